This design comes from an exercise in tuning for small area on the open sky130 flow, not from production work. RTL that was checked went through simulation tests only; none was proved equivalent to the original. Runs are listed by start time; runs that overlapped did not see each other's results, and the first one shown may already differ from the original design. The series may have gaps, and a smaller design here may also do less where the tests do not look. No functional check of the RTL was part of run 1. Power and IR drop assume default switching activity.

--- flow/config.mk ---
export PLATFORM = sky130hd
export DESIGN_NAME = AXI_LITE_PROJ
export DESIGN_NICKNAME = AXI_LITE_PROJ
export VERILOG_FILES = /design/flow/design.v
export SDC_FILE = /design/flow/constraint.sdc
export NUM_CORES = 4
export LEC_CHECK = 0
export CAP_MARGIN = 20
export CORE_MARGIN = 2
export CORE_UTILIZATION = 40
export PLACE_DENSITY = 0.6
export SLEW_MARGIN = 20
--- flow/constraint.sdc ---
create_clock -name core_clock -period 10.0 [get_ports {clk}]
set_input_delay 2.0000 -clock core_clock [delete_from_list [all_inputs] [get_ports {clk}]]
set_output_delay 2.0000 -clock core_clock [all_outputs]
set_load 0.01 [all_outputs]
--- flow/run.sh ---
#!/bin/bash
# synth_recipe.tcl (not shown) runs the flow's synth.tcl, then flattens the netlist and writes it again
# the make line also repeats each setting of config.mk as NAME=value (left out here)
make -C /OpenROAD-flow-scripts/flow DESIGN_CONFIG=/design/flow/config.mk WORK_HOME=/design/flow/orfs CLKGATE_MAP_FILE= SYNTH_SCRIPT=/design/flow/synth_recipe.tcl finish
--- flow/design.v ---
module AXI_MASTER(
    input ACLK,
    input ARESETN,
    input              AWREADY,
    output reg         AWVALID,
    output reg [31:0]  AWADDR,
    input              WREADY,
    output reg         WVALID,
    output reg [31:0]  WDATA,
    output reg [3:0 ]  WSTRB,
    input              BVALID,
    input      [1:0]   BRESP,
    output reg         BREADY,
    output reg         READY,
    input              ARREADY,
    output reg         ARVALID,
    output reg [31:0]  ARADDR,
    input               RREADY,
    output reg          RVALID,
    input      [31:0]   RDATA,
    input      [31:0]  C_ADRR,
    input      [31:0]  C_DATA,
    input              C_VALID,
    input              C_VALID_R,
    input      [31:0]  C_ADRR_R,
    output     [31:0]  C_DATA_READ,
    input      [3:0 ]  C_STRB
    );
    parameter   AW_IDLE     =    2'b01;
    parameter   AW_VALID    =    2'b10;
    reg      [1:0 ]  AW_STATE, AW_NEXT_STATE;
    reg      [31:0]  AW_DATA;
    always @(posedge ACLK or negedge ARESETN) begin
        if (!ARESETN) begin
            AW_STATE <= AW_IDLE;
        end
        else begin
            AW_STATE <= AW_NEXT_STATE;
        end    
    end
    always @(negedge ACLK) begin
        if (!ARESETN) begin
            AW_NEXT_STATE <= AW_IDLE;
            AWVALID       <= 0;
            AWADDR        <= 0;
        end
        else begin
            case (AW_STATE)
                AW_IDLE : begin
                    AWVALID <= 0;
                    if (C_VALID) begin
                        AW_NEXT_STATE <= AW_VALID;
                        AW_DATA <= C_ADRR;
                    end
                end
                AW_VALID : begin
                    AWVALID <= 1;
                    AWADDR <= AW_DATA;
                    if ( AWVALID && AWREADY ) begin
                        AW_NEXT_STATE <= AW_IDLE;
                         AWVALID <= 0;
                    end
                end
            endcase
        end
    end
    parameter   W_IDLE     =    2'b01;
    parameter   W_VALID    =    2'b10;
    reg      [1:0 ] W_STATE, W_NEXT_STATE;
    reg      [31:0] W_DATA;
    reg      [3: 0] W_STRB;
        always @(posedge ACLK or negedge ARESETN) begin
        if (!ARESETN) begin
            W_STATE     <= W_IDLE;
        end
        else begin
            W_STATE     <= W_NEXT_STATE;
        end    
    end
    always @(negedge ACLK) begin
        if (!ARESETN) begin
            W_NEXT_STATE <= W_IDLE;
            WVALID       <= 0;
            WDATA        <= 0;
            WSTRB        <= 0;
        end
        else begin
            case (W_STATE)
                W_IDLE : begin
                    WVALID   <= 0;
                    if (C_VALID) begin
                        W_NEXT_STATE <= W_VALID;
                        W_DATA  <= C_DATA;
                        W_STRB  <= C_STRB;
                    end
                end
                W_VALID : begin
                    WVALID   <= 1;
                    WDATA    <= W_DATA;
                    WSTRB    <= W_STRB;
                    if (WVALID && WREADY) begin
                        W_NEXT_STATE <= W_IDLE;
                        WVALID   <= 0;
                    end
                end
            endcase
        end
    end
    parameter   B_IDLE     =    2'b01;
    parameter   B_VALID    =    2'b10;
    reg      [1:0] B_STATE, B_NEXT_STATE;
    reg      [1:0] B_DATA;
    always @(posedge ACLK or negedge ARESETN) begin
        if (!ARESETN) begin
            B_STATE      <= B_IDLE;
        end
        else begin
            B_STATE      <= B_NEXT_STATE;
        end    
    end
    always @(negedge ACLK) begin
        if (!ARESETN) begin
            B_NEXT_STATE <= B_IDLE;
            BREADY       <= 0;
            READY        <= 0;
        end
        else begin
            case (B_STATE)
                B_IDLE : begin
                    BREADY   <= 0;
                    if (WVALID) begin
                        B_NEXT_STATE <= B_VALID;
                    end
                end
                B_VALID : begin
                    BREADY   <= 1;
                    if (BVALID && BREADY) begin
                        B_NEXT_STATE <= B_IDLE;
                        B_DATA       <= BRESP;
                        READY        <= 1'b1;
                    end
                end
            endcase
        end
    end
    parameter   AR_IDLE     =    2'b01;
    parameter   AR_VALID    =    2'b10;
    reg         [1:0]  AR_STATE, AR_NEXT_STATE;          
    reg         [31:0] AR_ADDR_SAVE_DATA;
    always @(posedge ACLK or negedge ARESETN) begin
        if (!ARESETN) begin
            AR_STATE <= AR_IDLE;
        end
        else begin
            AR_STATE <= AR_NEXT_STATE;
        end
    end
    always @(negedge ACLK) begin
        if (!ARESETN) begin
            AR_NEXT_STATE <= AR_IDLE;
            AR_ADDR_SAVE_DATA <= 0;
            ARVALID <= 0;
        end
        else begin
            case(AR_STATE)
                AR_IDLE : begin
                    ARVALID <= 0;
                    if(C_VALID_R) begin
                        AR_NEXT_STATE <= AR_VALID;
                        AR_ADDR_SAVE_DATA <= C_ADRR_R;
                    end
                end
                AR_VALID : begin
                    ARVALID <= 1;
                    ARADDR <= AR_ADDR_SAVE_DATA;
                    if(ARVALID && ARREADY) begin
                        AR_NEXT_STATE <= AR_IDLE;
                        ARVALID <= 0;
                    end
                end
            endcase
        end
    end
    parameter   R_IDLE      =   3'b001;
    parameter   R_VALID     =   3'b010;
    parameter   R_SAVE      =   3'b100;
    reg             [2:0]  R_STATE, R_NEXT_STATE;
    reg             [31:0] R_SAVE_DATA;
    reg             [31:0] R_MASTER_DATA;
    assign C_DATA_READ = R_MASTER_DATA;
    always @(posedge ACLK or negedge ARESETN) begin
        if(!ARESETN)begin
            R_STATE <= R_IDLE;
        end
        else begin
            R_STATE <= R_NEXT_STATE;
        end
    end
    always @(negedge ACLK) begin
        if(!ARESETN)begin
            R_NEXT_STATE <= R_IDLE;
            R_SAVE_DATA <= 0;
            RVALID <= 0;
        end
        else begin
            case(R_STATE)
                R_IDLE : begin
                    RVALID <= 0;
                    R_MASTER_DATA <= R_SAVE_DATA;
                    if(C_VALID_R) begin
                        R_NEXT_STATE <= R_VALID;
                    end
                end
                R_VALID : begin
                    RVALID <= 1;
                    if(RVALID && RREADY) begin
                        R_NEXT_STATE <= R_SAVE;
                        RVALID <= 0;
                    end
                end
                R_SAVE : begin
                    R_SAVE_DATA <= RDATA;
                    if(!RVALID) begin
                        R_NEXT_STATE <= R_IDLE;
                    end
                end
            endcase
        end
    end
endmodule
module AXI_SLAVE(
    input ACLK,
    input ARESETN,
    output reg        AWREADY,
    input             AWVALID,
    input      [31:0] AWADDR,
    output reg        WREADY,
    input             WVALID,
    input      [31:0] WDATA,
    input      [3:0 ] WSTRB,
    output reg       BVALID,
    output reg [1:0] BRESP,
    input            BREADY,
    output reg       ARREADY,
    input            ARVALID,
    input     [31:0] ARADDR,
    output reg      RREADY,
    input           RVALID,
    output  [31:0]  RDATA
    );
    parameter   AW_IDLE     =    2'b01;
    parameter   AW_VALID    =    2'b10;
    reg      [1:0 ]  AW_STATE, AW_NEXT_STATE;
    reg      [31:0]  AW_ADDR_SAVE_DATA;
    always @(posedge ACLK or negedge ARESETN) begin
        if (!ARESETN) begin
            AW_STATE <= AW_IDLE;
        end
        else begin
            AW_STATE <= AW_NEXT_STATE;
        end    
    end
    always @(negedge ACLK) begin
        if (!ARESETN) begin
            AW_NEXT_STATE <= AW_IDLE;
            AWREADY       <= 0;
            AW_ADDR_SAVE_DATA <= 0;
        end
        else begin
            case (AW_STATE)
                AW_IDLE : begin
                    AWREADY <= 0;
                    if (AWVALID) begin
                        AW_NEXT_STATE <= AW_VALID;
                    end
                end
                AW_VALID : begin
                    AWREADY <= 1;
                    if ( AWVALID && AWREADY ) begin
                        AW_NEXT_STATE <= AW_IDLE;
                        AW_ADDR_SAVE_DATA <= AWADDR;
                        AWREADY       <= 0;
                    end
                end
            endcase
        end
    end
    parameter   W_IDLE     =    3'b001;
    parameter   W_VALID    =    3'b010;
    parameter   W_SAVE     =    3'b100;
    reg      [2:0]  W_STATE, W_NEXT_STATE;
    reg      [31:0] W_SAVE_DATA;
    reg      [3:0]  W_STRB_REG;
    reg      [7:0] slave_mem [0:31];
    wire     [31:0] W_ADDR0 = AW_ADDR_SAVE_DATA;
    wire     [31:0] W_ADDR1 = AW_ADDR_SAVE_DATA + 32'd1;
    wire     [31:0] W_ADDR2 = AW_ADDR_SAVE_DATA + 32'd2;
    wire     [31:0] W_ADDR3 = AW_ADDR_SAVE_DATA + 32'd3;
        always @(posedge ACLK or negedge ARESETN) begin
            if(!ARESETN) begin
                W_STATE <= W_IDLE;
            end
            else begin
                W_STATE <= W_NEXT_STATE;
            end
        end
    always @(negedge ACLK) begin
        if (!ARESETN) begin
            W_NEXT_STATE <= W_IDLE;
            W_SAVE_DATA  <= 0;
            W_STRB_REG        <= 0;
            WREADY       <= 0;
        end
        else begin
            case (W_STATE)
                W_IDLE : begin
                    WREADY   <= 0;
                    if (WVALID) begin
                        W_NEXT_STATE <= W_VALID;
                    end
                end
                W_VALID : begin
                    WREADY   <= 1;
                    if (WVALID && WREADY) begin
                        WREADY   <= 0;
                        W_NEXT_STATE <= W_SAVE;
                        W_SAVE_DATA  <= WDATA;
                        W_STRB_REG <= WSTRB;
                    end
                end
                W_SAVE : begin
                    if(W_STRB_REG[0] && W_ADDR0 < 32) begin
                    slave_mem[W_ADDR0[4:0]] <= W_SAVE_DATA[7:0];     
                    end
                    if(W_STRB_REG[1] && W_ADDR1 < 32) begin
                    slave_mem[W_ADDR1[4:0]] <= W_SAVE_DATA[15:8];    
                    end
                    if(W_STRB_REG[2] && W_ADDR2 < 32) begin
                    slave_mem[W_ADDR2[4:0]] <= W_SAVE_DATA[23:16];   
                    end
                    if(W_STRB_REG[3] && W_ADDR3 < 32) begin
                    slave_mem[W_ADDR3[4:0]] <= W_SAVE_DATA[31:24];   
                    end
                    if (!WREADY) begin
                        W_NEXT_STATE <= W_IDLE;
                    end
                end
            endcase
        end
    end
    parameter   B_IDLE     =    2'b01;
    parameter   B_VALID    =    2'b10;
    reg      [1:0] B_STATE, B_NEXT_STATE;
    reg      [1:0] B_DATA;
    always @(posedge ACLK or negedge ARESETN) begin
        if (!ARESETN) begin
            B_STATE      <= B_IDLE;
        end
        else begin
            B_STATE      <= B_NEXT_STATE;
        end    
    end
    always @(negedge ACLK) begin
        if (!ARESETN) begin
            B_NEXT_STATE <= B_IDLE;
            BVALID       <= 0;
            B_DATA       <= 0;
            BRESP        <= 0;
        end
        else begin
            case (B_STATE)
                B_IDLE : begin
                    BVALID   <= 0;
                    if (WVALID && WREADY) begin
                        B_NEXT_STATE <= B_VALID;
                        BRESP <= 2'b00;
                    end
                end
                B_VALID : begin
                    BVALID   <= 1;
                    if (BVALID && BREADY) begin
                        B_NEXT_STATE <= B_IDLE;
                    end
                end
            endcase
        end
    end
    parameter   AR_IDLE     =   2'b01;
    parameter   AR_VALID    =   2'b10;
    reg         [1:0]  AR_STATE, AR_NEXT_STATE;
    reg         [31:0] AR_ADDR_SAVE_DATA;
    always @(posedge ACLK or negedge ARESETN) begin
        if(!ARESETN) begin
            AR_STATE <= AR_IDLE;
        end
        else begin
            AR_STATE <= AR_NEXT_STATE;
        end
    end
    always @(negedge ACLK) begin
        if(!ARESETN) begin
            AR_NEXT_STATE <= AR_IDLE;
            AR_ADDR_SAVE_DATA <= 0;
            ARREADY <= 0;
        end
        else begin
            case(AR_STATE)
                AR_IDLE : begin
                    ARREADY <= 0;
                    if(ARVALID)begin
                        AR_NEXT_STATE <= AR_VALID;
                        AR_ADDR_SAVE_DATA <= ARADDR;
                    end
                end
                AR_VALID : begin
                    ARREADY <= 1;
                    if(ARVALID && ARREADY) begin
                        AR_NEXT_STATE <= AR_IDLE;
                        ARREADY <= 0;
                    end
                end
            endcase
        end
    end
    parameter   R_IDLE      =   3'b001;
    parameter   R_VALID     =   3'b010;
    parameter   R_SAVE      =   3'b010;
    reg             [2:0]  R_STATE, R_NEXT_STATE;
    reg             [31:0] R_SAVE_DATA;
    wire     [31:0] R_ADDR0 = AR_ADDR_SAVE_DATA;
    wire     [31:0] R_ADDR1 = AR_ADDR_SAVE_DATA + 32'd1;
    wire     [31:0] R_ADDR2 = AR_ADDR_SAVE_DATA + 32'd2;
    wire     [31:0] R_ADDR3 = AR_ADDR_SAVE_DATA + 32'd3;
    wire     [7:0]  R_BYTE0 = (R_ADDR0 < 32) ? slave_mem[R_ADDR0[4:0]] : 8'd0;
    wire     [7:0]  R_BYTE1 = (R_ADDR1 < 32) ? slave_mem[R_ADDR1[4:0]] : 8'd0;
    wire     [7:0]  R_BYTE2 = (R_ADDR2 < 32) ? slave_mem[R_ADDR2[4:0]] : 8'd0;
    wire     [7:0]  R_BYTE3 = (R_ADDR3 < 32) ? slave_mem[R_ADDR3[4:0]] : 8'd0;
    assign RDATA = R_SAVE_DATA;   
    always @(posedge ACLK or negedge ARESETN) begin
        if(!ARESETN) begin
            R_STATE <= R_IDLE;
        end
        else begin
            R_STATE <= R_NEXT_STATE;
        end
    end
    always @(negedge ACLK or negedge ARESETN) begin
        if(!ARESETN) begin
            R_NEXT_STATE <= R_IDLE;
            RREADY <= 0;
        end
        else begin
            case(R_STATE)
                R_IDLE : begin
                RREADY <= 0;
                    if(RVALID) begin
                        R_NEXT_STATE <= R_VALID;
                    end
                end
                R_VALID: begin
                RREADY <= 1;
                    if (RVALID && RREADY) begin
                        R_SAVE_DATA <= {R_BYTE3, R_BYTE2, R_BYTE1, R_BYTE0};
                        RREADY <= 0;
                        R_NEXT_STATE <= R_IDLE;
                    end
                end
            endcase
        end
    end
endmodule
module AXI_LITE_PROJ #(
    parameter   ADDRESS     =   32,
    parameter   DATA_WIDTH  =   32
)
(
    input                   clk,
    input                   reset_n,
    input      [31:0]       C_ADRR,
    input      [31:0]       C_DATA,
    input                   C_VALID,
    input                   C_VALID_R,
    input      [31:0]       C_ADRR_R,
    output     [31:0]       C_DATA_READ,
    input      [3:0 ]       C_STRB,
    output reg              READY_S
);
 wire                       S_AWREADY;
 wire                       M_AWVALID;
 wire          [31: 0]      M_AWADDR;
 wire                       S_WREADY;
 wire                       M_WVALID;
 wire          [31: 0]      M_WDATA;
 wire                       S_BVALID;
 wire          [1 : 0]      S_BRESP;
 wire                       M_BREADY;
 wire                       S_ARREADY;
 wire                       M_ARVALID;
 wire          [31: 0]      M_ARADDR;
 wire                       S_RREADY;
 wire                       M_RVALID;
 wire          [31: 0]      S_RDATA;
 wire          [3 : 0]      M_WSTRB;
 wire                       READY;
always @(*) READY_S = READY;
 AXI_MASTER            AXI_M(
    .ACLK(clk),
    .ARESETN(reset_n),
    .AWREADY(S_AWREADY),
    .AWVALID(M_AWVALID),
    .AWADDR(M_AWADDR),
    .WREADY(S_WREADY),
    .WVALID(M_WVALID),
    .WDATA(M_WDATA),
    .WSTRB(M_WSTRB),
    .BVALID(S_BVALID),
    .BRESP(S_BRESP),
    .BREADY(M_BREADY),
    .READY(READY),
    .ARREADY(S_ARREADY),
    .ARVALID(M_ARVALID),
    .ARADDR(M_ARADDR),
    .RREADY(S_RREADY),
    .RVALID(M_RVALID),
    .RDATA(S_RDATA),
    .C_ADRR(C_ADRR),
    .C_DATA(C_DATA),
    .C_VALID(C_VALID),
    .C_VALID_R(C_VALID_R),
    .C_ADRR_R(C_ADRR_R),
    .C_DATA_READ(C_DATA_READ),
    .C_STRB(C_STRB)
    );
AXI_SLAVE               AXI_S(
    .ACLK(clk),
    .ARESETN(reset_n),
    .AWREADY(S_AWREADY),
    .AWVALID(M_AWVALID),
    .AWADDR(M_AWADDR),
    .WREADY(S_WREADY),
    .WVALID(M_WVALID),
    .WDATA(M_WDATA),
    .WSTRB(M_WSTRB),
    .BVALID(S_BVALID),
    .BRESP(S_BRESP),
    .BREADY(M_BREADY),
    .ARREADY(S_ARREADY),
    .ARVALID(M_ARVALID),
    .ARADDR(M_ARADDR),
    .RREADY(S_RREADY),
    .RVALID(M_RVALID),
    .RDATA(S_RDATA)
    );
endmodule
==> results by group, run 1 <==
CTS
  • Clk buf depth: 3
  • TritonCTS Sinks: about 710
  • CTS tree: built
  • H-tree level count: 3
  • Worst-Skew Late Latency: about 0.7 ns
  • CTS resizes: 0
  • Hold_buf cts: 0
  • CTS buffer count: about 80
  • CTS root buf: clkbuf_16
  • Reg clk slew, reported paths: roughly 0.03 ns
  • Post-CTS Setup Inserts: 0

Placement
  • Gpl congestion: 0.9782
  • Pre-CTS setup slack: -0.04784 ns
  • Post-DP HPWL: approximately 110000 µm
  • DP Area: 0.05001 mm²
  • Port Buf Inserts: between 100 and 150
  • Placed cell count: 5508

Critical path
  • CP required: 5.43 ns
  • CP bufs+invs: 6
  • RR Endpoint: AXI_S.slave_mem[22][1]
  • Delay-heaviest family, CP: buffers and inverters
  • Critical path type: in -> reg
  • Critical-path top delay cell: a2111oi_0
  • Reg2Reg Setup Slack: 1.46 ns
  • Most used cell, CP: buf_4
  • Crit-path cells: buf_6 > nor4bb_1 > buf_4 > o311ai_0 > a2111oi_0 > buf_4 > and4_1 > nand4b_1 > buf_4 > buf_4 > nor2_1 > buf_4 > nand2_1 > o221a_1
  • Critical Path AT: around 4.9 ns
  • Worst reg-to-reg path cell count: 13
  • Worst path max stage delay: 0.41 ns
  • Nature of the critical path endpoint: register
  • FF-to-FF Start: AXI_S.W_STATE[1]
  • Startpoint type of the worst setup path: input pin
  • Crit path max fanout: 8

Synth
  • Largest family of logic cells by synthesized area: multiplexers
  • Syn Area/Cell: ~11 µm²
  • XOR/XNOR Fraction of Synth Area: 0.01351
  • Top_reg_cell synth: edfxtp_1
  • Async S/R FF share, synth: 0.03536
  • Area share of fa/ha/maj cells after synthesis: 0.006065
  • Post-Syn Area: approximately 0.045 mm²
  • Yosys reg bits: ~710
  • Synth Instances: 3997
  • Post-synth EDFFs: 420
  • Mux cell area share after synthesis: 0.2775
  • Synth cell types: 94
  • Yosys warnings: 3
  • Synth Area in Simple Gates: 0.1486
  • Seq/Total Area, Yosys: 0.4075
  • Area fraction in compound gates after synthesis: 0.1092
  • Syn Nets: 4123

Timing
  • Post-route setup TNS: 0 ns
  • Max-slew violation count: 0
  • RSZ-0062 raised after global routing: no
  • Setup slack after layout: 0.5721 ns
  • Worst slew margin: 0.2164
  • Final Hold Viols: 0
  • Tightest Pin Transition: 1.175 ns
  • Final setup violating endpoints: 0
  • WHS: 0.4176 ns
  • Clock Skew: 0.06145 ns

Finish
  • # diodes: 0
  • Layout cells sized above 1: 0.1818
  • Fin cells: 6340
  • Final net count: 4900
  • Final Cell Area: 0.05534 mm²
  • Register area: 0.01851 mm²
  • Commonest non-fill, non-tap cell in the layout: inv_1
  • Area of the multi-input gates: ~0.025 mm²
  • Post-layout util: 0.4919
  • Area grow syn2layout: 21.94%
  • Fillcell total: 10.26k
  • Most frequent cells in the layout: inv_1, nand2_1, mux2i_1

Drt
  • DRT Pass-1 Iters: 6
  • Detailed Route WL: about 160000 µm
  • WL/cell: between 20 and 30 µm
  • DRT iter0 DRCs: 5004
  • Via density per instance: 6.143
  • Drt drc: 0
  • Vias: slightly below 40k
  • Antenna viol nets, final: 0

Floorplan
  • Die ar.: 0.1162 mm²
  • Die Width: 340.8 µm
  • Die Ht: between 300 and 400 µm
  • Starting Density: 0.4034
  • Io pins: 137
  • Total core area: approximately 0.11 mm²
  • Std-Cell Rows: 123

Global route
  • Initial antenna violation count: 2
  • First-pass GRT wire length: 241500 µm
  • Met2 Use GR: 0.4093
  • Maximum number of pins on one net before global-route repair: 200
  • Total congestion overflow: 0
  • M1 GR Usage: 0.3510
  • Busiest grt layer: met2
  • Vias in the first global route: 38.42k
  • GRT met3 Usage: 0.1055
  • Tot GR Track Use: 0.2768

Pwr
  • Pwr/cell area: roughly 150 mW/mm²
  • Leak: 21.36 nW
  • VDD IR max: approximately 0.15 mV
  • Total Power: just over 8 mW

Worst hold path
  • Worst Hold Class: reg -> reg
  • Hold depth: 0
  • Hold Path End: AXI_M.ARADDR[21]
  • HP Start: AXI_M.AR_ADDR_SAVE_DATA[21]

Run
  • MaxCap Viol Count: 0

Status
  • Status: finished clean
[power by group]
group | internal, mW | switching, mW
combinational | 0.318 | 0.345
clock | 2.19 | 1.99
sequential | 3.24 | 0.0743
[cells in the mapped netlist (53+ instances only)]
cell | instances | share of area
clkbuf_1 | 268 | 0.022
a21boi_0 | 104 | 0.017
nor2_1 | 156 | 0.013
nor3_1 | 65 | 0.0072
a21oi_1 | 169 | 0.019
nand4_1 | 56 | 0.0077
mux2_1 | 55 | 0.014
nand2_1 | 558 | 0.046
mux2i_1 | 446 | 0.098
o221a_1 | 80 | 0.020
mux4_2 | 320 | 0.16
nand3_1 | 73 | 0.0081
o22ai_1 | 77 | 0.011
dfxtp_1 | 262 | 0.12
nor2b_1 | 53 | 0.0073
edfxtp_1 | 420 | 0.28
buf_1 | 70 | 0.0058
[logic make-up (layout without fill, tap and decap cells)]
| logic type | Yosys count | in the layout |
|---|---|---|
| muxes | 848 | 848 |
| and+or+nand+nor | 1235 | 1235 |
| DFF | 707 | 707 |
| AOI/OAI and AO/OA | 686 | 686 |
| xor gates and xnor gates | 70 | 70 |
| buffers and inverters | 429 | 1272 |
| adders and majority gates | 22 | 22 |
[layer usage]
metal  routed length (µm)  vias to the layer above
met3                21200                      514
met1                62010                    18880
met2                72190                     2541
li1                     -                    17020
met4                 8135                        0
met5                    0                        -
[final cells by class]
cell class / instances / share of cell area
multi-input cells: 2861 / 0.4577
flip-flops and latches: 707 / 0.3345
repair buffers: 389 / 0.07400
clock inverters: 742 / 0.05650
clock buffers: 91 / 0.03997
well taps: 1500 / 0.03391
inverters: 50 / 0.003414
[worst register-to-register path: cells and delay by family, from the launching register on]
kind,cells,cell delay [ns]
buffers and inverters,5,0.91
and+or+nand+nor,5,1.07
AOI/OAI and AO/OA,3,0.89
DFF,1,0.45
[flip-flops by register name (all words and copies together), names as in the netlist, 3 cells and up]
register,flops
AXI_M.WSTRB,4
AXI_M.W_STRB,4
AXI_M.R_NEXT_STATE,3
AXI_M.AR_ADDR_SAVE_DATA,32
AXI_S.W_STRB_REG,4
AXI_M.AW_DATA,32
AXI_S.slave_mem,256
AXI_S.W_SAVE_DATA,32
AXI_S.AR_ADDR_SAVE_DATA,32
AXI_M.R_SAVE_DATA,32
AXI_M.W_DATA,32
AXI_M.AWADDR,32
AXI_M.R_MASTER_DATA,32
AXI_S.W_STATE,3
AXI_M.WDATA,32
AXI_S.AW_ADDR_SAVE_DATA,32
AXI_M.R_STATE,3
AXI_S.W_NEXT_STATE,3
AXI_M.ARADDR,32
AXI_S.R_SAVE_DATA,32
[how the worst max path moves through the flow]
stage / startpoint / to / cells after the start
detailed placement: reset_n / AXI_S.slave_mem[22][4] / 14
floorplan: reset_n / AXI_S.slave_mem[7][0] / 10
global route: reset_n / AXI_S.slave_mem[22][2] / 14
finish: reset_n / AXI_S.slave_mem[22][1] / 14
global placement: reset_n / AXI_S.slave_mem[3][1] / 14
CTS: reset_n / AXI_S.slave_mem[22][4] / 14
==> run 2, diff against run 1 <==
==> flow/design.v (replaced) <==
module AXI_LITE_PROJ #(
    parameter   ADDRESS     =   32,
    parameter   DATA_WIDTH  =   32
)
(
    input                   clk,
    input                   reset_n,
    input      [31:0]       C_ADRR,
    input      [31:0]       C_DATA,
    input                   C_VALID,
    input                   C_VALID_R,
    input      [31:0]       C_ADRR_R,
    output reg [31:0]       C_DATA_READ,
    input      [3:0 ]       C_STRB,
    output reg              READY_S
);
    reg  [31:0] mem [0:7];
    reg  [2:0]  w_cnt;       
    reg  [4:0]  w_addr;      
    reg  [3:0]  w_en;        
    reg  [31:0] w_data;      
    wire        w_hi_zero = ~|C_ADRR[31:5];
    wire        w_hi_ones = &C_ADRR[31:5];
    wire [3:0]  w_ovf;
    assign w_ovf[0] = 1'b0;
    assign w_ovf[1] = &C_ADRR[4:0];
    assign w_ovf[2] = &C_ADRR[4:1];
    assign w_ovf[3] = &C_ADRR[4:2] & (C_ADRR[1] | C_ADRR[0]);
    wire [3:0]  w_inr = ({4{w_hi_zero}} & ~w_ovf) | ({4{w_hi_ones}} & w_ovf);
    wire        w_load   = C_VALID & reset_n;
    wire        w_rotate = (w_cnt != 3'd0) & (w_cnt <= {1'b0, w_addr[1:0]});
    always @(posedge clk) begin
        if (!reset_n)
            w_cnt <= 3'd0;
        else if (C_VALID)
            w_cnt <= 3'd1;
        else if (w_cnt == 3'd6)
            w_cnt <= 3'd0;
        else if (w_cnt != 3'd0)
            w_cnt <= w_cnt + 3'd1;
    end
    always @(posedge clk) begin
        if (C_VALID) begin
            w_addr <= C_ADRR[4:0];
            w_en   <= C_STRB & w_inr;
        end
    end
    always @(posedge clk) begin
        if (C_VALID)
            w_data <= C_DATA;
        else if (w_rotate)
            w_data <= {w_data[23:0], w_data[31:24]};
    end
    wire        w_commit = (w_cnt == 3'd6);
    wire [2:0]  w_word   = w_addr[4:2];
    wire [2:0]  w_word1  = w_addr[4:2] + 3'd1;
    genvar k, l;
    generate
        for (l = 0; l < 4; l = l + 1) begin : wlane
            wire       lo    = (l < w_addr[1:0]);
            wire [2:0] word  = lo ? w_word1 : w_word;
            wire       en    = w_commit & w_en[(l - w_addr[1:0]) & 2'd3];
            for (k = 0; k < 8; k = k + 1) begin : wword
                always @(posedge clk)
                    if (en && word == k)
                        mem[k][8*l +: 8] <= w_data[8*l +: 8];
            end
        end
    endgenerate
    always @(posedge clk) begin
        if (!reset_n)
            READY_S <= 1'b0;
        else if (w_cnt == 3'd5)
            READY_S <= 1'b1;
    end
    reg  [2:0]  r_cnt;       
    reg  [4:0]  r_addr;      
    reg         r_wrap;      
    wire        r_hi_zero = ~|C_ADRR_R[31:5];
    wire        r_hi_ones = &C_ADRR_R[31:5];
    always @(posedge clk) begin
        if (!reset_n)
            r_cnt <= 3'd0;
        else if (C_VALID_R)
            r_cnt <= 3'd1;
        else if (r_cnt == 3'd5)
            r_cnt <= 3'd0;
        else if (r_cnt != 3'd0)
            r_cnt <= r_cnt + 3'd1;
    end
    always @(posedge clk) begin
        if (C_VALID_R) begin
            r_addr <= (r_hi_zero | r_hi_ones) ? C_ADRR_R[4:0] : 5'd0;
            r_wrap <= ~r_hi_zero;
        end
    end
    wire [3:0]  r_ovf;
    assign r_ovf[0] = 1'b0;
    assign r_ovf[1] = &r_addr[4:0];
    assign r_ovf[2] = &r_addr[4:1];
    assign r_ovf[3] = &r_addr[4:2] & (r_addr[1] | r_addr[0]);
    wire [3:0]  r_inr = r_wrap ? r_ovf : ~r_ovf;
    wire [2:0]  r_word  = r_addr[4:2];
    wire [2:0]  r_word1 = r_addr[4:2] + 3'd1;
    wire [31:0] r_lane;
    generate
        for (l = 0; l < 4; l = l + 1) begin : rlane
            wire       lo   = (l < r_addr[1:0]);
            wire [2:0] word = lo ? r_word1 : r_word;
            wire [31:0] w   = mem[word];
            assign r_lane[8*l +: 8] = w[8*l +: 8];
        end
    endgenerate
    wire [31:0] r_data;
    generate
        for (k = 0; k < 4; k = k + 1) begin : rbyte
            wire [1:0] lane = r_addr[1:0] + k;
            assign r_data[8*k +: 8] = r_inr[k] ? r_lane[8*lane +: 8] : 8'd0;
        end
    endgenerate
    always @(posedge clk) begin
        if (!reset_n)
            C_DATA_READ <= 32'd0;
        else if (r_cnt == 3'd5)
            C_DATA_READ <= r_data;
    end
endmodule
==> run 2 against run 1 <==
Clock power fell by 67%; register-to-register slack improved by 4.7 ns; clock skew fell by 0.037 ns; critical path depth is 5 lower; cell area decreased by 67%; via count down 74%; critical path type is now reg -> reg.
==> results by group, run 2 <==
Global route
  • First-pass GRT wire length: 61600 µm (was 241500 µm)
  • Total congestion overflow: 0 (unchanged)
  • Vias in the first global route: 9956 (was 38.42k)
  • Initial antenna violation count: 0 (was 2)
  • Tot GR Track Use: 0.2118 (was 0.2768)
  • Maximum number of pins on one net before global-route repair: 45 (was 200)

CTS
  • CTS tree: built (unchanged)
  • Worst-Skew Late Latency: 0.53 ns (was 0.71 ns)
  • Clk buf depth: 3 (unchanged)
  • Hold_buf cts: 0 (unchanged)
  • Post-CTS Setup Inserts: 0 (unchanged)
  • TritonCTS Sinks: 342 (was 707)
  • CTS root buf: clkbuf_16 (unchanged)
  • Reg clk slew, reported paths: 0.06 ns (was 0.03 ns)
  • H-tree level count: 2 (was 3)
  • CTS resizes: 0 (unchanged)
  • CTS buffer count: 38 (was 82)

Floorplan
  • Total core area: 0.03758 mm² (was 0.1125 mm²)
  • Die Width: 199.0 µm (was 340.8 µm)
  • Die Ht: 199.0 µm (was 340.8 µm)
  • Starting Density: 0.4050 (was 0.4034)
  • Io pins: 137 (unchanged)
  • Std-Cell Rows: 71 (was 123)
  • Die ar.: 0.03962 mm² (was 0.1162 mm²)

Timing
  • Crit share post-route: 0.3884
  • Max-slew violation count: 0 (unchanged)
  • Fmax: roughly 260 MHz
  • Tightest Pin Transition: 1.023 ns (was 1.175 ns)
  • Clock Skew: 0.02412 ns (was 0.06145 ns)
  • Clock period minus final worst setup slack: 3.884 ns
  • RSZ-0062 raised after global routing: no (unchanged)
  • Final setup violating endpoints: 0 (unchanged)
  • Worst slew margin: 0.3141 (was 0.2164)
  • Post-route setup TNS: 0 ns (unchanged)
  • Final Hold Viols: 0 (unchanged)

Critical path
  • CP bufs+invs: 1 (was 6)
  • Critical Path AT: 4.28 ns (was 4.86 ns)
  • Nature of the critical path endpoint: register (unchanged)
  • Delay-heaviest family, CP: compound AO/OA/AOI/OAI gates (was buffers and inverters)
  • Worst path max stage delay: 0.78 ns (was 0.41 ns)
  • Crit-path cells: inv_1 > ha_1 > nand2b_1 > nand2_1 > o21ai_0 > a222oi_1 > o32ai_1 > a22oi_1 > o21ai_0 (was buf_6 > nor4bb_1 > buf_4 > o311ai_0 > a2111oi_0 > buf_4 > and4_1 > nand4b_1 > buf_4 > buf_4 > nor2_1 > buf_4 > nand2_1 > o221a_1)
  • Critical path type: reg -> reg (was in -> reg)
  • CP required: 10.39 ns (was 5.43 ns)
  • Most used cell, CP: o21ai_0 (was buf_4)
  • Critical-path top delay cell: edfxtp_1 (was a2111oi_0)
  • Startpoint type of the worst setup path: register (was input pin)
  • Crit path max fanout: 18 (was 8)

Synth
  • Largest cells by area after synthesis: edfxtp_1, dfxtp_1, mux2_2, mux2i_1, ha_1 (was edfxtp_1, mux4_2, dfxtp_1, mux2i_1, nand2_1)
  • Syn Nets: 1253 (was 4123)
  • Synth Instances: 1122 (was 3997)
  • Area leader, netlist: edfxtp_1 (unchanged)
  • Synth cell types: 82 (was 94)
  • Seq/Total Area, Yosys: 0.6492 (was 0.4075)
  • Top_reg_cell synth: edfxtp_1 (unchanged)
  • Yosys reg bits: 342 (was 707)
  • Synth top area share: 0.5979 (was 0.2779)
  • Syn Area/Cell: 13.56 µm² (was 11.35 µm²)
  • Top cells by count, synth: edfxtp_1, nand2_1, nor2_1 (was nand2_1, mux2i_1, edfxtp_1)
  • Post-Syn Area: 0.01522 mm² (was 0.04538 mm²)
  • Most common cell in the synthesized netlist: edfxtp_1 (was nand2_1)
  • Async S/R FF share, synth: 0 (was 0.03536)
  • Post-synth EDFFs: 303 (was 420)
  • Yosys warnings: 2 (was 3)

Worst hold path
  • Worst Hold Class: reg -> reg (unchanged)

Drt
  • DRT iter0 DRCs: 1014 (was 5004)
  • WL/cell: 23.41 µm (was 25.79 µm)
  • Via density per instance: 5.726 (was 6.143)
  • Vias: 10.28k (was 38.95k)
  • Detailed Route WL: 42040 µm (was 163500 µm)
  • Drt drc: 0 (unchanged)
  • Antenna viol nets, final: 0 (unchanged)
  • DRT Pass-1 Iters: 7 (was 6)

Placement
  • Port Buf Inserts: 136 (unchanged)
  • Gpl congestion: 0.8930 (was 0.9782)
  • Post-DP HPWL: 29280 µm (was 108600 µm)

Finish
  • Commonest non-fill, non-tap cell in the layout: edfxtp_1 (was inv_1)
  • Post-layout util: 0.4866 (was 0.4919)
  • # diodes: 0 (unchanged)
  • Largest registers: mem x256, C_DATA_READ x32, w_data x32
  • Final net count: 1388 (was 4900)
  • Area grow syn2layout: 20.17% (was 21.94%)
  • Max reg flops: 256 (unchanged)
  • Most frequent cells in the layout: edfxtp_1, clkdlybuf4s50_1, nand2_1 (was inv_1, nand2_1, mux2i_1)
  • Layout cells sized above 1: 0.1152 (was 0.1818)

Pwr
  • Leak: 6.103 nW (was 21.36 nW)
  • Total Power: 3.409 mW (was 8.162 mW)
  • VDD IR max: 0.08871 mV (was 0.1537 mV)
  • Pwr/cell area: 186.4 mW/mm² (was 147.5 mW/mm²)

Status
  • Status: finished clean (unchanged)

Run
  • MaxCap Viol Count: 0 (unchanged)
[run 2: cell types whose count changed in the layout (fill, tap and decap cells not counted), sizes merged, moves of 103 or more]
cell    previous run  this run
mux4             320         9
buf              254        16
nand2            559        77
edfxtp           420       303
a21boi           106         3
dfxtp            262        39
a21oi            170        48
mux2i            446        37
inv              757        20
[run 2: logic make-up (layout without fill, tap and decap cells)]
kind of cell | count (synthesis) | after routing | synth area share
flops | 342 | 342 | 0.6492
simple gates | 311 | 311 | 0.1039
compound gates | 260 | 260 | 0.1174
mux | 99 | 99 | 0.07688
buf+inv | 76 | 239 | 0.02409
fa+ha+maj | 27 | 27 | 0.02220
xor+xnor | 7 | 7 | 0.006250
[run 2: final cells by class]
class                      count  area (µm²)
fill                        3327       19290
sequential                   342        9879
multi-input combinational    704        4979
timing repair buffer         151        1469
clock buffer                  52        1067
tap                          511       639.4
clock inverter                16       177.7
inverter                      20       75.07
[run 2: worst paths after layout]
kind                  start               to  slack (ns)  cells past startpoint
setup / recovery  r_addr[1]  C_DATA_READ[17]        6.12                      9
setup reg to reg  r_addr[1]  C_DATA_READ[17]        6.12                      9
hold / removal      READY_S          READY_S        0.49                      2
hold reg to reg     READY_S          READY_S        0.49                      2
[run 2: per-layer routing]
| metal | GRT usage | vias to the layer above | wire, µm |
|---|---|---|---|
| met1 | 0.2978 | 5088 | 18420 |
| met2 | 0.3354 | 417 | 19460 |
| met3 | 0.03035 | 72 | 2780 |
| li1 | - | 4707 | - |
| met4 | 0.07546 | 0 | 1382 |
| met5 | 0 | - | 0 |
[run 2: where the power goes]
part           internal [mW]  switching [mW]  leakage, nW
sequential              1.61          0.0652         3.08
combinational          0.137           0.195         2.42
clock                  0.850           0.552        0.601
total                   2.60           0.812         6.10
[run 2: tightest hold or removal path: cells and delay by family (launching register included)]
kind | cells | cell delay, ns
AO/OA/AOI/OAI | 1 | 0.04
flip-flops | 1 | 0.32
AND/OR/NAND/NOR | 1 | 0.09
[run 2: metrics by stage]
step / worst slack, ns / hold slack [ns] / instance area, µm² / instances
2_1_floorplan: 6.300 / 0.4625 / 15220 / 1122
3_3_place_gp: 5.910 / 0.4895 / 17040 / 1728
3_5_place_dp: 5.840 / 0.4804 / 17040 / 1728
4_1_cts: 6.143 / 0.4998 / 18290 / 1796
5_1_grt: 5.878 / 0.5139 / 18290 / 1796
6_report: 6.116 / 0.4903 / 18290 / 1796
==> run 3, diff against run 2 <==
--- a/flow/design.v
+++ b/flow/design.v
@@ -1,3 +1,17 @@
+module AXI_AO8 (
+    input  [7:0] a,
+    input  [7:0] s,
+    output       y
+);
+    assign y = |(a & s);
+endmodule
+module AXI_AO4 (
+    input  [3:0] a,
+    input  [3:0] s,
+    output       y
+);
+    assign y = |(a & s);
+endmodule
 module AXI_LITE_PROJ #(
     parameter   ADDRESS     =   32,
     parameter   DATA_WIDTH  =   32
@@ -14,6 +28,7 @@
     input      [3:0 ]       C_STRB,
     output reg              READY_S
 );
+    genvar k, l, b;
     reg  [31:0] mem [0:7];
     reg  [2:0]  w_cnt;       
     reg  [4:0]  w_addr;      
@@ -27,7 +42,6 @@
     assign w_ovf[2] = &C_ADRR[4:1];
     assign w_ovf[3] = &C_ADRR[4:2] & (C_ADRR[1] | C_ADRR[0]);
     wire [3:0]  w_inr = ({4{w_hi_zero}} & ~w_ovf) | ({4{w_hi_ones}} & w_ovf);
-    wire        w_load   = C_VALID & reset_n;
     wire        w_rotate = (w_cnt != 3'd0) & (w_cnt <= {1'b0, w_addr[1:0]});
     always @(posedge clk) begin
         if (!reset_n)
@@ -39,30 +53,31 @@
         else if (w_cnt != 3'd0)
             w_cnt <= w_cnt + 3'd1;
     end
+    always @(posedge clk)
+        if (C_VALID)
+            w_addr <= C_ADRR[4:0];
     always @(posedge clk) begin
         if (C_VALID) begin
-            w_addr <= C_ADRR[4:0];
+            w_data <= C_DATA;
             w_en   <= C_STRB & w_inr;
+        end else if (w_rotate) begin
+            w_data <= {w_data[23:0], w_data[31:24]};
+            w_en   <= {w_en[2:0], w_en[3]};
         end
     end
-    always @(posedge clk) begin
-        if (C_VALID)
-            w_data <= C_DATA;
-        else if (w_rotate)
-            w_data <= {w_data[23:0], w_data[31:24]};
-    end
     wire        w_commit = (w_cnt == 3'd6);
-    wire [2:0]  w_word   = w_addr[4:2];
-    wire [2:0]  w_word1  = w_addr[4:2] + 3'd1;
-    genvar k, l;
+    wire [7:0]  w_dec;
     generate
+        for (k = 0; k < 8; k = k + 1) begin : wdec
+            assign w_dec[k] = (w_addr[4:2] == k);
+        end
         for (l = 0; l < 4; l = l + 1) begin : wlane
-            wire       lo    = (l < w_addr[1:0]);
-            wire [2:0] word  = lo ? w_word1 : w_word;
-            wire       en    = w_commit & w_en[(l - w_addr[1:0]) & 2'd3];
+            wire       lo = (l < w_addr[1:0]);
+            wire       go = w_commit & w_en[l];
             for (k = 0; k < 8; k = k + 1) begin : wword
+                wire we = go & (lo ? w_dec[(k + 7) % 8] : w_dec[k]);
                 always @(posedge clk)
-                    if (en && word == k)
+                    if (we)
                         mem[k][8*l +: 8] <= w_data[8*l +: 8];
             end
         end
@@ -100,28 +115,43 @@
     assign r_ovf[2] = &r_addr[4:1];
     assign r_ovf[3] = &r_addr[4:2] & (r_addr[1] | r_addr[0]);
     wire [3:0]  r_inr = r_wrap ? r_ovf : ~r_ovf;
-    wire [2:0]  r_word  = r_addr[4:2];
-    wire [2:0]  r_word1 = r_addr[4:2] + 3'd1;
+    wire [7:0]  r_dec;
     wire [31:0] r_lane;
     generate
+        for (k = 0; k < 8; k = k + 1) begin : rdec
+            assign r_dec[k] = (r_addr[4:2] == k);
+        end
         for (l = 0; l < 4; l = l + 1) begin : rlane
-            wire       lo   = (l < r_addr[1:0]);
-            wire [2:0] word = lo ? r_word1 : r_word;
-            wire [31:0] w   = mem[word];
-            assign r_lane[8*l +: 8] = w[8*l +: 8];
+            wire       lo = (l < r_addr[1:0]);
+            wire [7:0] sel = lo ? {r_dec[6:0], r_dec[7]} : r_dec;
+            for (b = 0; b < 8; b = b + 1) begin : rbit
+                AXI_AO8 mux (
+                    .a ({mem[7][8*l+b], mem[6][8*l+b], mem[5][8*l+b], mem[4][8*l+b],
+                         mem[3][8*l+b], mem[2][8*l+b], mem[1][8*l+b], mem[0][8*l+b]}),
+                    .s (sel),
+                    .y (r_lane[8*l+b])
+                );
+            end
         end
     endgenerate
     wire [31:0] r_data;
     generate
         for (k = 0; k < 4; k = k + 1) begin : rbyte
             wire [1:0] lane = r_addr[1:0] + k;
-            assign r_data[8*k +: 8] = r_inr[k] ? r_lane[8*lane +: 8] : 8'd0;
+            wire [3:0] sel;
+            for (l = 0; l < 4; l = l + 1) begin : rrot
+                assign sel[l] = reset_n & r_inr[k] & (lane == l);
+            end
+            for (b = 0; b < 8; b = b + 1) begin : obit
+                AXI_AO4 mux (
+                    .a ({r_lane[24+b], r_lane[16+b], r_lane[8+b], r_lane[b]}),
+                    .s (sel),
+                    .y (r_data[8*k+b])
+                );
+            end
         end
     endgenerate
-    always @(posedge clk) begin
-        if (!reset_n)
-            C_DATA_READ <= 32'd0;
-        else if (r_cnt == 3'd5)
+    always @(posedge clk)
+        if (!reset_n || r_cnt == 3'd5)
             C_DATA_READ <= r_data;
-    end
 endmodule
--- a/flow/config.mk
+++ b/flow/config.mk
@@ -7,6 +7,8 @@
 export LEC_CHECK = 0
 export CAP_MARGIN = 20
 export CORE_MARGIN = 2
-export CORE_UTILIZATION = 40
-export PLACE_DENSITY = 0.6
+export CORE_UTILIZATION = 65
+export CTS_BUF_LIST = sky130_fd_sc_hd__clkbuf_4
+export PLACE_DENSITY = 0.75
 export SLEW_MARGIN = 20
+export SYNTH_HIERARCHICAL = 1
==> run 3 against run 2 <==
Die area down 43%; sequential share of layout area increased by 6.8 points; utilization is 31 points higher; combinational power is 29% lower; clock power is 19% lower; critical path type is now in -> reg; critical endpoint is now C_DATA_READ[27]; largest cell class unchanged; largest power group unchanged.
==> results by group, run 3 <==
Synth
  • Largest cells by area after synthesis: edfxtp_1, a22oi_1, mux2_2, nand4_1, nand2_1 (was edfxtp_1, dfxtp_1, mux2_2, mux2i_1, ha_1)
  • Yosys warnings: 8 (was 2)
  • Syn Nets: 1021 (was 1253)
  • Async S/R FF share, synth: 0 (unchanged)
  • XOR/XNOR Fraction of Synth Area: 0.004408 (was 0.006249)
  • Post-synth EDFFs: 335 (was 303)
  • Area fraction in compound gates after synthesis: 0.1198 (was 0.1174)
  • Synth Area in Simple Gates: 0.08924 (was 0.1039)
  • Post-Syn Area: 0.01391 mm² (was 0.01522 mm²)
  • Area share of fa/ha/maj cells after synthesis: 0.008096 (was 0.02220)
  • Synth cell types: 39 (was 82)
  • Most common cell in the synthesized netlist: edfxtp_1 (unchanged)
  • Syn Area/Cell: 15.32 µm² (was 13.56 µm²)
  • Mux cell area share after synthesis: 0.03347 (was 0.07688)
  • Top cells by count, synth: edfxtp_1, a22oi_1, nand2_1 (was edfxtp_1, nand2_1, nor2_1)
  • Top_reg_cell synth: edfxtp_1 (unchanged)
  • Seq/Total Area, Yosys: 0.7334 (was 0.6492)
  • Synth Instances: 908 (was 1122)
  • Synth top area share: 0.7233 (was 0.5979)
  • Area leader, netlist: edfxtp_1 (unchanged)
  • Yosys reg bits: 342 (unchanged)
  • Largest family of logic cells by synthesized area: compound AO/OA/AOI/OAI gates (unchanged)

Critical path
  • Worst path max stage delay: 1.02 ns (was 0.78 ns)
  • CP required: 10.54 ns (was 10.39 ns)
  • Critical path type: in -> reg (was reg -> reg)
  • Reg2Reg Setup Slack: 6.93 ns (was 6.12 ns)
  • Crit-path cells: clkdlybuf4s50_1 > nand2b_1 > nor3_1 > a22oi_1 > nand2_1 (was inv_1 > ha_1 > nand2b_1 > nand2_1 > o21ai_0 > a222oi_1 > o32ai_1 > a22oi_1 > o21ai_0)
  • Critical Path AT: 4.31 ns (was 4.28 ns)
  • Nature of the critical path endpoint: register (unchanged)
  • Crit path max fanout: 10 (was 18)
  • Startpoint type of the worst setup path: input pin (was register)
  • Critical-path top delay cell: nor3_1 (was edfxtp_1)

CTS
  • Hold_buf cts: 0 (unchanged)
  • H-tree level count: 3 (was 2)
  • TritonCTS Sinks: 342 (unchanged)
  • Clk buf depth: 3 (unchanged)
  • CTS buffer count: 82 (was 38)
  • Worst-Skew Late Latency: 0.72 ns (was 0.53 ns)
  • Post-CTS Setup Inserts: 0 (unchanged)
  • Reg clk slew, reported paths: 0.06 ns (about the same)
  • CTS tree: built (unchanged)
  • CTS root buf: clkbuf_4 (was clkbuf_16)
  • CTS resizes: 0 (unchanged)

Worst hold path
  • Worst Hold Class: reg -> reg (unchanged)

Floorplan
  • Total core area: 0.02102 mm² (was 0.03758 mm²)
  • Die Width: 150.3 µm (was 199.0 µm)
  • Die ar.: 0.02258 mm² (was 0.03962 mm²)
  • Std-Cell Rows: 53 (was 71)
  • Io pins: 137 (unchanged)
  • Die Ht: 150.3 µm (was 199.0 µm)
  • Starting Density: 0.6616 (was 0.4050)

Global route
  • Tot GR Track Use: 0.3252 (was 0.2118)
  • Initial antenna violation count: 2 (was 0)
  • Maximum number of pins on one net before global-route repair: 52 (was 45)
  • Total congestion overflow: 0 (unchanged)
  • First-pass GRT wire length: 53500 µm (was 61600 µm)
  • Vias in the first global route: 9290 (was 9956)

Pwr
  • Pwr/cell area: 183.8 mW/mm² (was 186.4 mW/mm²)
  • VDD IR max: 0.1219 mV (was 0.08871 mV)
  • Total Power: 3.080 mW (was 3.409 mW)
  • Leak: 5.606 nW (was 6.103 nW)

Finish
  • Layout cells sized above 1: 0.1632 (was 0.1152)
  • Commonest non-fill, non-tap cell in the layout: edfxtp_1 (unchanged)
  • Register area: 0.01020 mm² (was 0.009879 mm²)
  • Largest registers: mem x256, C_DATA_READ x32, w_data x32 (unchanged)
  • Max reg flops: 256 (unchanged)
  • Fillcell total: 1205 (was 3327)
  • Area of the multi-input gates: 0.003571 mm² (was 0.004979 mm²)
  • Final net count: 1242 (was 1388)
  • Most frequent cells in the layout: edfxtp_1, a22oi_1, clkdlybuf4s50_1 (was edfxtp_1, clkdlybuf4s50_1, nand2_1)
  • Area grow syn2layout: 20.48% (was 20.17%)

Drt
  • Antenna viol nets, final: 0 (unchanged)
  • Via density per instance: 6.620 (was 5.726)
  • DRT Pass-1 Iters: 6 (was 7)
  • Vias: 9699 (was 10.28k)
  • DRT iter0 DRCs: 1167 (was 1014)
  • Drt drc: 0 (unchanged)
  • WL/cell: 24.53 µm (was 23.41 µm)
  • Detailed Route WL: 35940 µm (was 42040 µm)

Timing
  • Clock period minus final worst setup slack: 3.765 ns (was 3.884 ns)
  • Post-route setup TNS: 0 ns (unchanged)
  • Tightest Pin Transition: 1.245 ns (was 1.023 ns)
  • Clock Skew: 0.06910 ns (was 0.02412 ns)
  • Final setup violating endpoints: 0 (unchanged)
  • Max-slew violation count: 0 (unchanged)
  • RSZ-0062 raised after global routing: no (unchanged)
  • Final Hold Viols: 0 (unchanged)
  • Setup slack after layout: 6.235 ns (was 6.116 ns)
  • Worst slew margin: 0.1636 (was 0.3141)
  • Fmax: 265.6 MHz (was 257.4 MHz)
  • Crit share post-route: 0.3765 (was 0.3884)

Run
  • MaxCap Viol Count: 0 (unchanged)

Placement
  • Port Buf Inserts: 136 (unchanged)
  • Pre-CTS setup slack: 5.767 ns (was 5.840 ns)
  • Gpl congestion: 0.9454 (was 0.8930)
  • Post-DP HPWL: 24650 µm (was 29280 µm)

Status
  • Status: finished clean (unchanged)
## run 3: final timing paths
check / from / endpoint / depth (start not counted)
max: reset_n / C_DATA_READ[27] / 5
min: r_cnt[1] / r_cnt[1] / 2
max reg2reg: r_addr[1] / C_DATA_READ[27] / 7
min reg2reg: r_cnt[1] / r_cnt[1] / 2
## run 3: kinds of logic (layout without fill, tap and decap cells)
group | Yosys count | count (layout)
flops | 342 | 342
simple gates | 246 | 246
compound gates | 228 | 228
mux | 42 | 42
buf+inv | 34 | 315
fa+ha+maj | 9 | 9
xor+xnor | 7 | 7
other cells | 0 | 1
## run 3: cell type report
type                       count  share of cell area
antenna                        1           0.0001493
timing repair buffer         157             0.09035
inverter                      14            0.003136
tap                          275             0.02053
multi-input combinational    532              0.2131
sequential                   342              0.6087
clock buffer                 116             0.05197
clock inverter                28             0.01202
## run 3: modules after synthesis (local to each module, per instance)
module | times used | cells inside
AXI_AO4 | 32 | 3
AXI_AO8 | 32 | 5
AXI_LITE_PROJ | 1 | 652
## run 3: layer usage
| layer | share of wire | GRT usage | wire (µm) | up-vias |
|---|---|---|---|---|
| met1 | 0.38 | 0.4508 | 13650 | 4609 |
| met5 | 0.00036 | 0 | 13 | - |
| met2 | 0.47 | 0.5059 | 16880 | 757 |
| met3 | 0.12 | 0.07000 | 4201 | 93 |
| met4 | 0.033 | 0.1401 | 1193 | 2 |
| li1 | - | - | - | 4238 |
## run 3: critical path, delay by kind of cell
kind / cells / cell delay (ns)
AND/OR/NAND/NOR: 3 / 1.45
buffers and inverters: 1 / 0.67
AO/OA/AOI/OAI: 1 / 0.19
## run 3: where the power goes
group	switching [mW]	internal (mW)
registers	0.0635	1.64
clock network	0.525	0.615
logic	0.135	0.102
total	0.724	2.36
## run 3: through the flow
| stage | cells | hold WS, ns | utilization | instance area [µm²] |
|---|---|---|---|---|
| final | 1465 | 0.5425 | 0.7971 | 16760 |
| after floorplan | 908 | 0.4905 | - | 13910 |
| after global routing | 1465 | 0.5800 | 0.7971 | 16760 |
| after global placement | 1320 | 0.5244 | 0.7456 | 15670 |
| after CTS | 1464 | 0.5451 | 0.7968 | 16750 |
| after detailed placement | 1320 | 0.5316 | 0.7458 | 15680 |
==> run 4, diff against run 3 <==
--- a/flow/config.mk
+++ b/flow/config.mk
@@ -8,7 +8,9 @@
 export CAP_MARGIN = 20
 export CORE_MARGIN = 2
 export CORE_UTILIZATION = 65
-export CTS_BUF_LIST = sky130_fd_sc_hd__clkbuf_4
+export CTS_BUF_LIST = sky130_fd_sc_hd__clkbuf_16
+export CTS_CLUSTER_DIAMETER = 100
+export CTS_CLUSTER_SIZE = 30
 export PLACE_DENSITY = 0.75
 export SLEW_MARGIN = 20
 export SYNTH_HIERARCHICAL = 1
==> run 4 against run 3 <==
Synthesized area unchanged; register-to-register slack hardly changed; largest cell class unchanged; utilization is 3.0 points lower; setup slack improved by 0.042 ns; synthesized cell count stayed put.
==> results by group, run 4 <==
Status
  • Status: finished clean (unchanged)

Drt
  • Drt drc: 0 (unchanged)
  • Antenna viol nets, final: 0 (unchanged)
  • Vias: 9241 (was 9699)
  • WL/cell: 25.74 µm (was 24.53 µm)
  • Via density per instance: 6.866 (was 6.620)
  • Detailed Route WL: 34650 µm (was 35940 µm)
  • DRT iter0 DRCs: 1063 (was 1167)
  • DRT Pass-1 Iters: 6 (unchanged)

Synth
  • Syn Area/Cell: 15.32 µm² (unchanged)
  • Synth top area share: 0.7233 (unchanged)
  • Post-Syn Area: 0.01391 mm² (unchanged)
  • Most common cell in the synthesized netlist: edfxtp_1 (unchanged)
  • Area fraction in compound gates after synthesis: 0.1198 (unchanged)
  • Area leader, netlist: edfxtp_1 (unchanged)
  • Area share of fa/ha/maj cells after synthesis: 0.008096 (unchanged)
  • Async S/R FF share, synth: 0 (unchanged)
  • XOR/XNOR Fraction of Synth Area: 0.004408 (unchanged)
  • Yosys reg bits: 342 (unchanged)
  • Largest cells by area after synthesis: edfxtp_1, a22oi_1, mux2_2, nand4_1, nand2_1 (unchanged)
  • Synth cell types: 39 (unchanged)
  • Synth Instances: 908 (unchanged)
  • Top_reg_cell synth: edfxtp_1 (unchanged)
  • Post-synth EDFFs: 335 (unchanged)
  • Seq/Total Area, Yosys: 0.7334 (unchanged)
  • Yosys warnings: 8 (unchanged)
  • Syn Nets: 1021 (unchanged)
  • Mux cell area share after synthesis: 0.03347 (unchanged)
  • Synth Area in Simple Gates: 0.08924 (unchanged)
  • Top cells by count, synth: edfxtp_1, a22oi_1, nand2_1 (unchanged)
  • Largest family of logic cells by synthesized area: compound AO/OA/AOI/OAI gates (unchanged)

CTS
  • H-tree level count: 1 (was 3)
  • CTS resizes: 0 (unchanged)
  • Clk buf depth: 3 (unchanged)
  • CTS tree: built (unchanged)
  • Reg clk slew, reported paths: 0.11 ns (was 0.06 ns)
  • CTS root buf: clkbuf_16 (was clkbuf_4)
  • CTS buffer count: 15 (was 82)
  • Worst-Skew Late Latency: 0.51 ns (was 0.72 ns)
  • Post-CTS Setup Inserts: 0 (unchanged)
  • TritonCTS Sinks: 342 (unchanged)
  • Hold_buf cts: 0 (unchanged)

Critical path
  • Nature of the critical path endpoint: register (unchanged)
  • CP required: 10.36 ns (was 10.54 ns)
  • Crit path max fanout: 10 (unchanged)
  • FF-to-FF Start: r_addr[1] (unchanged)
  • Worst reg-to-reg path cell count: 7 (unchanged)
  • Critical Path AT: 4.09 ns (was 4.31 ns)
  • Startpoint type of the worst setup path: input pin (unchanged)
  • Critical path type: in -> reg (unchanged)
  • Worst Setup SP: reset_n (unchanged)

Finish
  • Largest registers: mem x256, C_DATA_READ x32, w_data x32 (unchanged)
  • Max reg flops: 256 (unchanged)
  • Commonest non-fill, non-tap cell in the layout: edfxtp_1 (unchanged)
  • Area grow syn2layout: 15.87% (was 20.48%)
  • Register area: 0.01020 mm² (unchanged)
  • Fillcell total: 1251 (was 1205)
  • Area of the multi-input gates: 0.003571 mm² (unchanged)
  • # diodes: 0 (was 1)
  • Final net count: 1176 (was 1242)
  • Layout cells sized above 1: 0.08030 (was 0.1632)
  • Fin cells: 1346 (was 1465)
  • Most frequent cells in the layout: edfxtp_1, a22oi_1, clkdlybuf4s50_1 (unchanged)

Floorplan
  • Io pins: 137 (unchanged)
  • Total core area: 0.02102 mm² (unchanged)
  • Die ar.: 0.02258 mm² (unchanged)
  • Die Ht: 150.3 µm (unchanged)
  • Die Width: 150.3 µm (unchanged)
  • Std-Cell Rows: 53 (unchanged)
  • Starting Density: 0.6616 (unchanged)

Pwr
  • Leak: 5.223 nW (was 5.606 nW)
  • VDD IR max: 0.1245 mV (was 0.1219 mV)
  • Pwr/cell area: 162.8 mW/mm² (was 183.8 mW/mm²)

Timing
  • Crit share post-route: 0.3723 (was 0.3765)
  • Final Hold Viols: 0 (unchanged)
  • Worst slew margin: 0.2776 (was 0.1636)
  • WHS: 0.5534 ns (was 0.5425 ns)
  • Clock period minus final worst setup slack: 3.723 ns (was 3.765 ns)
  • Post-route setup TNS: 0 ns (unchanged)
  • RSZ-0062 raised after global routing: no (unchanged)
  • Fmax: 268.6 MHz (was 265.6 MHz)
  • Clock Skew: 0.02674 ns (was 0.06910 ns)
  • Final setup violating endpoints: 0 (unchanged)
  • Max-slew violation count: 0 (unchanged)
  • Tightest Pin Transition: 1.084 ns (was 1.245 ns)

Global route
  • Maximum number of pins on one net before global-route repair: 52 (unchanged)
  • Total congestion overflow: 0 (unchanged)
  • Initial antenna violation count: 1 (was 2)
  • Tot GR Track Use: 0.3112 (was 0.3252)
  • Vias in the first global route: 8623 (was 9290)
  • First-pass GRT wire length: 51300 µm (was 53500 µm)

Worst hold path
  • HP Start: r_cnt[1] (unchanged)
  • Hold depth: 2 (unchanged)
  • Worst Hold Class: reg -> reg (unchanged)

Placement
  • Gpl congestion: 0.9454 (unchanged)
  • Placed cell count: 1320 (unchanged)
  • Post-DP HPWL: 24650 µm (unchanged)
  • Port Buf Inserts: 136 (unchanged)

Run
  • MaxCap Viol Count: 0 (unchanged)
[run 4: where the power goes]
group | internal (mW) | leakage [nW] | switching, mW
Combinational | 0.102 | 1.82 | 0.133
Sequential | 1.64 | 3.17 | 0.0636
Clock | 0.283 | 0.243 | 0.404
[run 4: area by class of cell]
cell class                      instances  area share
Inverter                               14    0.003261
Multi-Input combinational cell        532      0.2216
Tap cell                              275     0.02135
Timing Repair Buffer                  158     0.09425
Sequential cell                       342      0.6329
Clock buffer                           15     0.02329
Clock inverter                         10    0.003339
[run 4: critical path, stage by stage]
cell	delay, ns
clkdlybuf4s50_1	0.67
nand2b_1	0.28
nor3_1	0.82
a22oi_1	0.19
nand2_1	0.13
[run 4: final timing paths]
kind / to / slack [ns]
max: C_DATA_READ[8] / 6.28
min: r_cnt[1] / 0.55
max reg2reg: C_DATA_READ[16] / 6.94
min reg2reg: r_cnt[1] / 0.55
[run 4: per-layer routing]
layer	part of all wire	track usage	wire length (µm)
met1	0.38	0.4444	13170
met2	0.46	0.4834	15860
met3	0.12	0.05848	4164
met4	0.042	0.1203	1446
met5	0.00038	0	13
[run 4: metrics by stage]
| step | cell area, µm² | power, mW | utilization | worst slack [ns] |
|---|---|---|---|---|
| finish | 16120 | 2.624 | 0.7666 | 6.277 |
| global route | 16120 | 2.697 | 0.7666 | 6.078 |
| CTS | 16110 | 2.623 | 0.7662 | 6.287 |
| detailed placement | 15680 | 1.962 | 0.7458 | 5.767 |
| global placement | 15670 | 1.957 | 0.7456 | 5.868 |
| floorplan | 13910 | 1.817 | - | 6.492 |
[run 4: kinds of logic (layout without fill, tap and decap cells)]
| logic type | count (synthesis) | count (layout) |
|---|---|---|
| AND/OR/NAND/NOR | 246 | 246 |
| buffers and inverters | 34 | 197 |
| AO/OA/AOI/OAI | 228 | 228 |
| XOR/XNOR | 7 | 7 |
| multiplexers | 42 | 42 |
| flip-flops | 342 | 342 |
| adder cells (fa/ha/maj) | 9 | 9 |
[run 4: modules after synthesis (local to each module, per instance)]
module / times used / cells
AXI_AO4: 32 / 3
AXI_AO8: 32 / 5
AXI_LITE_PROJ: 1 / 652
==> run 5, diff against run 4 <==
==> flow/flow/run.sh (new file) <==
#!/bin/bash
cp standard.sh standard.sh.log
export BUFFER_PORTS_ARGS="-buffer_cell sky130_fd_sc_hd__buf_1"
export CTS_ARGS="-sink_clustering_enable -repair_clock_nets -buf_list sky130_fd_sc_hd__clkbuf_16 -dont_use_dummy_load -sink_clustering_size 30 -sink_clustering_max_diameter 100"
bash standard.sh > standard.log 2>&1
==> flow/standard.sh (new file) <==
#!/bin/bash
# synth_recipe.tcl (not shown) runs the flow's synth.tcl, then flattens the netlist and writes it again
# the make line also repeats each setting of config.mk as NAME=value (left out here)
make -C /OpenROAD-flow-scripts/flow DESIGN_CONFIG=/design/flow/config.mk WORK_HOME=/design/flow/orfs CLKGATE_MAP_FILE= SYNTH_SCRIPT=/design/flow/synth_recipe.tcl "${@:-finish}"
--- a/flow/config.mk
+++ b/flow/config.mk
@@ -8,9 +8,6 @@
 export CAP_MARGIN = 20
 export CORE_MARGIN = 2
 export CORE_UTILIZATION = 65
-export CTS_BUF_LIST = sky130_fd_sc_hd__clkbuf_16
-export CTS_CLUSTER_DIAMETER = 100
-export CTS_CLUSTER_SIZE = 30
 export PLACE_DENSITY = 0.75
 export SLEW_MARGIN = 20
 export SYNTH_HIERARCHICAL = 1
removed: flow/run.sh
==> run 5 against run 4 <==
Sequential cell count unchanged; global-route usage down 0.40 points; cell count down 0.89%; power down 2.2%; routed wire length down 1.0%; sequential power about the same; clock skew up 0.030 ns; maximum frequency up 7.9%; critical path type unchanged; critical endpoint is now C_DATA_READ[24]; largest power group unchanged.
==> results by group, run 5 <==
Floorplan
  • Die Ht: 150.3 µm (unchanged)
  • Total core area: 0.02102 mm² (unchanged)
  • Std-Cell Rows: 53 (unchanged)
  • Die Width: 150.3 µm (unchanged)
  • Die ar.: 0.02258 mm² (unchanged)
  • Io pins: 137 (unchanged)
  • Starting Density: 0.6616 (unchanged)

Finish
  • Post-layout util: 0.7236 (was 0.7666)
  • Commonest non-fill, non-tap cell in the layout: edfxtp_1 (unchanged)
  • Max reg flops: 256 (unchanged)
  • Layout cells sized above 1: 0.07932 (was 0.08030)
  • Final net count: 1174 (was 1176)
  • Most frequent cells in the layout: edfxtp_1, a22oi_1, buf_1 (was edfxtp_1, a22oi_1, clkdlybuf4s50_1)
  • # diodes: 0 (unchanged)
  • Area grow syn2layout: 9.365% (was 15.87%)
  • Largest registers: mem x256, C_DATA_READ x32, w_data x32 (unchanged)

CTS
  • CTS buffer count: 15 (unchanged)
  • Reg clk slew, reported paths: 0.11 ns (about the same)
  • H-tree level count: 1 (unchanged)
  • Hold_buf cts: 0 (unchanged)
  • TritonCTS Sinks: 342 (unchanged)
  • Worst-Skew Late Latency: 0.52 ns (was 0.51 ns)
  • Clk buf depth: 3 (unchanged)
  • Post-CTS Setup Inserts: 0 (unchanged)
  • CTS root buf: clkbuf_16 (unchanged)
  • CTS resizes: 0 (unchanged)
  • CTS tree: built (unchanged)

Synth
  • Synth Instances: 908 (unchanged)
  • Yosys warnings: 8 (unchanged)
  • Largest cells by area after synthesis: edfxtp_1, a22oi_1, mux2_2, nand4_1, nand2_1 (unchanged)
  • Syn Nets: 1021 (unchanged)
  • Syn Area/Cell: 15.32 µm² (unchanged)
  • Yosys reg bits: 342 (unchanged)
  • Most common cell in the synthesized netlist: edfxtp_1 (unchanged)
  • Async S/R FF share, synth: 0 (unchanged)
  • Post-synth EDFFs: 335 (unchanged)
  • Seq/Total Area, Yosys: 0.7334 (unchanged)
  • Synth top area share: 0.7233 (unchanged)
  • Top_reg_cell synth: edfxtp_1 (unchanged)
  • Synth cell types: 39 (unchanged)
  • Post-Syn Area: 0.01391 mm² (unchanged)
  • Area leader, netlist: edfxtp_1 (unchanged)
  • Top cells by count, synth: edfxtp_1, a22oi_1, nand2_1 (unchanged)

Timing
  • Clock period minus final worst setup slack: 3.452 ns (was 3.723 ns)
  • Max-slew violation count: 0 (unchanged)
  • Crit share post-route: 0.3452 (was 0.3723)
  • Fmax: 289.7 MHz (was 268.6 MHz)
  • Final setup violating endpoints: 0 (unchanged)
  • Final Hold Viols: 0 (unchanged)
  • Worst slew margin: 0.1775 (was 0.2776)
  • Setup slack after layout: 6.548 ns (was 6.277 ns)
  • Post-route setup TNS: 0 ns (unchanged)
  • RSZ-0062 raised after global routing: no (unchanged)
  • Tightest Pin Transition: 1.234 ns (was 1.084 ns)
  • WHS: 0.5341 ns (was 0.5534 ns)
  • Clock Skew: 0.05658 ns (was 0.02674 ns)

Critical path
  • FF-to-FF Start: r_addr[1] (unchanged)
  • Critical Path AT: 3.80 ns (was 4.09 ns)
  • CP required: 10.34 ns (was 10.36 ns)
  • Reg2Reg Setup Slack: 6.75 ns (was 6.94 ns)
  • Crit path max fanout: 10 (unchanged)
  • RR Endpoint: C_DATA_READ[24] (was C_DATA_READ[16])
  • Startpoint type of the worst setup path: input pin (unchanged)
  • Worst reg-to-reg path cell count: 7 (unchanged)
  • Critical path type: in -> reg (unchanged)
  • Nature of the critical path endpoint: register (unchanged)

Global route
  • First-pass GRT wire length: 51030 µm (was 51300 µm)
  • Maximum number of pins on one net before global-route repair: 52 (unchanged)
  • Total congestion overflow: 0 (unchanged)
  • Initial antenna violation count: 1 (unchanged)
  • Tot GR Track Use: 0.3073 (was 0.3112)
  • Vias in the first global route: 8532 (was 8623)

Worst hold path
  • Hold depth: 2 (unchanged)
  • Worst Hold Class: reg -> reg (unchanged)
  • Hold Path End: r_cnt[1] (unchanged)
  • HP Start: r_cnt[1] (unchanged)

Pwr
  • Leak: 4.796 nW (was 5.223 nW)
  • Pwr/cell area: 168.7 mW/mm² (was 162.8 mW/mm²)
  • Total Power: 2.565 mW (was 2.624 mW)
  • VDD IR max: 0.1195 mV (was 0.1245 mV)

Drt
  • DRT Pass-1 Iters: 6 (unchanged)
  • WL/cell: 25.70 µm (was 25.74 µm)
  • Vias: 9131 (was 9241)
  • Drt drc: 0 (unchanged)
  • DRT iter0 DRCs: 1244 (was 1063)
  • Antenna viol nets, final: 0 (unchanged)
  • Detailed Route WL: 34280 µm (was 34650 µm)
  • Via density per instance: 6.845 (was 6.866)

Placement
  • Post-DP HPWL: 24170 µm (was 24650 µm)
  • Pre-CTS setup slack: 6.192 ns (was 5.767 ns)
  • Port Buf Inserts: 136 (unchanged)
  • Gpl congestion: 0.9421 (was 0.9454)

Status
  • Status: finished clean (unchanged)

Run
  • MaxCap Viol Count: 0 (unchanged)
## run 5: critical path, cell delays in order
cell and delay, ns:
buf_1 0.31, nand2b_1 0.31, nor3_1 0.87, a22oi_1 0.16
nand2_1 0.13
## run 5: per-module statistics from Yosys, one instance, submodules excluded
module / flip-flops and latches / area (µm²) / cells / times used
AXI_AO8: 0 / 36.28 / 5 / 32
AXI_AO4: 0 / 18.77 / 3 / 32
AXI_LITE_PROJ: 342 / 12150 / 652 / 1
## run 5: cells by family after synthesis
logic type	Yosys count	share of synthesized area
AO/OA/AOI/OAI	228	0.1198
AND/OR/NAND/NOR	246	0.08924
adder cells (fa/ha/maj)	9	0.008097
buffers and inverters	34	0.01160
flip-flops	342	0.7334
multiplexers	42	0.03347
XOR/XNOR	7	0.004408
## run 5: cell type report
type                            count  area (µm²)
Multi-Input combinational cell    532        3577
Tap cell                          275       344.1
Inverter                           14       52.55
Fill cell                        1350        5811
Clock buffer                       15       375.4
Timing Repair Buffer              156       661.9
Sequential cell                   342       10200
## run 5: where the power goes
part           internal [mW]  switching [mW]  leakage, nW
clock network          0.272           0.391        0.185
logic                 0.0665           0.134         1.45
registers               1.64          0.0642         3.17
## run 5: how the worst max path moves through the flow
| stage | startpoint | to | cells past startpoint | slack [ns] |
|---|---|---|---|---|
| final | reset_n | C_DATA_READ[24] | 5 | 6.55 |
| after global routing | reset_n | C_DATA_READ[1] | 5 | 6.42 |
| after CTS | r_addr[1] | C_DATA_READ[24] | 7 | 6.68 |
| after detailed placement | reset_n | C_DATA_READ[2] | 5 | 6.19 |
| after global placement | reset_n | C_DATA_READ[7] | 5 | 6.27 |
| after floorplan | C_VALID | w_data[0] | 3 | 6.49 |
## run 5: metrics by stage
stage	instance area (µm²)	cells
6_report	15210	1334
5_1_grt	15210	1334
4_1_cts	15210	1334
3_5_place_dp	14830	1319
3_3_place_gp	14830	1319
2_1_floorplan	13910	908
## run 5: metal layers
metal / share of wire / global-route usage / vias to the layer above
met5: 0.00035 / 0 / -
li1: - / - / 4009
met3: 0.11 / 0.04636 / 90
met2: 0.47 / 0.4859 / 703
met4: 0.034 / 0.09764 / 2
met1: 0.39 / 0.4478 / 4327
==> run 6, diff against run 5 <==
--- a/flow/design.v
+++ b/flow/design.v
@@ -1,16 +1,49 @@
+module AXI_AOI222 (
+    input  [2:0] a,
+    input  [2:0] b,
+    output       y
+);
+    assign y = ~|(a & b);
+endmodule
+module AXI_AOI22 (
+    input  [1:0] a,
+    input  [1:0] b,
+    output       y
+);
+    assign y = ~|(a & b);
+endmodule
+module AXI_NAND3 (
+    input  [2:0] a,
+    output       y
+);
+    assign y = ~&a;
+endmodule
+module AXI_NAND2 (
+    input  [1:0] a,
+    output       y
+);
+    assign y = ~&a;
+endmodule
 module AXI_AO8 (
     input  [7:0] a,
     input  [7:0] s,
     output       y
 );
-    assign y = |(a & s);
+    wire [2:0] n;
+    AXI_AOI222 g0 (.a(a[2:0]), .b(s[2:0]), .y(n[0]));
+    AXI_AOI222 g1 (.a(a[5:3]), .b(s[5:3]), .y(n[1]));
+    AXI_AOI22  g2 (.a(a[7:6]), .b(s[7:6]), .y(n[2]));
+    AXI_NAND3  g3 (.a(n), .y(y));
 endmodule
 module AXI_AO4 (
     input  [3:0] a,
     input  [3:0] s,
     output       y
 );
-    assign y = |(a & s);
+    wire [1:0] n;
+    AXI_AOI22 g0 (.a(a[1:0]), .b(s[1:0]), .y(n[0]));
+    AXI_AOI22 g1 (.a(a[3:2]), .b(s[3:2]), .y(n[1]));
+    AXI_NAND2 g2 (.a(n), .y(y));
 endmodule
 module AXI_LITE_PROJ #(
     parameter   ADDRESS     =   32,
@@ -42,16 +75,23 @@
     assign w_ovf[2] = &C_ADRR[4:1];
     assign w_ovf[3] = &C_ADRR[4:2] & (C_ADRR[1] | C_ADRR[0]);
     wire [3:0]  w_inr = ({4{w_hi_zero}} & ~w_ovf) | ({4{w_hi_ones}} & w_ovf);
-    wire        w_rotate = (w_cnt != 3'd0) & (w_cnt <= {1'b0, w_addr[1:0]});
+    wire        w_rotate = (w_cnt == 3'd1 && w_addr[1:0] != 2'd0) ||
+                           (w_cnt == 3'd2 && w_addr[1]) ||
+                           (w_cnt == 3'd3 && w_addr[1:0] == 2'd3);
     always @(posedge clk) begin
         if (!reset_n)
             w_cnt <= 3'd0;
         else if (C_VALID)
             w_cnt <= 3'd1;
-        else if (w_cnt == 3'd6)
-            w_cnt <= 3'd0;
-        else if (w_cnt != 3'd0)
-            w_cnt <= w_cnt + 3'd1;
+        else
+            case (w_cnt)
+                3'd1:    w_cnt <= 3'd2;
+                3'd2:    w_cnt <= 3'd3;
+                3'd3:    w_cnt <= 3'd4;
+                3'd4:    w_cnt <= 3'd5;
+                3'd5:    w_cnt <= 3'd6;
+                default: w_cnt <= 3'd0;
+            endcase
     end
     always @(posedge clk)
         if (C_VALID)
@@ -98,10 +138,14 @@
             r_cnt <= 3'd0;
         else if (C_VALID_R)
             r_cnt <= 3'd1;
-        else if (r_cnt == 3'd5)
-            r_cnt <= 3'd0;
-        else if (r_cnt != 3'd0)
-            r_cnt <= r_cnt + 3'd1;
+        else
+            case (r_cnt)
+                3'd1:    r_cnt <= 3'd2;
+                3'd2:    r_cnt <= 3'd3;
+                3'd3:    r_cnt <= 3'd4;
+                3'd4:    r_cnt <= 3'd5;
+                default: r_cnt <= 3'd0;
+            endcase
     end
     always @(posedge clk) begin
         if (C_VALID_R) begin
@@ -137,10 +181,9 @@
     wire [31:0] r_data;
     generate
         for (k = 0; k < 4; k = k + 1) begin : rbyte
-            wire [1:0] lane = r_addr[1:0] + k;
             wire [3:0] sel;
             for (l = 0; l < 4; l = l + 1) begin : rrot
-                assign sel[l] = reset_n & r_inr[k] & (lane == l);
+                assign sel[l] = reset_n & r_inr[k] & (r_addr[1:0] == ((l - k) & 3));
             end
             for (b = 0; b < 8; b = b + 1) begin : obit
                 AXI_AO4 mux (
==> flow/flow/run.sh (replaced) <==
#!/bin/bash
# The standard layout (standard.sh), with these changes:
#  - synthesis is the standard flow's (synth_recipe.tcl on ORFS's synth.tcl), except that
#    ABC maps the combinational logic with an area-oriented script
#    (flow/abc_area.script); registers are mapped exactly as before
#  - port buffers use the smallest buffer cell (sky130_fd_sc_hd__buf_1)
#  - the clock tree is built from clkbuf_16 in sink clusters of up to 30,
#    without dummy loads
# Each tool's output goes to the logs under orfs/logs; make's to flow.log.
set -euo pipefail
here=$(pwd)

sed "s#log_cmd abc {\*}\$abc_args#log_cmd abc -script $here/flow/abc_area.script {*}[lrange \$abc_args 2 end]#" \
    "$FLOW_HOME/scripts/synth.tcl" > my_synth.tcl
grep -q "abc_area.script" my_synth.tcl
sed "s#source \$::env(SCRIPTS_DIR)/synth.tcl#source $here/my_synth.tcl#" synth_recipe.tcl > my_synth_recipe.tcl
grep -q "my_synth.tcl" my_synth_recipe.tcl
sed "s#SYNTH_SCRIPT=$here/synth_recipe.tcl#SYNTH_SCRIPT=$here/my_synth_recipe.tcl#" standard.sh > my_standard.sh
grep -q "my_synth_recipe.tcl" my_standard.sh

export BUFFER_PORTS_ARGS="-buffer_cell sky130_fd_sc_hd__buf_1"
export CTS_ARGS="-sink_clustering_enable -repair_clock_nets -buf_list sky130_fd_sc_hd__clkbuf_16 -dont_use_dummy_load -sink_clustering_size 30 -sink_clustering_max_diameter 100"
bash my_standard.sh > flow.log 2>&1
==> flow/flow/abc_area.script (new file) <==
strash
dch
amap
topo
==> run 6 against run 5 <==
Combinational power down about 10%; die area down 3.9%; synthesized cell count down 9.9%; sequential cell count unchanged; sequential power about the same; sequential share of layout area up 1.9 points; critical path depth down 1; clock power about the same; cell count down 5.2%; maximum frequency down 12%; setup slack worse by 0.47 ns; routed wire length up 0.77%; critical path type unchanged.
==> results by group, run 6 <==
Timing
  • Tightest Pin Transition: 1.140 ns (was 1.234 ns)
  • Crit share post-route: 0.3917 (was 0.3452)
  • Max-slew violation count: 0 (unchanged)
  • Final Hold Viols: 0 (unchanged)
  • RSZ-0062 raised after global routing: no (unchanged)
  • Worst slew margin: 0.2370 (was 0.1775)
  • Final setup violating endpoints: 0 (unchanged)
  • Clock period minus final worst setup slack: 3.917 ns (was 3.452 ns)
  • Post-route setup TNS: 0 ns (unchanged)
  • Fmax: 255.3 MHz (was 289.7 MHz)
  • Clock Skew: 0.05547 ns (was 0.05658 ns)

Placement
  • Placed cell count: 1249 (was 1319)
  • Gpl congestion: 0.9614 (was 0.9421)
  • Post-DP HPWL: 24920 µm (was 24170 µm)
  • DP Area: 0.01441 mm² (was 0.01483 mm²)
  • Port Buf Inserts: 136 (unchanged)

Synth
  • Seq/Total Area, Yosys: 0.7639 (was 0.7334)
  • Most common cell in the synthesized netlist: edfxtp_1 (unchanged)
  • Post-Syn Area: 0.01335 mm² (was 0.01391 mm²)
  • Post-synth EDFFs: 335 (unchanged)
  • Area leader, netlist: edfxtp_1 (unchanged)
  • Top_reg_cell synth: edfxtp_1 (unchanged)
  • Synth cell types: 30 (was 39)
  • Yosys warnings: 8 (unchanged)
  • Top cells by count, synth: edfxtp_1, a22oi_1, a222oi_1 (was edfxtp_1, a22oi_1, nand2_1)
  • Yosys reg bits: 342 (unchanged)
  • Syn Nets: 923 (was 1021)
  • Async S/R FF share, synth: 0 (unchanged)
  • Syn Area/Cell: 16.32 µm² (was 15.32 µm²)
  • Synth Instances: 818 (was 908)
  • Synth top area share: 0.7534 (was 0.7233)
  • Largest cells by area after synthesis: edfxtp_1, a22oi_1, a222oi_1, a22o_1, nand3_1 (was edfxtp_1, a22oi_1, mux2_2, nand4_1, nand2_1)

Finish
  • Register area: 0.01020 mm² (unchanged)
  • Max reg flops: 256 (unchanged)
  • Fin cells: 1264 (was 1334)
  • Commonest non-fill, non-tap cell in the layout: edfxtp_1 (unchanged)
  • Post-layout util: 0.7330 (was 0.7236)
  • Fillcell total: 1302 (was 1350)
  • Largest registers: mem x256, C_DATA_READ x32, w_data x32 (unchanged)
  • Most frequent cells in the layout: edfxtp_1, buf_1, a22oi_1 (was edfxtp_1, a22oi_1, buf_1)
  • Area of the multi-input gates: 0.003004 mm² (was 0.003577 mm²)
  • Area grow syn2layout: 10.72% (was 9.365%)
  • Layout cells sized above 1: 0.05332 (was 0.07932)
  • # diodes: 0 (unchanged)
  • Final net count: 1101 (was 1174)
  • Final Cell Area: 0.01478 mm² (was 0.01521 mm²)

Pwr
  • Pwr/cell area: 170.3 mW/mm² (was 168.7 mW/mm²)
  • VDD IR max: 0.2196 mV (was 0.1195 mV)
  • Leak: 4.637 nW (was 4.796 nW)

CTS
  • Post-CTS Setup Inserts: 0 (unchanged)
  • CTS tree: built (unchanged)
  • Worst-Skew Late Latency: 0.52 ns (about the same)
  • CTS resizes: 0 (unchanged)
  • TritonCTS Sinks: 342 (unchanged)
  • Hold_buf cts: 0 (unchanged)
  • H-tree level count: 1 (unchanged)
  • CTS buffer count: 15 (unchanged)
  • Reg clk slew, reported paths: 0.11 ns (about the same)
  • CTS root buf: clkbuf_16 (unchanged)
  • Clk buf depth: 3 (unchanged)

Floorplan
  • Total core area: 0.02017 mm² (was 0.02102 mm²)
  • Starting Density: 0.6620 (was 0.6616)
  • Io pins: 137 (unchanged)
  • Die ar.: 0.02170 mm² (was 0.02258 mm²)
  • Std-Cell Rows: 52 (was 53)
  • Die Width: 147.3 µm (was 150.3 µm)
  • Die Ht: 147.3 µm (was 150.3 µm)

Critical path
  • RR Endpoint: C_DATA_READ[0] (was C_DATA_READ[24])
  • Critical Path AT: 4.08 ns (was 3.80 ns)
  • Worst reg-to-reg path cell count: 8 (was 7)
  • Worst setup path endpoint: w_en[1] (was C_DATA_READ[24])
  • FF-to-FF Start: r_addr[1] (unchanged)
  • Worst Setup SP: C_VALID (was reset_n)
  • CP required: 10.16 ns (was 10.34 ns)
  • Crit path max fanout: 41 (was 10)
  • Startpoint type of the worst setup path: input pin (unchanged)
  • Critical path type: in -> reg (unchanged)
  • Nature of the critical path endpoint: register (unchanged)
  • Reg2Reg Setup Slack: 6.14 ns (was 6.75 ns)

Global route
  • Total congestion overflow: 0 (unchanged)
  • Vias in the first global route: 8646 (was 8532)
  • Tot GR Track Use: 0.3157 (was 0.3073)
  • First-pass GRT wire length: 50900 µm (was 51030 µm)
  • Maximum number of pins on one net before global-route repair: 42 (was 52)
  • Initial antenna violation count: 0 (was 1)

Drt
  • Antenna viol nets, final: 0 (unchanged)
  • Vias: 9104 (was 9131)
  • DRT iter0 DRCs: 1414 (was 1244)
  • WL/cell: 27.33 µm (was 25.70 µm)
  • Via density per instance: 7.203 (was 6.845)
  • DRT Pass-1 Iters: 9 (was 6)
  • Detailed Route WL: 34550 µm (was 34280 µm)
  • Drt drc: 0 (unchanged)

Run
  • MaxCap Viol Count: 0 (unchanged)

Worst hold path
  • Worst Hold Class: reg -> reg (unchanged)

Status
  • Status: finished clean (unchanged)
run 6: cell count changes after synthesis, sizes merged, moves of 16 or more:
cell,previous run,this run
o22ai,2,25
a22o,0,32
nand3,12,44
nand2,61,45
nand4,50,16
nor2,56,31
mux2,36,0
a221oi,0,24
a22oi,193,96
clkinv,0,32
a222oi,0,65
run 6: stage by stage:
step	total power, mW	hold slack [ns]	setup WS, ns
2_1_floorplan	1.775	0.5050	5.995
4_1_cts	2.514	0.5347	5.316
3_5_place_dp	1.882	0.4919	4.786
5_1_grt	2.580	0.5861	5.924
6_report	2.517	0.5455	6.083
3_3_place_gp	1.870	0.4857	5.073
run 6: report_power, final:
part	internal [mW]	switching, mW	leakage (nW)
combinational	0.0541	0.127	1.29
sequential	1.62	0.0525	3.17
clock	0.272	0.390	0.185
run 6: cell type report:
cell class,count,area share
tap,270,0.02285
timing repair buffer,170,0.05052
sequential,342,0.6899
multi-input combinational,435,0.2032
clock buffer,15,0.02539
inverter,32,0.008125
run 6: cell families after synthesis:
logic type / synth area share
simple gates: 0.06475
fa+ha+maj: 0.0009369
flops: 0.7639
buf+inv: 0.01153
compound gates: 0.1589
run 6: Yosys stat by module (local to each module, per instance), excerpt:
module	area [µm²]	flops+latches	cells	copies in the design
AXI_LITE_PROJ	11710	342	594	1
AXI_AOI222	10.01	0	1	64
AXI_AOI22	7.507	0	1	96
AXI_NAND3	5.005	0	1	32
AXI_NAND2	3.754	0	1	32
run 6: worst max-delay path, stage by stage:
cell      delay (ns)
clkbuf_2        0.62
inv_2           0.51
nand2_1         0.50
buf_4           0.42
run 6: how the worst min path moves through the flow:
stage                     endpoint  slack [ns]     from  depth (start not counted)
after floorplan            READY_S        0.50  READY_S                          2
after global placement     READY_S        0.49  READY_S                          2
after detailed placement   READY_S        0.49  READY_S                          2
after CTS                  READY_S        0.53  READY_S                          2
after global routing       READY_S        0.59  READY_S                          2
final                      READY_S        0.55  READY_S                          2
run 6: layer usage:
metal	share of wire	GRT usage	vias to the layer above	wire length, µm
met4	0.047	0.1279	0	1625
li1	-	-	3918	-
met5	0	0	-	0
met3	0.11	0.04130	98	3811
met1	0.36	0.4460	4428	12500
met2	0.48	0.5096	660	16610
==> run 7, diff against run 6 <==
--- a/flow/design.v
+++ b/flow/design.v
@@ -23,6 +23,34 @@
     output       y
 );
     assign y = ~&a;
+endmodule
+module AXI_AO5 (
+    input        h,
+    input        q,
+    input  [3:0] a,
+    input  [3:0] s,
+    output       y
+);
+    wire [1:0] n;
+    AXI_AOI222 g0 (.a({q, a[1:0]}), .b({h, s[1:0]}), .y(n[0]));
+    AXI_AOI22  g1 (.a(a[3:2]), .b(s[3:2]), .y(n[1]));
+    AXI_NAND2  g2 (.a(n), .y(y));
+endmodule
+module AXI_AO222 (
+    input  [2:0] a,
+    input  [2:0] b,
+    output       y
+);
+    wire n;
+    AXI_AOI222 g0 (.a(a), .b(b), .y(n));
+    assign y = ~n;
+endmodule
+module AXI_AO22 (
+    input  [1:0] a,
+    input  [1:0] b,
+    output       y
+);
+    assign y = |(a & b);
 endmodule
 module AXI_AO8 (
     input  [7:0] a,
@@ -34,16 +62,6 @@
     AXI_AOI222 g1 (.a(a[5:3]), .b(s[5:3]), .y(n[1]));
     AXI_AOI22  g2 (.a(a[7:6]), .b(s[7:6]), .y(n[2]));
     AXI_NAND3  g3 (.a(n), .y(y));
-endmodule
-module AXI_AO4 (
-    input  [3:0] a,
-    input  [3:0] s,
-    output       y
-);
-    wire [1:0] n;
-    AXI_AOI22 g0 (.a(a[1:0]), .b(s[1:0]), .y(n[0]));
-    AXI_AOI22 g1 (.a(a[3:2]), .b(s[3:2]), .y(n[1]));
-    AXI_NAND2 g2 (.a(n), .y(y));
 endmodule
 module AXI_LITE_PROJ #(
     parameter   ADDRESS     =   32,
@@ -97,14 +115,22 @@
         if (C_VALID)
             w_addr <= C_ADRR[4:0];
     always @(posedge clk) begin
-        if (C_VALID) begin
-            w_data <= C_DATA;
-            w_en   <= C_STRB & w_inr;
-        end else if (w_rotate) begin
-            w_data <= {w_data[23:0], w_data[31:24]};
-            w_en   <= {w_en[2:0], w_en[3]};
-        end
-    end
+        if (C_VALID)
+            w_en <= C_STRB & w_inr;
+        else if (w_rotate)
+            w_en <= {w_en[2:0], w_en[3]};
+    end
+    wire        w_hold = ~C_VALID & ~w_rotate;
+    wire        w_rot  = ~C_VALID & w_rotate;
+    wire [31:0] w_prev = {w_data[23:0], w_data[31:24]};
+    wire [31:0] w_next;
+    generate
+        for (b = 0; b < 32; b = b + 1) begin : wd
+            AXI_AO222 g (.a({w_data[b], w_prev[b], C_DATA[b]}), .b({w_hold, w_rot, C_VALID}), .y(w_next[b]));
+        end
+    endgenerate
+    always @(posedge clk)
+        w_data <= w_next;
     wire        w_commit = (w_cnt == 3'd6);
     wire [7:0]  w_dec;
     generate
@@ -115,10 +141,14 @@
             wire       lo = (l < w_addr[1:0]);
             wire       go = w_commit & w_en[l];
             for (k = 0; k < 8; k = k + 1) begin : wword
-                wire we = go & (lo ? w_dec[(k + 7) % 8] : w_dec[k]);
+                wire we  = go & (lo ? w_dec[(k + 7) % 8] : w_dec[k]);
+                wire nwe = ~we;
+                wire [7:0] next;
+                for (b = 0; b < 8; b = b + 1) begin : mb
+                    AXI_AO22 g (.a({mem[k][8*l+b], w_data[8*l+b]}), .b({nwe, we}), .y(next[b]));
+                end
                 always @(posedge clk)
-                    if (we)
-                        mem[k][8*l +: 8] <= w_data[8*l +: 8];
+                    mem[k][8*l +: 8] <= next;
             end
         end
     endgenerate
@@ -178,15 +208,19 @@
             end
         end
     endgenerate
+    wire        r_take = reset_n & (r_cnt == 3'd5);
+    wire        r_hold = reset_n & (r_cnt != 3'd5);
     wire [31:0] r_data;
     generate
         for (k = 0; k < 4; k = k + 1) begin : rbyte
             wire [3:0] sel;
             for (l = 0; l < 4; l = l + 1) begin : rrot
-                assign sel[l] = reset_n & r_inr[k] & (r_addr[1:0] == ((l - k) & 3));
+                assign sel[l] = r_take & r_inr[k] & (r_addr[1:0] == ((l - k) & 3));
             end
             for (b = 0; b < 8; b = b + 1) begin : obit
-                AXI_AO4 mux (
+                AXI_AO5 mux (
+                    .h (r_hold),
+                    .q (C_DATA_READ[8*k+b]),
                     .a ({r_lane[24+b], r_lane[16+b], r_lane[8+b], r_lane[b]}),
                     .s (sel),
                     .y (r_data[8*k+b])
@@ -195,6 +229,5 @@
         end
     endgenerate
     always @(posedge clk)
-        if (!reset_n || r_cnt == 3'd5)
-            C_DATA_READ <= r_data;
-endmodule
+        C_DATA_READ <= r_data;
+endmodule
==> run 7 against run 6 <==
Die area fell by 4.1%; first-iteration DRC count up 44%; still clean; power decreased by 11%; critical path depth rose by 2; via count rose by 28%; utilization down 0.37 points; non-clock buffer count is 14 lower; combinational power shrank 41%.
==> results by group, run 7 <==
Global route
  • GRT met3 Usage: 0.07517 (was 0.04130)
  • Total congestion overflow: 0 (unchanged)
  • Busiest grt layer: met2 (unchanged)
  • Initial antenna violation count: 0 (unchanged)
  • Met2 Use GR: 0.5610 (was 0.5096)
  • Vias in the first global route: 10.20k (was 8646)
  • First-pass GRT wire length: 59130 µm (was 50900 µm)
  • Tot GR Track Use: 0.3702 (was 0.3157)
  • Maximum number of pins on one net before global-route repair: 47 (was 42)
  • M1 GR Usage: 0.5361 (was 0.4460)

Timing
  • RSZ-0062 raised after global routing: no (unchanged)
  • Max-slew violation count: 0 (unchanged)
  • Fmax: 212.6 MHz (was 255.3 MHz)
  • Worst slew margin: 0.2075 (was 0.2370)
  • Final Hold Viols: 0 (unchanged)
  • Crit share post-route: 0.4703 (was 0.3917)
  • Tightest Pin Transition: 1.176 ns (was 1.140 ns)
  • Final setup violating endpoints: 0 (unchanged)
  • Post-route setup TNS: 0 ns (unchanged)
  • Clock period minus final worst setup slack: 4.703 ns (was 3.917 ns)
  • WHS: 0.4853 ns (was 0.5455 ns)
  • Setup slack after layout: 5.297 ns (was 6.083 ns)
  • Clock Skew: 0.04559 ns (was 0.05547 ns)

Finish
  • Commonest non-fill, non-tap cell in the layout: dfxtp_1 (was edfxtp_1)
  • Final net count: 1418 (was 1101)
  • Area grow syn2layout: 10.58% (was 10.72%)
  • Layout cells sized above 1: 0.03127 (was 0.05332)
  • # diodes: 0 (unchanged)
  • Most frequent cells in the layout: dfxtp_1, a22o_1, buf_1 (was edfxtp_1, buf_1, a22oi_1)
  • Largest registers: mem x256, C_DATA_READ x32, w_data x32 (unchanged)
  • Max reg flops: 256 (unchanged)

CTS
  • CTS buffer count: 15 (unchanged)
  • Worst-Skew Late Latency: 0.51 ns (was 0.52 ns)
  • Clk buf depth: 3 (unchanged)
  • Post-CTS Setup Inserts: 0 (unchanged)
  • CTS tree: built (unchanged)
  • TritonCTS Sinks: 342 (unchanged)
  • H-tree level count: 1 (unchanged)
  • Reg clk slew, reported paths: 0.12 ns (was 0.11 ns)
  • CTS root buf: clkbuf_16 (unchanged)
  • CTS resizes: 0 (unchanged)
  • Hold_buf cts: 0 (unchanged)

Critical path
  • Crit-path cells: clkbuf_2 > clkinv_1 > nand2_1 > clkinv_1 > a222oi_1 > clkinv_1 (was clkbuf_2 > inv_2 > nand2_1 > buf_4)
  • Worst reg-to-reg path cell count: 8 (unchanged)
  • Nature of the critical path endpoint: register (unchanged)
  • Critical path type: in -> reg (unchanged)
  • FF-to-FF Start: r_addr[3] (was r_addr[1])
  • CP required: 10.39 ns (was 10.16 ns)
  • Critical-path top delay cell: clkinv_1 (was clkbuf_2)
  • Most used cell, CP: clkinv_1
  • RR Endpoint: C_DATA_READ[12] (was C_DATA_READ[0])
  • Reg2Reg Setup Slack: 6.05 ns (was 6.14 ns)
  • Startpoint type of the worst setup path: input pin (unchanged)
  • Worst path max stage delay: 0.85 ns (was 0.62 ns)
  • Critical Path AT: 5.09 ns (was 4.08 ns)
  • Crit path max fanout: 46 (was 41)

Worst hold path
  • Hold depth: 2 (unchanged)
  • Worst Hold Class: reg -> reg (unchanged)
  • HP Start: READY_S (unchanged)
  • Hold Path End: READY_S (unchanged)

Placement
  • Pre-CTS setup slack: 4.988 ns (was 4.786 ns)
  • Post-DP HPWL: 27550 µm (was 24920 µm)
  • Port Buf Inserts: 136 (unchanged)
  • Gpl congestion: 0.9664 (was 0.9614)

Floorplan
  • Die ar.: 0.02082 mm² (was 0.02170 mm²)
  • Total core area: 0.01940 mm² (was 0.02017 mm²)
  • Die Width: 144.3 µm (was 147.3 µm)
  • Std-Cell Rows: 51 (was 52)
  • Die Ht: 144.3 µm (was 147.3 µm)
  • Io pins: 137 (unchanged)
  • Starting Density: 0.6595 (was 0.6620)

Drt
  • Via density per instance: 7.411 (was 7.203)
  • Detailed Route WL: 39970 µm (was 34550 µm)
  • Antenna viol nets, final: 0 (unchanged)
  • WL/cell: 25.36 µm (was 27.33 µm)
  • Drt drc: 0 (unchanged)
  • DRT iter0 DRCs: 2033 (was 1414)
  • DRT Pass-1 Iters: 14 (was 9)
  • Vias: 11.68k (was 9104)

Synth
  • Syn Area/Cell: 11.13 µm² (was 16.32 µm²)
  • Top_reg_cell synth: dfxtp_1 (was edfxtp_1)
  • Syn Nets: 1254 (was 923)
  • Area leader, netlist: dfxtp_1 (was edfxtp_1)
  • Synth cell types: 26 (was 30)
  • Largest cells by area after synthesis: dfxtp_1, a22o_1, a222oi_1, a22oi_1, edfxtp_1 (was edfxtp_1, a22oi_1, a222oi_1, a22o_1, nand3_1)
  • Seq/Total Area, Yosys: 0.5469 (was 0.7639)
  • Yosys reg bits: 342 (unchanged)
  • Post-Syn Area: 0.01279 mm² (was 0.01335 mm²)
  • Post-synth EDFFs: 15 (was 335)
  • Synth Instances: 1149 (was 818)
  • Most common cell in the synthesized netlist: dfxtp_1 (was edfxtp_1)
  • Synth top area share: 0.5117 (was 0.7534)
  • Async S/R FF share, synth: 0 (unchanged)
  • Top cells by count, synth: dfxtp_1, a22o_1, a222oi_1 (was edfxtp_1, a22oi_1, a222oi_1)
  • Yosys warnings: 8 (unchanged)

Pwr
  • Leak: 5.068 nW (was 4.637 nW)
  • Total Power: 2.248 mW (was 2.517 mW)
  • Pwr/cell area: 158.9 mW/mm² (was 170.3 mW/mm²)
  • VDD IR max: 0.1295 mV (was 0.2196 mV)

Run
  • MaxCap Viol Count: 0 (unchanged)

Status
  • Status: finished clean (unchanged)
-- run 7: worst max-delay path by stage --
stage / from / endpoint / slack [ns] / cells after the start
global route: C_VALID / w_data[12] / 5.14 / 6
finish: C_VALID / w_data[12] / 5.30 / 6
floorplan: reset_n / C_DATA_READ[0] / 6.35 / 4
global placement: C_VALID / w_data[19] / 5.19 / 6
detailed placement: C_VALID / w_data[24] / 4.99 / 6
CTS: C_VALID / w_data[13] / 5.51 / 6
-- run 7: cell type report --
cell class                      instances  area (µm²)
Inverter                              103       386.6
Clock buffer                           15       375.4
Fill cell                            1480        5251
Sequential cell                       342        6997
Tap cell                              265       331.6
Timing Repair Buffer                  156       661.9
Multi-Input combinational cell        695        5395
-- run 7: per-module statistics from Yosys, one instance, submodules excluded, a selection --
module	area (µm²)	flops+latches	cells	times used
AXI_AO22	8.758	0	1	256
AXI_AOI222	10.01	0	1	128
AXI_AOI22	7.507	0	1	64
AXI_NAND3	5.005	0	1	32
AXI_NAND2	3.754	0	1	32
AXI_LITE_PROJ	8389	342	605	1
-- run 7: critical path, delay by kind of cell --
family	cells	cell delay, ns
AOI/OAI and AO/OA	1	0.69
buffers and inverters	4	2.10
and+or+nand+nor	1	0.26
-- run 7: where the power goes --
group | switching [mW] | total [mW] | internal, mW
clock | 0.405 | 0.677 | 0.273
sequential | 0.0719 | 1.47 | 1.39
combinational | 0.0732 | 0.106 | 0.0323
total | 0.550 | 2.25 | 1.70
-- run 7: kinds of logic (layout without fill, tap and decap cells) --
| family | count (synthesis) | count (layout) | share of synthesized area |
|---|---|---|---|
| DFF | 342 | 342 | 0.5469 |
| buffers and inverters | 112 | 274 | 0.03286 |
| adders and majority gates | 1 | 1 | 0.0009778 |
| and+or+nand+nor | 180 | 180 | 0.06807 |
| AOI/OAI and AO/OA | 514 | 514 | 0.3512 |
-- run 7: per-stage QoR --
step / utilization / instances / cell area (µm²)
floorplan: - / 1149 / 12790
global placement: 0.7090 / 1560 / 13750
detailed placement: 0.7090 / 1560 / 13750
CTS: 0.7284 / 1575 / 14130
global route: 0.7293 / 1576 / 14150
finish: 0.7293 / 1576 / 14150
-- run 7: per-layer routing --
metal | routed length (µm) | vias up
li1 | - | 5173
met1 | 16010 | 5572
met2 | 17610 | 834
met3 | 4996 | 100
met4 | 1361 | 0
met5 | 0 | -
==> run 8, diff against run 7 <==
--- a/flow/design.v
+++ b/flow/design.v
@@ -111,17 +111,24 @@
                 default: w_cnt <= 3'd0;
             endcase
     end
-    always @(posedge clk)
-        if (C_VALID)
-            w_addr <= C_ADRR[4:0];
-    always @(posedge clk) begin
-        if (C_VALID)
-            w_en <= C_STRB & w_inr;
-        else if (w_rotate)
-            w_en <= {w_en[2:0], w_en[3]};
-    end
     wire        w_hold = ~C_VALID & ~w_rotate;
     wire        w_rot  = ~C_VALID & w_rotate;
+    wire        w_keep = ~C_VALID;
+    wire [4:0]  w_addr_next;
+    wire [3:0]  w_en_next;
+    wire [3:0]  w_en_in = C_STRB & w_inr;
+    generate
+        for (b = 0; b < 5; b = b + 1) begin : wa
+            AXI_AO22 g (.a({w_addr[b], C_ADRR[b]}), .b({w_keep, C_VALID}), .y(w_addr_next[b]));
+        end
+        for (b = 0; b < 4; b = b + 1) begin : wenb
+            AXI_AO222 g (.a({w_en[b], w_en[(b + 3) % 4], w_en_in[b]}), .b({w_hold, w_rot, C_VALID}), .y(w_en_next[b]));
+        end
+    endgenerate
+    always @(posedge clk) begin
+        w_addr <= w_addr_next;
+        w_en   <= w_en_next;
+    end
     wire [31:0] w_prev = {w_data[23:0], w_data[31:24]};
     wire [31:0] w_next;
     generate
@@ -138,11 +145,17 @@
             assign w_dec[k] = (w_addr[4:2] == k);
         end
         for (l = 0; l < 4; l = l + 1) begin : wlane
-            wire       lo = (l < w_addr[1:0]);
-            wire       go = w_commit & w_en[l];
+            wire       lo    = (l < w_addr[1:0]);
+            wire       go_hi = w_commit & w_en[l] & ~lo;
+            wire       go_lo = w_commit & w_en[l] & lo;
             for (k = 0; k < 8; k = k + 1) begin : wword
-                wire we  = go & (lo ? w_dec[(k + 7) % 8] : w_dec[k]);
-                wire nwe = ~we;
+                wire nwe;
+                if (l == 3) begin : hi
+                    AXI_NAND2 g (.a({go_hi, w_dec[k]}), .y(nwe));
+                end else begin : both
+                    AXI_AOI22 g (.a({go_lo, go_hi}), .b({w_dec[(k + 7) % 8], w_dec[k]}), .y(nwe));
+                end
+                wire we = ~nwe;
                 wire [7:0] next;
                 for (b = 0; b < 8; b = b + 1) begin : mb
                     AXI_AO22 g (.a({mem[k][8*l+b], w_data[8*l+b]}), .b({nwe, we}), .y(next[b]));
@@ -177,11 +190,19 @@
                 default: r_cnt <= 3'd0;
             endcase
     end
-    always @(posedge clk) begin
-        if (C_VALID_R) begin
-            r_addr <= (r_hi_zero | r_hi_ones) ? C_ADRR_R[4:0] : 5'd0;
-            r_wrap <= ~r_hi_zero;
-        end
+    wire        r_keep = ~C_VALID_R;
+    wire        r_load = C_VALID_R & (r_hi_zero | r_hi_ones);
+    wire [4:0]  r_addr_next;
+    wire        r_wrap_next;
+    generate
+        for (b = 0; b < 5; b = b + 1) begin : ra
+            AXI_AO22 g (.a({r_addr[b], C_ADRR_R[b]}), .b({r_keep, r_load}), .y(r_addr_next[b]));
+        end
+    endgenerate
+    AXI_AO22 r_wrap_g (.a({r_wrap, ~r_hi_zero}), .b({r_keep, C_VALID_R}), .y(r_wrap_next));
+    always @(posedge clk) begin
+        r_addr <= r_addr_next;
+        r_wrap <= r_wrap_next;
     end
     wire [3:0]  r_ovf;
     assign r_ovf[0] = 1'b0;
==> run 8 against run 7 <==
Setup slack improved by 0.76 ns; combinational power fell by 27%; via count fell by 1.1%; still clean; synthesized area fell by 0.65%; largest power group unchanged; count of clock-buffer cells in the layout did not move; sequential cell count did not move; power fell by 2.3%; critical endpoint is now w_en[3]; synthesized cell count rose by 0.70%.
==> results by group, run 8 <==
Status
  • Status: finished clean (unchanged)

Synth
  • Synth cell types: 28 (was 26)
  • Yosys warnings: 8 (unchanged)
  • Largest cells by area after synthesis: dfxtp_1, a22o_1, a222oi_1, a22oi_1, clkinv_1 (was dfxtp_1, a22o_1, a222oi_1, a22oi_1, edfxtp_1)
  • Post-synth EDFFs: 0 (was 15)
  • Synth top area share: 0.5386 (was 0.5117)
  • Top cells by count, synth: dfxtp_1, a22o_1, a222oi_1 (unchanged)
  • Top_reg_cell synth: dfxtp_1 (unchanged)
  • Async S/R FF share, synth: 0 (unchanged)
  • Syn Area/Cell: 10.99 µm² (was 11.13 µm²)
  • Syn Nets: 1262 (was 1254)
  • Yosys reg bits: 342 (unchanged)
  • Synth Instances: 1157 (was 1149)
  • Post-Syn Area: 0.01271 mm² (was 0.01279 mm²)
  • Most common cell in the synthesized netlist: dfxtp_1 (unchanged)
  • Seq/Total Area, Yosys: 0.5386 (was 0.5469)
  • Area leader, netlist: dfxtp_1 (unchanged)

Critical path
  • Critical path type: in -> reg (unchanged)
  • Reg2Reg Setup Slack: 6.23 ns (was 6.05 ns)
  • Most used cell, CP: or4_1 (was clkinv_1)
  • Crit-path cells: buf_1 > or4_1 > or4_1 > or3_1 > nor4_1 > o221a_1 > a222oi_1 > clkinv_1 (was clkbuf_2 > clkinv_1 > nand2_1 > clkinv_1 > a222oi_1 > clkinv_1)
  • Nature of the critical path endpoint: register (unchanged)
  • Startpoint type of the worst setup path: input pin (unchanged)
  • Worst path max stage delay: 0.54 ns (was 0.85 ns)
  • CP required: 10.40 ns (was 10.39 ns)
  • Crit path max fanout: 4 (was 46)
  • Worst reg-to-reg path cell count: 8 (unchanged)
  • Critical-path top delay cell: nor4_1 (was clkinv_1)
  • Critical Path AT: 4.34 ns (was 5.09 ns)

CTS
  • CTS root buf: clkbuf_16 (unchanged)
  • Clk buf depth: 3 (unchanged)
  • CTS buffer count: 15 (unchanged)
  • Reg clk slew, reported paths: 0.10 ns (was 0.12 ns)
  • Post-CTS Setup Inserts: 0 (unchanged)
  • CTS tree: built (unchanged)
  • H-tree level count: 1 (unchanged)
  • Worst-Skew Late Latency: 0.51 ns (about the same)
  • Hold_buf cts: 0 (unchanged)
  • CTS resizes: 0 (unchanged)
  • TritonCTS Sinks: 342 (unchanged)

Worst hold path
  • Hold depth: 1 (was 2)
  • Worst Hold Class: reg -> reg (unchanged)

Floorplan
  • Io pins: 137 (unchanged)
  • Std-Cell Rows: 51 (unchanged)
  • Die Width: 143.8 µm (was 144.3 µm)
  • Total core area: 0.01933 mm² (was 0.01940 mm²)
  • Starting Density: 0.6574 (was 0.6595)
  • Die Ht: 143.8 µm (was 144.3 µm)
  • Die ar.: 0.02069 mm² (was 0.02082 mm²)

Drt
  • Drt drc: 0 (unchanged)
  • Vias: 11.55k (was 11.68k)
  • Antenna viol nets, final: 0 (unchanged)
  • DRT iter0 DRCs: 1796 (was 2033)
  • Via density per instance: 7.307 (was 7.411)
  • WL/cell: 24.82 µm (was 25.36 µm)
  • DRT Pass-1 Iters: 13 (was 14)
  • Detailed Route WL: 39230 µm (was 39970 µm)

Timing
  • Max-slew violation count: 0 (unchanged)
  • Worst slew margin: 0.2369 (was 0.2075)
  • Tightest Pin Transition: 1.136 ns (was 1.176 ns)
  • RSZ-0062 raised after global routing: no (unchanged)
  • Clock period minus final worst setup slack: 3.941 ns (was 4.703 ns)
  • Final setup violating endpoints: 0 (unchanged)
  • Fmax: 253.8 MHz (was 212.6 MHz)
  • Post-route setup TNS: 0 ns (unchanged)
  • Final Hold Viols: 0 (unchanged)
  • Clock Skew: 0.04894 ns (was 0.04559 ns)
  • Crit share post-route: 0.3941 (was 0.4703)

Global route
  • Vias in the first global route: 10.56k (was 10.20k)
  • Initial antenna violation count: 0 (unchanged)
  • Tot GR Track Use: 0.3696 (was 0.3702)
  • First-pass GRT wire length: 59470 µm (was 59130 µm)
  • Total congestion overflow: 0 (unchanged)
  • Maximum number of pins on one net before global-route repair: 46 (was 47)

Finish
  • Post-layout util: 0.7269 (was 0.7293)
  • # diodes: 0 (unchanged)
  • Layout cells sized above 1: 0.03040 (was 0.03127)
  • Commonest non-fill, non-tap cell in the layout: dfxtp_1 (unchanged)
  • Area grow syn2layout: 10.57% (was 10.58%)
  • Most frequent cells in the layout: dfxtp_1, a22o_1, buf_1 (unchanged)
  • Fillcell total: 1467 (was 1480)
  • Max reg flops: 256 (unchanged)
  • Final net count: 1423 (was 1418)
  • Largest registers: mem x256, C_DATA_READ x32, w_data x32 (unchanged)

Pwr
  • Leak: 5.087 nW (was 5.068 nW)
  • Pwr/cell area: 156.2 mW/mm² (was 158.9 mW/mm²)
  • VDD IR max: 0.1452 mV (was 0.1295 mV)

Placement
  • Gpl congestion: 0.9613 (was 0.9664)
  • Post-DP HPWL: 28000 µm (was 27550 µm)
  • Port Buf Inserts: 136 (unchanged)

Run
  • MaxCap Viol Count: 0 (unchanged)
run 8: cell count changes in the layout (fill, tap and decap cells not counted), sizes merged, moves of 4 or more:
cell    previous run  this run
edfxtp            15         0
nor2              30        35
a222oi           129       133
o221ai            28         1
nor4              14         8
dfxtp            327       342
a22oi             64        88
a22o             256       267
run 8: worst paths after layout:
path / from / end
setup / recovery: C_ADRR[25] / w_en[3]
hold reg to reg: mem[6][10] / mem[6][10]
hold / removal: mem[6][10] / mem[6][10]
setup reg to reg: r_addr[2] / C_DATA_READ[8]
run 8: power by group:
group	internal [mW]	switching, mW	leakage [nW]
registers	1.38	0.0651	2.77
logic	0.0300	0.0468	2.13
clock network	0.273	0.401	0.185
run 8: cell type report:
class	count	area [µm²]	area share
timing repair buffer	153	639.4	0.04549
clock buffer	15	375.4	0.02671
sequential	342	6847	0.4871
tap	265	331.6	0.02359
multi-input combinational	706	5487	0.3904
inverter	100	375.4	0.02671
run 8: kinds of logic after synthesis:
kind of cell,count (synthesis),synth area share
buffers and inverters,109,0.03219
AND/OR/NAND/NOR,179,0.06713
flip-flops,342,0.5386
AO/OA/AOI/OAI,526,0.3611
adder cells (fa/ha/maj),1,0.0009842
run 8: metrics by stage:
stage | hold WS, ns | area, µm² | cells | setup WS (ns) | power, mW
4_1_cts | 0.4956 | 14040 | 1580 | 6.095 | 2.194
6_report | 0.4957 | 14050 | 1581 | 6.059 | 2.196
5_1_grt | 0.5043 | 14050 | 1581 | 5.922 | 2.250
3_3_place_gp | 0.4660 | 13660 | 1565 | 5.685 | 1.545
2_1_floorplan | 0.4508 | 12710 | 1157 | 5.994 | 1.479
3_5_place_dp | 0.4698 | 13670 | 1565 | 5.625 | 1.548
run 8: modules after synthesis (local to each module, per instance), excerpt:
module / cells / flip-flops and latches / cell area, µm² / times used
AXI_AOI22: 1 / 0 / 7.507 / 88
AXI_NAND3: 1 / 0 / 5.005 / 32
AXI_AOI222: 1 / 0 / 10.01 / 132
AXI_AO222: 1 / 0 / 3.754 / 36
AXI_AO22: 1 / 0 / 8.758 / 267
AXI_NAND2: 1 / 0 / 3.754 / 40
AXI_LITE_PROJ: 562 / 342 / 7945 / 1
run 8: per-layer routing:
metal  GRT usage  vias to the layer above  wire, µm
met5           0                        -         0
met1      0.4981                     5579     15690
li1            -                     5194         -
met3     0.07431                       85      4092
met4      0.1275                        0      1290
met2      0.5952                      694     18170
run 8: worst max-delay path, delay by kind of cell:
family          cells  cell delay (ns)
compound gates      2             0.39
buf+inv             2             0.17
simple gates        4             1.78
==> run 9, diff against run 8 <==
--- a/flow/design.v
+++ b/flow/design.v
@@ -51,6 +51,12 @@
     output       y
 );
     assign y = |(a & b);
+endmodule
+module AXI_AND3 (
+    input  [2:0] a,
+    output       y
+);
+    assign y = &a;
 endmodule
 module AXI_AO8 (
     input  [7:0] a,
@@ -142,7 +148,7 @@
     wire [7:0]  w_dec;
     generate
         for (k = 0; k < 8; k = k + 1) begin : wdec
-            assign w_dec[k] = (w_addr[4:2] == k);
+            AXI_AND3 g (.a({w_addr[4] ~^ k[2], w_addr[3] ~^ k[1], w_addr[2] ~^ k[0]}), .y(w_dec[k]));
         end
         for (l = 0; l < 4; l = l + 1) begin : wlane
             wire       lo    = (l < w_addr[1:0]);
@@ -214,7 +220,7 @@
     wire [31:0] r_lane;
     generate
         for (k = 0; k < 8; k = k + 1) begin : rdec
-            assign r_dec[k] = (r_addr[4:2] == k);
+            AXI_AND3 g (.a({r_addr[4] ~^ k[2], r_addr[3] ~^ k[1], r_addr[2] ~^ k[0]}), .y(r_dec[k]));
         end
         for (l = 0; l < 4; l = l + 1) begin : rlane
             wire       lo = (l < r_addr[1:0]);
--- a/flow/flow/run.sh
+++ b/flow/flow/run.sh
@@ -4,7 +4,7 @@
 #    ABC maps the combinational logic with an area-oriented script
 #    (flow/abc_area.script); registers are mapped exactly as before
 #  - port buffers use the smallest buffer cell (sky130_fd_sc_hd__buf_1)
-#  - the clock tree is built from clkbuf_16 in sink clusters of up to 30,
+#  - the clock tree is built from clkbuf_16 in sink clusters of up to 30 within 80 um,
 #    without dummy loads
 # Each tool's output goes to the logs under orfs/logs; make's to flow.log.
 set -euo pipefail
@@ -19,5 +19,5 @@
 grep -q "my_synth_recipe.tcl" my_standard.sh
 
 export BUFFER_PORTS_ARGS="-buffer_cell sky130_fd_sc_hd__buf_1"
-export CTS_ARGS="-sink_clustering_enable -repair_clock_nets -buf_list sky130_fd_sc_hd__clkbuf_16 -dont_use_dummy_load -sink_clustering_size 30 -sink_clustering_max_diameter 100"
+export CTS_ARGS="-sink_clustering_enable -repair_clock_nets -buf_list sky130_fd_sc_hd__clkbuf_16 -dont_use_dummy_load -sink_clustering_size 30 -sink_clustering_max_diameter 80"
 bash my_standard.sh > flow.log 2>&1
==> run 9 against run 8 <==
Global-route usage grew 0.47 points; sequential share of layout area increased by 0.17 points; utilization down 0.25 points; still clean; clock power barely moved; critical endpoint is now C_DATA_READ[17]; routed wire length increased by 1.1%; synthesized cell count decreased by 0.26%; die area rose by 0.11%; critical path depth unchanged; count of clock-buffer cells in the layout unchanged; clock skew is 0.021 ns higher; cell area down 0.34%; largest cell class unchanged; via count down 0.28%.
==> results by group, run 9 <==
CTS
  • Hold_buf cts: 0 (unchanged)
  • CTS root buf: clkbuf_16 (unchanged)
  • CTS resizes: 0 (unchanged)
  • Reg clk slew, reported paths: 0.11 ns (was 0.10 ns)
  • TritonCTS Sinks: 342 (unchanged)
  • Clk buf depth: 3 (unchanged)
  • Post-CTS Setup Inserts: 0 (unchanged)
  • CTS buffer count: 15 (unchanged)
  • Worst-Skew Late Latency: 0.53 ns (was 0.51 ns)
  • CTS tree: built (unchanged)
  • H-tree level count: 1 (unchanged)

Drt
  • Detailed Route WL: 39650 µm (was 39230 µm)
  • Antenna viol nets, final: 0 (unchanged)
  • DRT Pass-1 Iters: 13 (unchanged)
  • WL/cell: 25.24 µm (was 24.82 µm)
  • DRT iter0 DRCs: 1690 (was 1796)
  • Drt drc: 0 (unchanged)
  • Vias: 11.52k (was 11.55k)
  • Via density per instance: 7.333 (was 7.307)

Finish
  • Largest registers: mem x256, C_DATA_READ x32, w_data x32 (unchanged)
  • Final Cell Area: 0.01401 mm² (was 0.01405 mm²)
  • Final net count: 1413 (was 1423)
  • # diodes: 0 (unchanged)
  • Most frequent cells in the layout: dfxtp_1, a22o_1, buf_1 (unchanged)
  • Commonest non-fill, non-tap cell in the layout: dfxtp_1 (unchanged)
  • Layout cells sized above 1: 0.02450 (was 0.03040)
  • Max reg flops: 256 (unchanged)
  • Fillcell total: 1483 (was 1467)
  • Register area: 0.006847 mm² (unchanged)
  • Area of the multi-input gates: 0.005484 mm² (was 0.005487 mm²)
  • Area grow syn2layout: 10.07% (was 10.57%)

Worst hold path
  • Hold Path End: w_en[1] (was mem[6][10])
  • Worst Hold Class: reg -> reg (unchanged)
  • Hold depth: 2 (was 1)
  • HP Start: w_en[0] (was mem[6][10])

Synth
  • Seq/Total Area, Yosys: 0.5380 (was 0.5386)
  • Area fraction in compound gates after synthesis: 0.3603 (was 0.3611)
  • Yosys reg bits: 342 (unchanged)
  • Most common cell in the synthesized netlist: dfxtp_1 (unchanged)
  • Syn Area/Cell: 11.03 µm² (was 10.99 µm²)
  • Syn Nets: 1259 (was 1262)
  • XOR/XNOR Fraction of Synth Area: 0 (unchanged)
  • Post-synth EDFFs: 0 (unchanged)
  • Synth Instances: 1154 (was 1157)
  • Yosys warnings: 8 (unchanged)
  • Largest family of logic cells by synthesized area: compound AO/OA/AOI/OAI gates (unchanged)
  • Mux cell area share after synthesis: 0 (unchanged)
  • Synth top area share: 0.5380 (was 0.5386)
  • Async S/R FF share, synth: 0 (unchanged)
  • Area share of fa/ha/maj cells after synthesis: 0.0009832 (was 0.0009843)
  • Post-Syn Area: 0.01273 mm² (was 0.01271 mm²)
  • Area leader, netlist: dfxtp_1 (unchanged)
  • Synth cell types: 27 (was 28)
  • Top cells by count, synth: dfxtp_1, a22o_1, a222oi_1 (unchanged)
  • Top_reg_cell synth: dfxtp_1 (unchanged)
  • Synth Area in Simple Gates: 0.06794 (was 0.06713)
  • Largest cells by area after synthesis: dfxtp_1, a22o_1, a222oi_1, a22oi_1, clkinv_1 (unchanged)

Timing
  • RSZ-0062 raised after global routing: no (unchanged)
  • Max-slew violation count: 0 (unchanged)
  • Tightest Pin Transition: 0.9728 ns (was 1.136 ns)
  • Crit share post-route: 0.3775 (was 0.3941)
  • Post-route setup TNS: 0 ns (unchanged)
  • Clock period minus final worst setup slack: 3.775 ns (was 3.941 ns)
  • Final setup violating endpoints: 0 (unchanged)
  • Worst slew margin: 0.3515 (was 0.2369)
  • Clock Skew: 0.07026 ns (was 0.04894 ns)
  • Fmax: 264.9 MHz (was 253.8 MHz)
  • Final Hold Viols: 0 (unchanged)

Global route
  • Busiest grt layer: met2 (unchanged)
  • Tot GR Track Use: 0.3743 (was 0.3696)
  • Met2 Use GR: 0.5882 (was 0.5952)
  • M1 GR Usage: 0.5135 (was 0.4981)
  • GRT met3 Usage: 0.06931 (was 0.07431)
  • First-pass GRT wire length: 59800 µm (was 59470 µm)
  • Maximum number of pins on one net before global-route repair: 47 (was 46)
  • Total congestion overflow: 0 (unchanged)
  • Vias in the first global route: 10.62k (was 10.56k)
  • Initial antenna violation count: 0 (unchanged)

Placement
  • Port Buf Inserts: 136 (unchanged)
  • Gpl congestion: 0.9252 (was 0.9613)
  • DP Area: 0.01363 mm² (was 0.01367 mm²)
  • Post-DP HPWL: 27760 µm (was 28000 µm)

Pwr
  • VDD IR max: 0.1764 mV (was 0.1452 mV)
  • Power Internal: 1.680 mW (was 1.682 mW)
  • Leak: 5.123 nW (was 5.087 nW)
  • Reg power frac: 0.658 (about the same)
  • Part of the power in the clock network: 0.308 (was 0.307)
  • Switch share: 0.2341 (was 0.2337)
  • Pwr/cell area: 156.6 mW/mm² (was 156.2 mW/mm²)
  • Combinational Power Share: 0.034 (was 0.035)
  • Total Power: 2.194 mW (was 2.196 mW)
  • Sw power: 0.5136 mW (was 0.5131 mW)

Critical path
  • RR Endpoint: C_DATA_READ[17] (was C_DATA_READ[8])
  • Worst reg-to-reg path cell count: 8 (unchanged)
  • Critical path type: reg -> reg (was in -> reg)
  • Crit-path cells: clkinv_1 > nor2_1 > clkinv_1 > o22ai_1 > a222oi_1 > nand3_1 > a22oi_1 > nand2_1 (was buf_1 > or4_1 > or4_1 > or3_1 > nor4_1 > o221a_1 > a222oi_1 > clkinv_1)
  • Critical Path AT: 4.21 ns (was 4.34 ns)
  • Most used cell, CP: clkinv_1 (was or4_1)
  • Reg2Reg Setup Slack: 6.23 ns (about the same)
  • Crit path max fanout: 12 (was 4)
  • Worst path max stage delay: 0.71 ns (was 0.54 ns)
  • Nature of the critical path endpoint: register (unchanged)
  • Critical-path top delay cell: o22ai_1 (was nor4_1)
  • Startpoint type of the worst setup path: register (was input pin)
  • FF-to-FF Start: r_addr[1] (was r_addr[2])
  • CP required: 10.43 ns (was 10.40 ns)

Floorplan
  • Starting Density: 0.6582 (was 0.6574)
  • Die ar.: 0.02071 mm² (was 0.02069 mm²)
  • Total core area: 0.01933 mm² (unchanged)
  • Die Ht: 143.9 µm (was 143.8 µm)
  • Io pins: 137 (unchanged)
  • Die Width: 143.9 µm (was 143.8 µm)
  • Std-Cell Rows: 51 (unchanged)

Run
  • MaxCap Viol Count: 0 (unchanged)

Status
  • Status: finished clean (unchanged)
-- run 9: changes by cell type in the layout (fill, tap and decap cells not counted), sizes merged, moves of 3 or more --
cell	delta
nand3	+3
a21oi	+3
nor2	-12
nor3	-11
nand4	-3
buf	-7
and3	+18
-- run 9: critical path, delay by kind of cell, from the launching register on --
kind,cells,cell delay [ns]
AO/OA/AOI/OAI,3,1.14
buffers and inverters,2,0.96
flip-flops,1,0.69
AND/OR/NAND/NOR,3,0.95
-- run 9: worst max-delay path by stage --
stage,start,to,slack [ns]
5_1_grt,r_addr[1],C_DATA_READ[20],6.02
3_5_place_dp,reset_n,C_DATA_READ[17],6.03
6_report,r_addr[1],C_DATA_READ[17],6.23
3_3_place_gp,reset_n,C_DATA_READ[5],6.06
4_1_cts,r_addr[1],C_DATA_READ[17],6.40
2_1_floorplan,C_ADRR[25],w_en[1],6.34
-- run 9: Yosys stat by module (local to each module, per instance), a selection --
module	flip-flops and latches	cells inside	area [µm²]	copies in the design
AXI_NAND3	0	1	5.005	32
AXI_AO222	0	1	3.754	36
AXI_AOI222	0	1	10.01	132
AXI_NAND2	0	1	3.754	40
AXI_AO22	0	1	8.758	267
AXI_LITE_PROJ	342	543	7860	1
AXI_AND3	0	1	6.256	16
AXI_AOI22	0	1	7.507	88
-- run 9: power by group through the flow --
stage / clock, mW / sequential, mW / combinational [mW]
6_report: 0.676 / 1.44 / 0.0736
5_1_grt: 0.728 / 1.45 / 0.0795
4_1_cts: 0.678 / 1.44 / 0.0716
3_5_place_dp: 0 / 1.47 / 0.0710
3_3_place_gp: 0 / 1.47 / 0.0689
2_1_floorplan: 0 / 1.44 / 0.0357
-- run 9: cells by family (layout without fill, tap and decap cells) --
family | after synthesis | in the layout
buffers and inverters | 111 | 263
and+or+nand+nor | 173 | 173
AOI/OAI and AO/OA | 527 | 527
DFF | 342 | 342
adders and majority gates | 1 | 1
-- run 9: layer usage --
metal,wire [µm],part of all wire
met1,15770,0.40
met2,17740,0.45
met3,4269,0.11
met4,1868,0.047
met5,0,0
-- run 9: cell type report --
| cell class | count | share of cell area |
|---|---|---|
| multi-input combinational | 701 | 0.3915 |
| inverter | 102 | 0.02733 |
| tap | 265 | 0.02367 |
| sequential | 342 | 0.4888 |
| timing repair buffer | 146 | 0.04189 |
| clock buffer | 15 | 0.02680 |
-- run 9: metrics by stage --
step           hold WS, ns  std cells  setup WS, ns  utilization
2_1_floorplan       0.4300       1154         6.337            -
3_3_place_gp        0.4474       1556         6.062       0.7045
3_5_place_dp        0.4589       1556         6.029       0.7048
4_1_cts             0.4899       1571         6.401       0.7242
5_1_grt             0.5018       1571         6.015       0.7245
6_report            0.4861       1571         6.225       0.7245

-- separate check: timing with driven ports --
The flow's constraints put no driver on any port. The routed layouts listed below were extracted and timed again, unchanged, in two steps.
Step 1: set_driving_cell puts a clkbuf_16 on clk and a buf_2 on each other input, an assumption about the parent block.
Step 2 times the ports against the registers' clock, not the clock port: input delays grow and output delays shrink by t, the midpoint of the rising clock arrivals with the driver on.
a / b / c = no drivers / after step 1 / after step 2; a / b = the first two.
run | t, ns | slack for setup (ns) | worst register clock-pin slew, ns
run 2 | 0.567 | 6.116 / 6.116 / 5.798 | 0.06 / 0.06
run 3 | 0.724 | 6.235 / 6.253 / 5.529 | 0.08 / 0.08
run 4 | 0.546 | 6.277 / 6.303 / 5.757 | 0.12 / 0.12
run 5 | 0.542 | 6.548 / 6.572 / 6.030 | 0.11 / 0.11
run 6 | 0.537 | 6.083 / 6.102 / 5.565 | 0.12 / 0.12
run 7 | 0.539 | 5.297 / 5.328 / 4.789 | 0.12 / 0.12
run 8 | 0.530 | 6.059 / 6.084 / 5.554 | 0.12 / 0.12
run 9 | 0.543 | 6.225 / 6.225 / 6.034 | 0.12 / 0.12
After both steps setup and hold are still met in every run listed. For run 3, which loses most, drivers alone change the setup slack by +0.018 ns; drivers and shift together by -0.706 ns.
